Background: an optimization exercise with open tools, aiming at a short achievable clock period and few clock cycles. Do not read the settings as production practice.
Function was checked by simulation only, so behaviour that the tests miss may differ from the original.
Order is by start time. A run may have started before the one above it ended, and the first run may already hold edits.
Some runs may be left out. An edit can pass the tests and still lose a function that they never use.
Power is estimated from default activity; no workload was simulated.

**design/flow/run.sh**
```bash
#!/bin/bash
# synth_recipe.tcl (not shown) runs the flow's synth.tcl, then flattens the netlist and writes it again
# the make line also repeats each setting of config.mk as NAME=value (left out here)
make -C /OpenROAD-flow-scripts/flow DESIGN_CONFIG=/design/flow/config.mk WORK_HOME=/design/flow/orfs CLKGATE_MAP_FILE= SYNTH_SCRIPT=/design/flow/synth_recipe.tcl finish
```
**design/flow/config.mk**
```make
export PLATFORM = sky130hd
export DESIGN_NAME = rvMagic
export DESIGN_NICKNAME = rvMagic
export VERILOG_FILES = /design/flow/design.v
export SDC_FILE = /design/flow/constraint.sdc
export NUM_CORES = 4
export LEC_CHECK = 0
export ABC_CLOCK_PERIOD_IN_PS = 3500
export CAP_MARGIN = 20
export CORE_MARGIN = 2
export CORE_UTILIZATION = 40
export SETUP_SLACK_MARGIN = 5
export SLEW_MARGIN = 20
```
**design/flow/constraint.sdc**
```tcl
create_clock -name core_clock -period 10.0 [get_ports {clk}]
set_input_delay 2.0000 -clock core_clock [delete_from_list [all_inputs] [get_ports {clk}]]
set_output_delay 2.0000 -clock core_clock [all_outputs]
set_load 0.01 [all_outputs]
```
**design/flow/design.v**
```verilog
module register(clk, rst_n, clr, en, d, q);
	parameter NB = 32;
	input clk, rst_n, clr, en;
	input [NB-1:0] d;
	output logic [NB-1:0] q;
	always_ff @(posedge clk, negedge rst_n) begin
		if (rst_n == 0)
			q <= 0;
		else 
			if (clr == 1)
				q <= 0;
			else 
				if (en == 1)
					q <= d;
		end
endmodule
module mux2(in0, in1, sel, out);
   parameter NB = 32;  
   input [NB-1:0] in0, in1;
   input sel;
   output logic [NB-1:0] out;
   assign out = sel ? in1 : in0;
endmodule
module mux3(in0, in1, in2, sel, out);
   parameter NB = 32;  
   input [NB-1:0] in0, in1, in2;
   input [1:0] sel;
   output logic [NB-1:0] out;
   always_comb begin
      case(sel)
         2'b00: out = in0;
         2'b01: out = in1;
         2'b10: out = in2;
         default: out = in0;  
      endcase
   end
endmodule
module rf
(
    input clk, regWrite, rst_n,
    input [5-1:0] readAddr0, readAddr1, writeAddr,
    input [32-1:0] dataIn,
    output logic [32-1:0] dataOut0, dataOut1
);
    localparam REGS = 1 << 5;  
    logic [32-1:0] regs [0:REGS-1];
    always_comb begin
        if (!readAddr0) dataOut0 = 0;
        else if ((readAddr0 == writeAddr) && regWrite) dataOut0 = dataIn;
        else dataOut0 = regs[readAddr0];
        if (!readAddr1) dataOut1 = 0;
        else if ((readAddr1 == writeAddr) && regWrite) dataOut1 = dataIn;
        else dataOut1 = regs[readAddr1];
    end
    always @ (posedge clk or negedge rst_n) begin
    	if (rst_n == 0) begin
    		for (integer i = 0; i < REGS; i++) begin
    			regs[i] <= 32'b0;
    		end
    	end
    	else if (regWrite && (writeAddr != 0)) regs[writeAddr] <= dataIn;
    end
endmodule
module hdu (
    input [5-1:0] ifidRs1, ifidRs2, idexRd,
    input ifidMemWrite, idexMemRead, branchOrJump,
    output logic stall_n, flushIdEx, flushIfIdExMem
);
    always_comb begin
        if (branchOrJump) 
            {stall_n, flushIdEx, flushIfIdExMem} = 3'b111;
        else if (idexMemRead && (idexRd != 0) && !ifidMemWrite && ((idexRd == ifidRs1) || (idexRd == ifidRs2)))
            {stall_n, flushIdEx, flushIfIdExMem} = 3'b010;
        else 
            {stall_n, flushIdEx, flushIfIdExMem} = 3'b100;
    end
endmodule
module fwu (
    input [5-1:0] idexRs1, idexRs2, exmemRs1, exmemRs2, exmemRd, memwbRd,
    input exmemRegWrite, exmemMemWrite, memwbRegWrite, memwbMemToReg,
    output logic [1:0] fwdA, fwdB,
    output logic fwdWriteData, fwdWriteAddr
);
    always_comb begin
        if (exmemRegWrite && (exmemRd != 0) && (exmemRd == idexRs1)) 
            fwdA = 2'b10;  
        else if (memwbRegWrite && (memwbRd != 0) && (memwbRd == idexRs1)) 
            fwdA = 2'b01;  
        else
            fwdA = 2'b00;  
        if (exmemRegWrite && (exmemRd != 0) && (exmemRd == idexRs2)) 
            fwdB = 2'b10;  
        else if (memwbRegWrite && (memwbRd != 0) && (memwbRd == idexRs2)) 
            fwdB = 2'b01;  
        else
            fwdB = 2'b00;  
        if (memwbMemToReg && exmemMemWrite && (memwbRd != 0) && (memwbRd == exmemRs2))
            fwdWriteData = 1;  
        else 
            fwdWriteData = 0;  
        if (memwbMemToReg && exmemMemWrite && (memwbRd != 0) && (memwbRd == exmemRs1))
            fwdWriteAddr = 1;  
        else 
            fwdWriteAddr = 0;  
    end
endmodule
module next_addr_sel_cu (
	input branchIn, compResult, 
	input jumpIn, jalrIn,
	output jalrOut, jumpOrBranch
);
	logic branchTaken;
	assign jalrOut = jalrIn;
	assign branchTaken = branchIn & compResult;
	assign jumpOrBranch = jumpIn | branchTaken;
endmodule
module immgen
(
    input [32-1:0] instruction,
    input [3-1:0] imm_type,  
    output logic [32-1:0] immediate
);
    always_comb begin
        case(imm_type)
            3'b110 :
            begin
                immediate[0] = instruction[20];
                immediate[1+:4] = instruction[21+:4];
                immediate[5+:6] = instruction[25+:6];
                for (int i = 0; i < 21; i++)
                    immediate[11+i] = instruction[31];
            end
            3'b001 :
            begin
                immediate[0] = instruction[7];
                immediate[1+:4] = instruction[8+:4];
                immediate[5+:6] = instruction[25+:6];
                for (int i = 0; i < 21; i++)
                    immediate[11+i] = instruction[31];
            end
            3'b010 :
            begin
                immediate[0+:4] = instruction[8+:4];
                immediate[4+:6] = instruction[25+:6];
                immediate[10] = instruction[7];
                for (int i = 0; i < 21; i++)
                    immediate[11+i] = instruction[31];
            end
            3'b011 :
            begin
                for (int i = 0; i < 12; i++)
                immediate[i] = 0;
                immediate[12+:8] = instruction[12+:8];
                immediate[20+:11] = instruction[20+:11];
                immediate[31] = instruction[31];
            end
            3'b100 :
            begin
                immediate[0+:4] = instruction[21+:4];
                immediate[4+:6] = instruction[25+:6];
                immediate[10] = instruction[20];
                immediate[11+:8] = instruction[12+:8];
                for (int i = 0; i < 13; i++)
                    immediate[19+i] = instruction[31];
            end
            default: immediate = 0;
        endcase
    end
endmodule
module alu (
    input [32-1:0] a, b,
    input [4-1:0] ctl,
    output logic [32-1:0] out
);
    always_comb begin
        case (ctl)
            4'h0:    out = a + b;
            4'h1:    out = a - b;
            4'h2:    out = a & b;
            4'h3:     out = a | b;
            4'h4:    out = a ^ b;
            4'h5:    out = a << b[5 - 1:0];
            4'h6:    out = a >> b[5 - 1:0];
            4'h7:    out = $signed(a) >>> b[5 - 1:0];
            4'h8:    out = a == b ? 1 : 0;
            4'h9:    out = a != b ? 1 : 0;
            4'hA:    out = $signed(a) < $signed(b) ? 1 : 0;
            4'hB:    out = $signed(a) >= $signed(b) ? 1 : 0;
            4'hC:   out = a < b ? 1 : 0;
            4'hD:   out = a >= b ? 1 : 0;
            4'hE:    out = b;
            default: out = 0;  
        endcase
    end
endmodule
module alu_decoder (
    input [6:0] opcode,
    input [2:0] funct3,
    input [6:0] funct7,
    output logic [4-1:0] ctl
);
    always_comb begin
        case (opcode)
            7'b0000011, 7'b0100011, 7'b0010111: ctl = 4'h0;
            7'b0110111: ctl = 4'hE;
            7'b1100011: 
                case (funct3)
                    0:    ctl = 4'h8;
                    1:    ctl = 4'h9;
                    4:    ctl = 4'hA;
                    5:    ctl = 4'hB;
                    6:   ctl = 4'hC;
                    7:   ctl = 4'hD;
                    default: ctl = 4'h0;  
                endcase
            7'b0110011, 7'b0010011:
                case (funct3)
                    0:    
                        ctl = (opcode == 7'b0110011 && funct7[5]) ? 
                        4'h1 : 4'h0;
                    1:        ctl = 4'h5;
                    2:        ctl = 4'hA;
                    3:       ctl = 4'hC;
                    4:        ctl = 4'h4;
                    5:    ctl = funct7[5] ? 4'h7 : 4'h6;
                    6:         ctl = 4'h3;
                    7:        ctl = 4'h2;
                    default: ctl = 4'h0;                
                    endcase
            default: ctl = 0;
        endcase
    end
endmodule
module cu
(
    input [32-1:0] instruction,   
    output logic [3-1:0] imm_type,  
    output logic D_MEM_write, D_MEM_read,  
    output logic [2-1:0] D_MEM_mode,
    output logic RF_write,  
    output logic RS1_PC_ALU_SRC_MUX_sel,  
    output logic RS2_IMM_ALU_SRC_MUX_sel,  
    output logic DMEM_ALU_WB_MUX_sel,  
    output logic branch, jump, jalr  
);
    always_comb begin
        imm_type = 3'b000;
        D_MEM_write = 0;
        D_MEM_read = 0;
        D_MEM_mode = 2'b00;
        RF_write = 0;
        RS1_PC_ALU_SRC_MUX_sel = 0;
        RS2_IMM_ALU_SRC_MUX_sel = 0;
        DMEM_ALU_WB_MUX_sel = 0;
        branch = 0;
        jump = 0;
        jalr = 0;
        if (instruction[0+:7] == 7'b0110111)
        begin
            imm_type = 3'b011;
            DMEM_ALU_WB_MUX_sel = 0;  
            RF_write = 1;
            RS2_IMM_ALU_SRC_MUX_sel = 1;  
        end
        else if (instruction[0+:7] == 7'b0010111)
        begin
            imm_type = 3'b011;
            RF_write = 1;
            RS1_PC_ALU_SRC_MUX_sel = 1;  
            RS2_IMM_ALU_SRC_MUX_sel = 1;  
        end
        else if (instruction[0+:7] == 7'b1101111)
        begin
            imm_type = 3'b100;
            RF_write = 1;
            jump = 1;
        end
        else if (instruction[0+:7] == 7'b1100111 && instruction[12+:3] == 3'b000)
        begin
            imm_type = 3'b110;
            RS2_IMM_ALU_SRC_MUX_sel = 1;
            RF_write = 1;
            jump = 1;
            jalr = 1;
        end
        else if (instruction[0+:7] == 7'b1100011 && instruction[12+:3] == 3'b000)
        begin
            imm_type = 3'b010;
            branch = 1;
        end
        else if (instruction[0+:7] == 7'b1100011 && instruction[12+:3] == 3'b001)
        begin
            imm_type = 3'b010;
            branch = 1;
        end
        else if (instruction[0+:7] == 7'b1100011 && instruction[12+:3] == 3'b100)
        begin
            imm_type = 3'b010;
            branch = 1;
        end
        else if (instruction[0+:7] == 7'b1100011 && instruction[12+:3] == 3'b101)
        begin
            imm_type = 3'b010;
            branch = 1;
        end
        else if (instruction[0+:7] == 7'b1100011 && instruction[12+:3] == 3'b110)
        begin
            imm_type = 3'b010;
            branch = 1;
        end
        else if (instruction[0+:7] == 7'b1100011 && instruction[12+:3] == 3'b111)
        begin
            imm_type = 3'b010;
            branch = 1;
        end
        else if (instruction[0+:7] == 7'b0000011 && instruction[12+:3] == 3'b000)
        begin
            imm_type = 3'b110;
            RS2_IMM_ALU_SRC_MUX_sel = 1;  
            DMEM_ALU_WB_MUX_sel = 1;  
            D_MEM_read = 1;
            D_MEM_mode = 2'b00;
            RF_write = 1;
        end
        else if (instruction[0+:7] == 7'b0000011 && instruction[12+:3] == 3'b001)
        begin
            imm_type = 3'b110;
            RS2_IMM_ALU_SRC_MUX_sel = 1;  
            DMEM_ALU_WB_MUX_sel = 1;  
            D_MEM_read = 1;
            D_MEM_mode = 2'b01;
            RF_write = 1;
        end
        else if (instruction[0+:7] == 7'b0000011 && instruction[12+:3] == 3'b010)
        begin
            imm_type = 3'b110;
            RS2_IMM_ALU_SRC_MUX_sel = 1;  
            DMEM_ALU_WB_MUX_sel = 1;  
            D_MEM_read = 1;
            D_MEM_mode = 2'b10;
            RF_write = 1;
        end
        else if (instruction[0+:7] == 7'b0000011 && instruction[12+:3] == 3'b100)
        begin
            imm_type = 3'b110;
            RS2_IMM_ALU_SRC_MUX_sel = 1;  
            DMEM_ALU_WB_MUX_sel = 1;  
            D_MEM_read = 1;
            D_MEM_mode = 2'b00;
            RF_write = 1;
        end
        else if (instruction[0+:7] == 7'b0000011 && instruction[12+:3] == 3'b101)
        begin
            imm_type = 3'b110;
            RS2_IMM_ALU_SRC_MUX_sel = 1;  
            DMEM_ALU_WB_MUX_sel = 1;  
            D_MEM_read = 1;
            D_MEM_mode = 2'b01;
            RF_write = 1;
        end
        else if (instruction[0+:7] == 7'b0100011 && instruction[12+:3] == 3'b000)
        begin
            imm_type = 3'b001;
            RS2_IMM_ALU_SRC_MUX_sel = 1;  
            D_MEM_write = 1;
            D_MEM_mode = 2'b00;
        end
        else if (instruction[0+:7] == 7'b0100011 && instruction[12+:3] == 3'b001)
        begin
            imm_type = 3'b001;
            RS2_IMM_ALU_SRC_MUX_sel = 1;  
            D_MEM_write = 1;
            D_MEM_mode = 2'b01;
        end
        else if (instruction[0+:7] == 7'b0100011 && instruction[12+:3] == 3'b010)
        begin
            imm_type = 3'b001;
            RS2_IMM_ALU_SRC_MUX_sel = 1;  
            D_MEM_write = 1;
            D_MEM_mode = 2'b10;
        end
        else if (instruction[0+:7] == 7'b0010011 && instruction[12+:3] == 3'b000)
        begin
            imm_type = 3'b110;
            RF_write = 1;
            RS2_IMM_ALU_SRC_MUX_sel = 1;  
            DMEM_ALU_WB_MUX_sel = 0;  
        end
        else if (instruction[0+:7] == 7'b0010011 && instruction[12+:3] == 3'b010)
        begin
            imm_type = 3'b110;
            RF_write = 1;
            RS2_IMM_ALU_SRC_MUX_sel = 1;  
            DMEM_ALU_WB_MUX_sel = 0;  
        end
        else if (instruction[0+:7] == 7'b0010011 && instruction[12+:3] == 3'b011)
        begin
            imm_type = 3'b110;
            RF_write = 1;
            RS2_IMM_ALU_SRC_MUX_sel = 1;  
            DMEM_ALU_WB_MUX_sel = 0;  
        end
        else if (instruction[0+:7] == 7'b0010011 && instruction[12+:3] == 3'b100)
        begin
            imm_type = 3'b110;
            RF_write = 1;
            RS2_IMM_ALU_SRC_MUX_sel = 1;  
            DMEM_ALU_WB_MUX_sel = 0;  
        end
        else if (instruction[0+:7] == 7'b0010011 && instruction[12+:3] == 3'b110)
        begin
            imm_type = 3'b110;
            RF_write = 1;
            RS2_IMM_ALU_SRC_MUX_sel = 1;  
            DMEM_ALU_WB_MUX_sel = 0;  
        end
        else if (instruction[0+:7] == 7'b0010011 && instruction[12+:3] == 3'b111)
        begin
            imm_type = 3'b110;
            RF_write = 1;
            RS2_IMM_ALU_SRC_MUX_sel = 1;  
            DMEM_ALU_WB_MUX_sel = 0;  
        end
        else if (instruction[0+:7] == 7'b0010011 && instruction[12+:3] == 3'b001 && instruction[25+:7] == 7'b0000000)
        begin
            imm_type = 3'b110;
            RF_write = 1;
            RS2_IMM_ALU_SRC_MUX_sel = 1;  
            DMEM_ALU_WB_MUX_sel = 0;  
        end
        else if (instruction[0+:7] == 7'b0010011 && instruction[12+:3] == 3'b101 && instruction[25+:7] == 7'b0000000)
        begin
            imm_type = 3'b110;
            RF_write = 1;
            RS2_IMM_ALU_SRC_MUX_sel = 1;  
            DMEM_ALU_WB_MUX_sel = 0;  
        end
        else if (instruction[0+:7] == 7'b0010011 && instruction[12+:3] == 3'b101 && instruction[25+:7] == 7'b0100000)
        begin
            imm_type = 3'b110;
            RF_write = 1;
            RS2_IMM_ALU_SRC_MUX_sel = 1;  
            DMEM_ALU_WB_MUX_sel = 0;  
        end
        else if (instruction[0+:7] == 7'b0110011 && instruction[12+:3] == 3'b000 && instruction[25+:7] == 7'b0000000)
        begin
            imm_type = 3'b101;
            RF_write = 1;
            RS2_IMM_ALU_SRC_MUX_sel = 0;  
            DMEM_ALU_WB_MUX_sel = 0;  
        end
        else if (instruction[0+:7] == 7'b0110011 && instruction[12+:3] == 3'b000 && instruction[25+:7] == 7'b0100000)
        begin
            imm_type = 3'b101;
            RF_write = 1;
            RS2_IMM_ALU_SRC_MUX_sel = 0;  
            DMEM_ALU_WB_MUX_sel = 0;  
        end
        else if (instruction[0+:7] == 7'b0110011 && instruction[12+:3] == 3'b001 && instruction[25+:7] == 7'b0000000)
        begin
            imm_type = 3'b101;
            RF_write = 1;
            RS2_IMM_ALU_SRC_MUX_sel = 0;  
            DMEM_ALU_WB_MUX_sel = 0;  
        end
        else if (instruction[0+:7] == 7'b0110011 && instruction[12+:3] == 3'b010 && instruction[25+:7] == 7'b0000000)
        begin
            imm_type = 3'b101;
            RF_write = 1;
            RS2_IMM_ALU_SRC_MUX_sel = 0;  
            DMEM_ALU_WB_MUX_sel = 0;  
        end
        else if (instruction[0+:7] == 7'b0110011 && instruction[12+:3] == 3'b011 && instruction[25+:7] == 7'b0000000)
        begin
            imm_type = 3'b101;
            RF_write = 1;
            RS2_IMM_ALU_SRC_MUX_sel = 0;  
            DMEM_ALU_WB_MUX_sel = 0;  
        end
        else if (instruction[0+:7] == 7'b0110011 && instruction[12+:3] == 3'b100 && instruction[25+:7] == 7'b0000000)
        begin
            imm_type = 3'b101;
            RF_write = 1;
            RS2_IMM_ALU_SRC_MUX_sel = 0;  
            DMEM_ALU_WB_MUX_sel = 0;  
        end
        else if (instruction[0+:7] == 7'b0110011 && instruction[12+:3] == 3'b101 && instruction[25+:7] == 7'b0000000)
        begin
            imm_type = 3'b101;
            RF_write = 1;
            RS2_IMM_ALU_SRC_MUX_sel = 0;  
            DMEM_ALU_WB_MUX_sel = 0;  
        end
        else if (instruction[0+:7] == 7'b0110011 && instruction[12+:3] == 3'b101 && instruction[25+:7] == 7'b0100000)
        begin
            imm_type = 3'b101;
            RF_write = 1;
            RS2_IMM_ALU_SRC_MUX_sel = 0;  
            DMEM_ALU_WB_MUX_sel = 0;  
        end
        else if (instruction[0+:7] == 7'b0110011 && instruction[12+:3] == 3'b110 && instruction[25+:7] == 7'b0000000)
        begin
            imm_type = 3'b101;
            RF_write = 1;
            RS2_IMM_ALU_SRC_MUX_sel = 0;  
            DMEM_ALU_WB_MUX_sel = 0;  
        end
        else if (instruction[0+:7] == 7'b0110011 && instruction[12+:3] == 3'b111 && instruction[25+:7] == 7'b0000000)
        begin
            imm_type = 3'b101;
            RF_write = 1;
            RS2_IMM_ALU_SRC_MUX_sel = 0;  
            DMEM_ALU_WB_MUX_sel = 0;  
        end
    end
endmodule
module rvMagic (
    input clk, rst_n,
    output [31:0] I_MEM_addr,
    output I_MEM_memRead,
    input [31:0] I_MEM_dataOut,
    output [31:0] D_MEM_addr,
    output [31:0] D_MEM_dataIn,
    output D_MEM_memRead, D_MEM_memWrite,
    output [1:0] D_MEM_memMode,
    input [31:0] D_MEM_dataOut
);
    localparam [6:0] OP_LUI    = 7'b0110111,
                     OP_AUIPC  = 7'b0010111,
                     OP_JAL    = 7'b1101111,
                     OP_JALR   = 7'b1100111,
                     OP_BRANCH = 7'b1100011,
                     OP_LOAD   = 7'b0000011,
                     OP_STORE  = 7'b0100011,
                     OP_IMM    = 7'b0010011,
                     OP_OP     = 7'b0110011;
    localparam [3:0] R_ADD  = 4'd0,
                     R_SUB  = 4'd1,
                     R_AND  = 4'd2,
                     R_OR   = 4'd3,
                     R_XOR  = 4'd4,
                     R_SLL  = 4'd5,
                     R_SRL  = 4'd6,
                     R_SRA  = 4'd7,
                     R_SLT  = 4'd8,
                     R_SLTU = 4'd9,
                     R_B    = 4'd10,
                     R_LINK = 4'd11;
    logic [31:0] pc_f;           
    logic [31:0] pc_d;           
    logic        d_valid;        
    logic        use_hold;       
    logic [31:0] hold_instr;
    logic        e_valid;
    logic [31:0] e_pc, e_link, e_btarget, e_imm;
    logic [31:0] e_rs1v, e_rs2v;
    logic [4:0]  e_rd;
    logic        e_regwrite, e_load, e_store, e_branch, e_jalr, e_jal;
    logic        e_pred_taken;
    logic        e_imm4, e_imm8;
    logic [2:0]  e_f3;
    logic [3:0]  e_rsel;
    logic        e_a_pc, e_b_imm;
    logic [1:0]  e_fa, e_fb;     
    logic [1:0]  e_fs;           
    logic [1:0]  e_mode;
    logic        m_regwrite, m_load;
    logic [4:0]  m_rd;
    logic [31:0] m_res;
    logic        m_rd_o, m_wr_o;
    logic [1:0]  m_mode_o;
    logic [31:0] m_addr_o, m_data_o;
    logic        w_regwrite, w_load;
    logic [4:0]  w_rd;
    logic [31:0] w_res;
    logic [31:0] regs [1:31];
    wire [31:0] instr = use_hold ? hold_instr : I_MEM_dataOut;
    wire [6:0]  opc   = instr[6:0];
    wire [4:0]  d_rd  = instr[11:7];
    wire [2:0]  d_f3  = instr[14:12];
    wire [4:0]  d_rs1 = instr[19:15];
    wire [4:0]  d_rs2 = instr[24:20];
    wire d_is_lui    = opc == OP_LUI;
    wire d_is_auipc  = opc == OP_AUIPC;
    wire d_is_jal    = opc == OP_JAL;
    wire d_is_jalr   = opc == OP_JALR;
    wire d_is_branch = opc == OP_BRANCH;
    wire d_is_load   = opc == OP_LOAD;
    wire d_is_store  = opc == OP_STORE;
    wire d_is_imm    = opc == OP_IMM;
    wire d_is_op     = opc == OP_OP;
    wire d_use1 = d_is_jalr | d_is_branch | d_is_load | d_is_store | d_is_imm | d_is_op;
    wire d_use2 = d_is_branch | d_is_store | d_is_op;
    wire d_use2_alu = d_is_branch | d_is_op;         
    wire d_writes = d_is_lui | d_is_auipc | d_is_jal | d_is_jalr | d_is_load | d_is_imm | d_is_op;
    wire [31:0] imm_i = {{21{instr[31]}}, instr[30:20]};
    wire [31:0] imm_s = {{21{instr[31]}}, instr[30:25], instr[11:7]};
    wire [31:0] imm_b = {{20{instr[31]}}, instr[7], instr[30:25], instr[11:8], 1'b0};
    wire [31:0] imm_u = {instr[31:12], 12'b0};
    wire [31:0] imm_j = {{12{instr[31]}}, instr[19:12], instr[20], instr[30:21], 1'b0};
    logic [31:0] d_imm;
    always_comb begin
        if (d_is_store)                 d_imm = imm_s;
        else if (d_is_lui | d_is_auipc) d_imm = imm_u;
        else                            d_imm = imm_i;
    end
    wire [31:0] d_timm = instr[2] ? imm_j : imm_b;
    wire [31:0] d_target = pc_d + d_timm;
    wire        d_pred_taken = d_is_jal | (d_is_branch & instr[31]);
    logic [3:0] d_rsel;
    always_comb begin
        d_rsel = R_ADD;
        if (d_is_op | d_is_imm) begin
            case (d_f3)
                3'b000: d_rsel = (d_is_op & instr[30]) ? R_SUB : R_ADD;
                3'b001: d_rsel = R_SLL;
                3'b010: d_rsel = R_SLT;
                3'b011: d_rsel = R_SLTU;
                3'b100: d_rsel = R_XOR;
                3'b101: d_rsel = instr[30] ? R_SRA : R_SRL;
                3'b110: d_rsel = R_OR;
                3'b111: d_rsel = R_AND;
            endcase
        end else if (d_is_lui)
            d_rsel = R_B;
        else if (d_is_jal | d_is_jalr)
            d_rsel = R_LINK;
    end
    wire [31:0] w_data = w_load ? D_MEM_dataOut : w_res;
    wire        w_we   = w_regwrite & (w_rd != 5'd0);
    logic [31:0] d_rs1v, d_rs2v;
    always_comb begin
        if (d_rs1 == 5'd0)                 d_rs1v = 32'd0;
        else if (w_we && (w_rd == d_rs1))  d_rs1v = w_data;
        else                               d_rs1v = regs[d_rs1];
        if (d_rs2 == 5'd0)                 d_rs2v = 32'd0;
        else if (w_we && (w_rd == d_rs2))  d_rs2v = w_data;
        else                               d_rs2v = regs[d_rs2];
    end
    wire e_wr_nz = e_valid & e_regwrite & (e_rd != 5'd0);
    wire m_wr_nz = m_regwrite & (m_rd != 5'd0);
    wire hit_e1 = e_wr_nz & (e_rd == d_rs1);
    wire hit_e2 = e_wr_nz & (e_rd == d_rs2);
    wire hit_m1 = m_wr_nz & (m_rd == d_rs1);
    wire hit_m2 = m_wr_nz & (m_rd == d_rs2);
    wire d_hazard = (e_load & ((hit_e1 & d_use1) | (hit_e2 & d_use2))) |
                    (m_load & ((hit_m1 & d_use1) | (hit_m2 & d_use2_alu)));
    logic e_redirect, e_kill_d;
    logic [31:0] e_target;
    wire d_stall    = d_valid & d_hazard;
    wire d_go       = d_valid & ~d_hazard & ~e_kill_d;
    wire d_redirect = d_go & d_pred_taken;
    logic [31:0] fa, fb, e_a, e_b, e_sd;
    always_comb begin
        case (e_fa)
            2'd1:    fa = m_res;
            2'd2:    fa = w_res;
            default: fa = e_rs1v;
        endcase
        case (e_fb)
            2'd1:    fb = m_res;
            2'd2:    fb = w_res;
            default: fb = e_rs2v;
        endcase
        case (e_fs)
            2'd1:    e_sd = m_res;
            2'd2:    e_sd = w_res;
            2'd3:    e_sd = D_MEM_dataOut;
            default: e_sd = e_rs2v;
        endcase
    end
    assign e_a = e_a_pc ? e_pc : fa;
    assign e_b = e_b_imm ? e_imm : fb;
    wire [31:0] sum  = e_a + e_b;
    wire [32:0] diff = {1'b0, e_a} - {1'b0, e_b};
    wire ltu = diff[32];
    wire lt  = (e_a[31] ^ e_b[31]) ? e_a[31] : diff[32];
    wire [4:0] shamt = e_b[4:0];
    logic [31:0] e_res;
    always_comb begin
        case (e_rsel)
            R_ADD:  e_res = sum;
            R_SUB:  e_res = diff[31:0];
            R_AND:  e_res = e_a & e_b;
            R_OR:   e_res = e_a | e_b;
            R_XOR:  e_res = e_a ^ e_b;
            R_SLL:  e_res = e_a << shamt;
            R_SRL:  e_res = e_a >> shamt;
            R_SRA:  e_res = $signed(e_a) >>> shamt;
            R_SLT:  e_res = {31'd0, lt};
            R_SLTU: e_res = {31'd0, ltu};
            R_B:    e_res = e_b;
            R_LINK: e_res = e_link;
            default: e_res = sum;
        endcase
    end
    wire [32:0] cdiff = {1'b0, fa} - {1'b0, fb};
    wire c_eq  = fa == fb;
    wire c_ltu = cdiff[32];
    wire c_lt  = (fa[31] ^ fb[31]) ? fa[31] : cdiff[32];
    logic c_taken;
    always_comb begin
        case (e_f3)
            3'b000:  c_taken = c_eq;
            3'b001:  c_taken = ~c_eq;
            3'b100:  c_taken = c_lt;
            3'b101:  c_taken = ~c_lt;
            3'b110:  c_taken = c_ltu;
            3'b111:  c_taken = ~c_ltu;
            default: c_taken = 1'b0;
        endcase
    end
    always_comb begin
        e_redirect = 1'b0;
        e_kill_d   = 1'b0;
        e_target   = e_btarget;
        if (e_valid & e_jalr) begin
            e_redirect = 1'b1;
            e_kill_d   = 1'b1;
            e_target   = {sum[31:1], 1'b0};
        end else if (e_valid & e_branch) begin
            if (e_pred_taken & ~c_taken) begin
                e_redirect = 1'b1;
                e_kill_d   = 1'b1;
                e_target   = e_link;
            end else if (~e_pred_taken & c_taken & ~e_imm4) begin
                e_kill_d   = 1'b1;
                e_redirect = ~e_imm8 | d_stall;
                e_target   = e_btarget;
            end
        end
    end
    always_ff @(posedge clk or negedge rst_n) begin
        if (!rst_n) begin
            pc_f     <= 32'd0;
            d_valid  <= 1'b0;
            use_hold <= 1'b0;
        end else begin
            if (e_redirect) begin
                pc_f     <= e_target;
                d_valid  <= 1'b0;
                use_hold <= 1'b0;
            end else if (d_stall) begin
                d_valid  <= 1'b1;
                use_hold <= 1'b1;
            end else if (d_redirect) begin
                pc_f     <= d_target;
                d_valid  <= 1'b0;
                use_hold <= 1'b0;
            end else begin
                pc_f     <= pc_f + 32'd4;
                d_valid  <= 1'b1;
                use_hold <= 1'b0;
            end
        end
    end
    always_ff @(posedge clk) begin
        if (!d_stall) pc_d <= pc_f;
        if (~use_hold) hold_instr <= I_MEM_dataOut;
    end
    always_ff @(posedge clk or negedge rst_n) begin
        if (!rst_n) begin
            e_valid    <= 1'b0;
            e_regwrite <= 1'b0;
            e_load     <= 1'b0;
            e_store    <= 1'b0;
            e_branch   <= 1'b0;
            e_jalr     <= 1'b0;
            e_jal      <= 1'b0;
        end else begin
            e_valid    <= d_go;
            e_regwrite <= d_go & d_writes;
            e_load     <= d_go & d_is_load;
            e_store    <= d_go & d_is_store;
            e_branch   <= d_go & d_is_branch;
            e_jalr     <= d_go & d_is_jalr;
            e_jal      <= d_go & d_is_jal;
        end
    end
    always_ff @(posedge clk) begin
        e_pc         <= pc_d;
        e_link       <= pc_d + 32'd4;
        e_btarget    <= d_target;
        e_imm        <= d_imm;
        e_imm4       <= d_timm == 32'd4;
        e_imm8       <= d_timm == 32'd8;
        e_rs1v       <= d_rs1v;
        e_rs2v       <= d_rs2v;
        e_rd         <= d_rd;
        e_f3         <= d_f3;
        e_mode       <= d_f3[1:0];
        e_rsel       <= d_rsel;
        e_pred_taken <= d_pred_taken;
        e_a_pc       <= d_is_auipc;
        e_b_imm      <= ~(d_is_op | d_is_branch);
        e_fa         <= hit_e1 ? 2'd1 : hit_m1 ? 2'd2 : 2'd0;
        e_fb         <= hit_e2 ? 2'd1 : hit_m2 ? 2'd2 : 2'd0;
        e_fs         <= hit_e2 ? 2'd1 : (hit_m2 & m_load) ? 2'd3 : hit_m2 ? 2'd2 : 2'd0;
    end
    always_ff @(posedge clk or negedge rst_n) begin
        if (!rst_n) begin
            m_regwrite <= 1'b0;
            m_load     <= 1'b0;
            m_rd_o     <= 1'b0;
            m_wr_o     <= 1'b0;
        end else begin
            m_regwrite <= e_regwrite;
            m_load     <= e_load;
            m_rd_o     <= e_load;
            m_wr_o     <= e_store;
        end
    end
    always_ff @(posedge clk) begin
        m_rd  <= e_rd;
        m_res <= e_res;
        if (e_load | e_store) begin
            m_addr_o <= sum;
            m_mode_o <= e_mode;
        end
        if (e_store) m_data_o <= e_sd;
    end
    always_ff @(posedge clk or negedge rst_n) begin
        if (!rst_n) begin
            w_regwrite <= 1'b0;
            w_load     <= 1'b0;
        end else begin
            w_regwrite <= m_regwrite;
            w_load     <= m_load;
        end
    end
    always_ff @(posedge clk) begin
        w_rd  <= m_rd;
        w_res <= m_res;
    end
    always_ff @(posedge clk or negedge rst_n) begin
        if (!rst_n) begin
            for (int i = 1; i < 32; i++) regs[i] <= 32'd0;
        end else if (w_we) begin
            regs[w_rd] <= w_data;
        end
    end
    assign I_MEM_addr     = pc_f;
    assign I_MEM_memRead  = 1'b1;
    assign D_MEM_addr     = m_addr_o;
    assign D_MEM_dataIn   = m_data_o;
    assign D_MEM_memRead  = m_rd_o;
    assign D_MEM_memWrite = m_wr_o;
    assign D_MEM_memMode  = m_mode_o;
endmodule
```
==> results of run 1 <==
worst max-delay path, cell delays in order:
cell and delay (ns):
clkdlybuf4s50_1 0.59, inv_1 0.06, o32ai_1 0.52, nand2_1 0.40
nor2_4 0.62, buf_6 0.52, a22oi_1 0.12, nand4_1 0.12
nand4b_1 0.12, nor3_1 0.07, a221oi_1 0.56
worst min-delay path by stage:
| stage | to |
|---|---|
| 6_report | e_btarget[0]$_DFF_P_ |
| 5_1_grt | w_res[23]$_DFF_P_ |
| 4_1_cts | e_btarget[0]$_DFF_P_ |
| 3_5_place_dp | e_btarget[0]$_DFF_P_ |
| 3_3_place_gp | e_btarget[0]$_DFF_P_ |
| 2_1_floorplan | e_btarget[0]$_DFF_P_ |
registers in the layout, indices dropped and copies added (netlist names), 4 cells and up:
register	cells
m_rd	5
w_rd	5
e_rs2v	32
e_imm	32
e_pc	30
pc_d	32
m_addr_o	32
e_link	31
e_rsel	4
pc_f	32
regs	992
w_res	32
e_btarget	32
e_rs1v	32
m_data_o	32
hold_instr	31
m_res	32
layer usage:
metal | up-vias | global-route usage | part of all wire
met4 | 14 | 0.312 | 0.10
met1 | 36996 | 0.490 | 0.35
met2 | 6807 | 0.602 | 0.42
met5 | - | 0.00496 | 0.00042
met3 | 2281 | 0.146 | 0.13
li1 | 31068 | - | -
layout by cell type, fill, tap and decap left out, drive strengths merged, types with 94 or more instances in the layout:
cell	netlist	routed
nand2	660	660
xnor2	99	99
nor2	1096	1096
mux2i	225	225
nand3	162	162
buf	193	348
a221oi	237	237
a22oi	555	555
clkdlybuf4s50	0	163
clkbuf	531	224
a22o	173	173
ha	168	168
edfxtp	98	98
inv	231	238
nand4	175	175
dfrtp	1037	1037
a21oi	968	968
nor3	102	102
o21ai	617	617
dfxtp	309	309
a222oi	94	94
cell type report:
class,instances,share of cell area
clock inverters,69,0.0113
clock buffers,220,0.0506
well taps,2511,0.0354
repair inverters,1,0.0000845
flip-flops and latches,1444,0.395
multi-input cells,6028,0.439
repair buffers,518,0.0584
diodes,18,0.000507
inverters,234,0.0103
report_power, final:
group / internal (mW) / switching [mW] / total, mW
Combinational: 1.80 / 3.38 / 5.18
Sequential: 6.74 / 1.23 / 7.97
Clock: 3.57 / 2.72 / 6.29
stage by stage:
step	util	setup WS, ns	total power [mW]	hold WS [ns]
after floorplan	-	5.01	10.2	0.347
after global placement	0.426	2.87	12.6	0.368
after detailed placement	0.427	3.07	12.7	0.358
after CTS	0.460	4.88	18.9	0.382
after global routing	0.469	4.82	20.0	0.393
final	0.469	4.91	19.4	0.382
kinds of logic after synthesis:
logic type | Yosys count | share of synthesized area
flip-flops | 1444 | 0.461
buffers and inverters | 958 | 0.0507
AO/OA/AOI/OAI | 3028 | 0.261
other | 1 | 0.0000493
XOR/XNOR | 122 | 0.0141
AND/OR/NAND/NOR | 2413 | 0.139
multiplexers | 293 | 0.0458
adder cells (fa/ha/maj) | 171 | 0.0284
what timing repair did:
action                                  4_1_cts  5_1_grt
gates cloned                                  3        4
pin swaps                                    10       32
resized for setup                            92      156
buffers inserted                             27       63
endpoints found under the setup margin      172      104
==> results.json, run 1 <==
{
  "required_ns": 10.65,
  "synth_flop_cell": "dfrtp_1",
  "cts_sinks": 1444,
  "yosys.area.top_type_share": 0.341,
  "viasPerCell": 6.99,
  "gr-total-overflow": 0,
  "cp-startpoint": "I_MEM_dataOut[17]",
  "grt_pass1_vias": 71652,
  "rows": 160,
  "root_buffer": "clkbuf_16",
  "worstSetupPathType": "in2reg",
  "antenna_found_initial": 18,
  "start_kind": "input port",
  "fin_crit_ns": 5.09,
  "syn_inst": 8430,
  "cp_max_fo": 22,
  "yosysUniqueCellTypes": 108,
  "io_pins": 167,
  "yosysTopAreaCell": "dfrtp_1",
  "wl_per_cell_microns": 37.0,
  "drt.antenna.violating_nets": 0,
  "synth-edff-count": 98,
  "drcViolationCount": 0,
  "ys_seq_elements": 1444,
  "multi_input_area_sq_um": 39000,
  "status": "timing/DRC/antenna clean",
  "holdBufCountCts": 0,
  "synth.avg_cell_area_sq_um": 9.02,
  "cp-endpoint": "e_rs1v[5]$_SDFF_PN0_",
  "place_area_sq_um": 81000,
  "synth_most_common_cell": "nor2_1",
  "dieWidth_microns": 440,
  "nFillCells": 17970,
  "hold_path.class": "reg2reg",
  "final-seq-area_sq_um": 35100,
  "skew_ns": 0.0612,
  "power_leakage_nw": 34.7,
  "grt_start_max_net_pins": 161,
  "hpwlAfterDp_mm": 257,
  "die_y_microns": 440,
  "timing.final.crit_share": 0.509,
  "async_flop_share": 0.718,
  "num_vias": 77166,
  "cts_buffers": 158,
  "worstHoldStart": "pc_d[0]$_DFFE_PN_",
  "firstDrtPassIters": 20,
  "initial_utilization": 0.401,
  "max_slew_margin": 0.154,
  "fin_area_sq_um": 88900,
  "io_buffer_count": 165,
  "drt_iter0_markers": 14919,
  "whs_path_depth": 0,
  "clock_path_buffers": 3,
  "max_cap_viol_count": 0,
  "clk_latency_ns": 0.88,
  "gp_congestion": 1.03,
  "tritoncts": "done",
  "grt_pass1_wl_mm": 563,
  "r2r_cells": 19,
  "syn_nets": 8667,
  "syn_to_final_growth_pct": 16.9,
  "yosys_warnings": 2,
  "final_max_slew_viol_count": 0,
  "drive_above_1_share": 0.119,
  "dp.cells": 10627,
  "synthTopCellsByCount": "nor2_1, dfrtp_1, a21oi_1",
  "netlist_top_cells_area": "dfrtp_1, dfxtp_1, a21oi_1, a22oi_1, nor2_1",
  "arrival_ns": 5.75,
  "setup_violations": 0,
  "num-nets-final": 8622,
  "grt_use_total": 0.410,
  "finalHoldViolCount": 0,
  "wl_mm": 409,
  "r2r_end": "pc_f[31]$_DFFE_PN0P_",
  "ir_worst_vdd_v": 0.000139,
  "power_density_nw_per_um2": 219,
  "rsz0062_at_grt": "yes",
  "ys_seq_area_frac": 0.461,
  "cp-end-kind": "flip-flop",
  "h-tree-depth": 4,
  "path_clk_slew_ns": 0.06,
  "max_freq_ghz": 0.196,
  "r2r_setup_slack_ns": 5.10,
  "worst_pin_slew_ns": 1.27,
  "worstReg2RegStart": "e_fa[1]$_SDFF_PP0_",
  "syn_area_sq_um": 76000,
  "die_area_sq_um": 194000,
  "fin_cells": 11043,
  "fp.coreArea_sq_um": 190000,
  "tns_ns": 0
}
Testbench counts, summed over its fixed seeds: cycles 69,207.
==> run 2, diff against run 1 <==
--- a/design/flow/design.v
+++ b/design/flow/design.v
@@ -526,4 +526,6 @@
     input [31:0] D_MEM_dataOut
 );
+    localparam BTBW   = 3;
+    localparam NBTB   = 1 << BTBW;
     localparam [6:0] OP_LUI    = 7'b0110111,
                      OP_AUIPC  = 7'b0010111,
@@ -535,16 +537,6 @@
                      OP_IMM    = 7'b0010011,
                      OP_OP     = 7'b0110011;
-    localparam [3:0] R_ADD  = 4'd0,
-                     R_SUB  = 4'd1,
-                     R_AND  = 4'd2,
-                     R_OR   = 4'd3,
-                     R_XOR  = 4'd4,
-                     R_SLL  = 4'd5,
-                     R_SRL  = 4'd6,
-                     R_SRA  = 4'd7,
-                     R_SLT  = 4'd8,
-                     R_SLTU = 4'd9,
-                     R_B    = 4'd10,
-                     R_LINK = 4'd11;
+    localparam S_ADD = 0, S_AND = 1, S_OR = 2, S_XOR = 3, S_SLL = 4, S_SR = 5,
+               S_SLT = 6, S_SLTU = 7, S_B = 8, S_LINK = 9, NSEL = 10;
     logic [31:0] pc_f;           
     logic [31:0] pc_d;           
@@ -552,18 +544,27 @@
     logic        use_hold;       
     logic [31:0] hold_instr;
+    logic        d_btb;          
+    logic [29:0] d_btb_tgt;
+    logic [BTBW-1:0] d_btb_idx, e_btb_idx, x_idx;
+    logic x_inval, x_alloc, e_back;
+    logic a_req, a_ret;
+    logic [29:0] a_pc, a_tgt;
+    logic [29:0] x_pc, x_tgt;
     logic        e_valid;
     logic [31:0] e_pc, e_link, e_btarget, e_imm;
     logic [31:0] e_rs1v, e_rs2v;
     logic [4:0]  e_rd;
-    logic        e_regwrite, e_load, e_store, e_branch, e_jalr, e_jal;
-    logic        e_pred_taken;
-    logic        e_imm4, e_imm8;
-    logic [2:0]  e_f3;
-    logic [3:0]  e_rsel;
-    logic        e_a_pc, e_b_imm;
-    logic [1:0]  e_fa, e_fb;     
-    logic [1:0]  e_fs;           
+    logic        e_regwrite, e_load, e_store, e_branch, e_jalr, e_jal, e_auipc;
+    logic        e_pred_taken, e_imm4, e_late, e_fused, e_btb;
+    logic [29:0] e_btb_tgt;
+    logic        e_beq, e_bne, e_blt, e_bge, e_bltu, e_bgeu;
+    logic [NSEL-1:0] e_sel;
+    logic        e_sub, e_sra, e_a_pc, e_b_imm;
+    logic        e_fa_m, e_fa_w, e_fa_l, e_fa_r;    
+    logic        e_fb_m, e_fb_w, e_fb_l, e_fb_r;    
+    logic        e_fs_m, e_fs_w, e_fs_l, e_fs_r;    
     logic [1:0]  e_mode;
-    logic        m_regwrite, m_load;
+    logic [31:0] au_val;         
+    logic        m_regwrite, m_load, m_late;
     logic [4:0]  m_rd;
     logic [31:0] m_res;
@@ -575,4 +576,28 @@
     logic [31:0] w_res;
     logic [31:0] regs [1:31];
+    logic [31:0] ras [0:3];
+    logic [3:0]  ras_v;
+    logic [1:0]  ras_p;
+    wire  [31:0] ras_top = ras[ras_p];
+    logic [NBTB-1:0] btb_v;
+    logic [29:0]     btb_tag [0:NBTB-1];
+    logic [29:0]     btb_dst [0:NBTB-1];
+    logic [NBTB-1:0] btb_ret;    
+    logic [BTBW-1:0] btb_rr;
+    logic            btb_hit;
+    logic [29:0]     btb_tgt;
+    logic [BTBW-1:0] btb_idx;
+    always_comb begin
+        btb_hit = 1'b0;
+        btb_tgt = 30'd0;
+        btb_idx = '0;
+        for (int i = 0; i < NBTB; i++) begin
+            if (btb_v[i] && btb_tag[i] == pc_f[31:2] && (!btb_ret[i] || ras_v[ras_p])) begin
+                btb_hit = 1'b1;
+                btb_idx = btb_idx | i[BTBW-1:0];
+                btb_tgt = btb_tgt | (btb_ret[i] ? ras_top[31:2] : btb_dst[i]);
+            end
+        end
+    end
     wire [31:0] instr = use_hold ? hold_instr : I_MEM_dataOut;
     wire [6:0]  opc   = instr[6:0];
@@ -605,25 +630,57 @@
         else                            d_imm = imm_i;
     end
-    wire [31:0] d_timm = instr[2] ? imm_j : imm_b;
-    wire [31:0] d_target = pc_d + d_timm;
-    wire        d_pred_taken = d_is_jal | (d_is_branch & instr[31]);
-    logic [3:0] d_rsel;
+    wire [31:0] d_link = pc_d + 32'd4;
+    wire [18:0] pc_h13   = pc_d[31:13];
+    wire [18:0] pc_h13p  = pc_d[31:13] + 19'd1;
+    wire [18:0] pc_h13m  = pc_d[31:13] - 19'd1;
+    wire [13:0] br_lo    = {1'b0, pc_d[12:0]} + {1'b0, imm_b[12:0]};
+    wire [18:0] br_hi    = instr[31] ? (br_lo[13] ? pc_h13 : pc_h13m)
+                                     : (br_lo[13] ? pc_h13p : pc_h13);
+    wire [31:0] t_br     = {br_hi, br_lo[12:0]};
+    wire [10:0] pc_h21   = pc_d[31:21];
+    wire [10:0] pc_h21p  = pc_d[31:21] + 11'd1;
+    wire [10:0] pc_h21m  = pc_d[31:21] - 11'd1;
+    wire [21:0] jl_lo    = {1'b0, pc_d[20:0]} + {1'b0, imm_j[20:0]};
+    wire [10:0] jl_hi    = instr[31] ? (jl_lo[21] ? pc_h21 : pc_h21m)
+                                     : (jl_lo[21] ? pc_h21p : pc_h21);
+    wire [31:0] t_jal    = {jl_hi, jl_lo[20:0]};
+    wire [19:0] au_h12   = au_val[31:12];
+    wire [19:0] au_h12p  = au_val[31:12] + 20'd1;
+    wire [19:0] au_h12m  = au_val[31:12] - 20'd1;
+    wire [12:0] fu_lo    = {1'b0, au_val[11:0]} + {1'b0, imm_i[11:0]};
+    wire [19:0] fu_hi    = instr[31] ? (fu_lo[12] ? au_h12 : au_h12m)
+                                     : (fu_lo[12] ? au_h12p : au_h12);
+    wire [31:0] t_fu     = {fu_hi, fu_lo[11:1], 1'b0};
+    wire d_rd_link  = (d_rd == 5'd1) | (d_rd == 5'd5);
+    wire d_rs1_link = (d_rs1 == 5'd1) | (d_rs1 == 5'd5);
+    wire d_is_call  = (d_is_jal | d_is_jalr) & d_rd_link;
+    wire d_is_ret   = d_is_jalr & d_rs1_link & (d_rd == 5'd0) & (instr[31:20] == 12'd0);
+    wire d_ret_pred = d_is_ret & ras_v[ras_p];
+    wire d_fused    = d_is_jalr & e_valid & e_auipc & (e_rd == d_rs1) & (d_rs1 != 5'd0);
+    wire [31:0] d_target = instr[2] ? (instr[3] ? t_jal : d_fused ? t_fu : ras_top) : t_br;
+    wire        d_pred_taken = d_is_jal | (d_is_branch & instr[31]) | d_ret_pred | d_fused;
+    logic [NSEL-1:0] d_sel;
+    logic d_sub, d_sra;
     always_comb begin
-        d_rsel = R_ADD;
+        d_sel = '0;
+        d_sub = 1'b0;
+        d_sra = instr[30];
         if (d_is_op | d_is_imm) begin
             case (d_f3)
-                3'b000: d_rsel = (d_is_op & instr[30]) ? R_SUB : R_ADD;
-                3'b001: d_rsel = R_SLL;
-                3'b010: d_rsel = R_SLT;
-                3'b011: d_rsel = R_SLTU;
-                3'b100: d_rsel = R_XOR;
-                3'b101: d_rsel = instr[30] ? R_SRA : R_SRL;
-                3'b110: d_rsel = R_OR;
-                3'b111: d_rsel = R_AND;
+                3'b000: begin d_sel[S_ADD] = 1'b1; d_sub = d_is_op & instr[30]; end
+                3'b001: d_sel[S_SLL] = 1'b1;
+                3'b010: begin d_sel[S_SLT] = 1'b1; d_sub = 1'b1; end
+                3'b011: begin d_sel[S_SLTU] = 1'b1; d_sub = 1'b1; end
+                3'b100: d_sel[S_XOR] = 1'b1;
+                3'b101: d_sel[S_SR] = 1'b1;
+                3'b110: d_sel[S_OR] = 1'b1;
+                3'b111: d_sel[S_AND] = 1'b1;
             endcase
         end else if (d_is_lui)
-            d_rsel = R_B;
+            d_sel[S_B] = 1'b1;
         else if (d_is_jal | d_is_jalr)
-            d_rsel = R_LINK;
+            d_sel[S_LINK] = 1'b1;
+        else
+            d_sel[S_ADD] = 1'b1;
     end
     wire [31:0] w_data = w_load ? D_MEM_dataOut : w_res;
@@ -644,91 +701,57 @@
     wire hit_m1 = m_wr_nz & (m_rd == d_rs1);
     wire hit_m2 = m_wr_nz & (m_rd == d_rs2);
-    wire d_hazard = (e_load & ((hit_e1 & d_use1) | (hit_e2 & d_use2))) |
-                    (m_load & ((hit_m1 & d_use1) | (hit_m2 & d_use2_alu)));
-    logic e_redirect, e_kill_d;
-    logic [31:0] e_target;
+    wire d_late = d_is_store & e_load & hit_e2 & ~hit_e1;
+    wire d_hazard = (e_load & ((hit_e1 & d_use1) | (hit_e2 & d_use2 & ~d_late))) |
+                    (e_late & (d_is_load | d_is_store)) |
+                    (m_load & ((hit_m1 & (d_is_branch | d_is_jalr)) | (hit_m2 & d_is_branch)));
+    wire d_btb_kind = d_is_jal | d_is_branch | d_is_ret;
     wire d_stall    = d_valid & d_hazard;
-    wire d_go       = d_valid & ~d_hazard & ~e_kill_d;
-    wire d_redirect = d_go & d_pred_taken;
-    logic [31:0] fa, fb, e_a, e_b, e_sd;
-    always_comb begin
-        case (e_fa)
-            2'd1:    fa = m_res;
-            2'd2:    fa = w_res;
-            default: fa = e_rs1v;
-        endcase
-        case (e_fb)
-            2'd1:    fb = m_res;
-            2'd2:    fb = w_res;
-            default: fb = e_rs2v;
-        endcase
-        case (e_fs)
-            2'd1:    e_sd = m_res;
-            2'd2:    e_sd = w_res;
-            2'd3:    e_sd = D_MEM_dataOut;
-            default: e_sd = e_rs2v;
-        endcase
-    end
-    assign e_a = e_a_pc ? e_pc : fa;
-    assign e_b = e_b_imm ? e_imm : fb;
-    wire [31:0] sum  = e_a + e_b;
-    wire [32:0] diff = {1'b0, e_a} - {1'b0, e_b};
-    wire ltu = diff[32];
-    wire lt  = (e_a[31] ^ e_b[31]) ? e_a[31] : diff[32];
+    wire d_redir    = d_valid & ~d_hazard & (d_btb ? ~d_btb_kind : d_pred_taken);
+    wire [31:0] d_next = d_pred_taken ? d_target : d_link;
+    wire [31:0] fa = ({32{e_fa_m}} & m_res) | ({32{e_fa_w}} & w_res) |
+                     ({32{e_fa_l}} & D_MEM_dataOut) | ({32{e_fa_r}} & e_rs1v);
+    wire [31:0] fb = ({32{e_fb_m}} & m_res) | ({32{e_fb_w}} & w_res) |
+                     ({32{e_fb_l}} & D_MEM_dataOut) | ({32{e_fb_r}} & e_rs2v);
+    wire [31:0] e_sd = ({32{e_fs_m}} & m_res) | ({32{e_fs_w}} & w_res) |
+                       ({32{e_fs_l}} & D_MEM_dataOut) | ({32{e_fs_r}} & e_rs2v);
+    wire [31:0] ca = ({32{e_fa_m}} & m_res) | ({32{e_fa_w}} & w_res) | ({32{e_fa_r}} & e_rs1v);
+    wire [31:0] cb = ({32{e_fb_m}} & m_res) | ({32{e_fb_w}} & w_res) | ({32{e_fb_r}} & e_rs2v);
+    wire [31:0] e_a = e_a_pc ? e_pc : fa;
+    wire [31:0] e_b = e_b_imm ? e_imm : fb;
+    wire [32:0] asum = {1'b0, e_a} + {1'b0, e_b ^ {32{e_sub}}} + {32'd0, e_sub};
+    wire [31:0] sum  = asum[31:0];
+    wire ltu = ~asum[32];
+    wire lt  = (e_a[31] ^ e_b[31]) ? e_a[31] : asum[31];
     wire [4:0] shamt = e_b[4:0];
-    logic [31:0] e_res;
-    always_comb begin
-        case (e_rsel)
-            R_ADD:  e_res = sum;
-            R_SUB:  e_res = diff[31:0];
-            R_AND:  e_res = e_a & e_b;
-            R_OR:   e_res = e_a | e_b;
-            R_XOR:  e_res = e_a ^ e_b;
-            R_SLL:  e_res = e_a << shamt;
-            R_SRL:  e_res = e_a >> shamt;
-            R_SRA:  e_res = $signed(e_a) >>> shamt;
-            R_SLT:  e_res = {31'd0, lt};
-            R_SLTU: e_res = {31'd0, ltu};
-            R_B:    e_res = e_b;
-            R_LINK: e_res = e_link;
-            default: e_res = sum;
-        endcase
-    end
-    wire [32:0] cdiff = {1'b0, fa} - {1'b0, fb};
-    wire c_eq  = fa == fb;
+    wire [31:0] shl = e_a << shamt;
+    wire [31:0] shr = $signed({e_sra & e_a[31], e_a}) >>> shamt;
+    wire [31:0] e_res = ({32{e_sel[S_ADD]}}  & sum) |
+                        ({32{e_sel[S_AND]}}  & (e_a & e_b)) |
+                        ({32{e_sel[S_OR]}}   & (e_a | e_b)) |
+                        ({32{e_sel[S_XOR]}}  & (e_a ^ e_b)) |
+                        ({32{e_sel[S_SLL]}}  & shl) |
+                        ({32{e_sel[S_SR]}}   & shr) |
+                        ({32{e_sel[S_SLT]}}  & {31'd0, lt}) |
+                        ({32{e_sel[S_SLTU]}} & {31'd0, ltu}) |
+                        ({32{e_sel[S_B]}}    & e_b) |
+                        ({32{e_sel[S_LINK]}} & e_link);
+    wire [32:0] cdiff = {1'b0, ca} - {1'b0, cb};
+    wire c_eq  = ca == cb;
     wire c_ltu = cdiff[32];
-    wire c_lt  = (fa[31] ^ fb[31]) ? fa[31] : cdiff[32];
-    logic c_taken;
-    always_comb begin
-        case (e_f3)
-            3'b000:  c_taken = c_eq;
-            3'b001:  c_taken = ~c_eq;
-            3'b100:  c_taken = c_lt;
-            3'b101:  c_taken = ~c_lt;
-            3'b110:  c_taken = c_ltu;
-            3'b111:  c_taken = ~c_ltu;
-            default: c_taken = 1'b0;
-        endcase
-    end
-    always_comb begin
-        e_redirect = 1'b0;
-        e_kill_d   = 1'b0;
-        e_target   = e_btarget;
-        if (e_valid & e_jalr) begin
-            e_redirect = 1'b1;
-            e_kill_d   = 1'b1;
-            e_target   = {sum[31:1], 1'b0};
-        end else if (e_valid & e_branch) begin
-            if (e_pred_taken & ~c_taken) begin
-                e_redirect = 1'b1;
-                e_kill_d   = 1'b1;
-                e_target   = e_link;
-            end else if (~e_pred_taken & c_taken & ~e_imm4) begin
-                e_kill_d   = 1'b1;
-                e_redirect = ~e_imm8 | d_stall;
-                e_target   = e_btarget;
-            end
-        end
-    end
+    wire c_lt  = (ca[31] ^ cb[31]) ? ca[31] : cdiff[32];
+    wire c_taken = (e_beq & c_eq) | (e_bne & ~c_eq) | (e_blt & c_lt) | (e_bge & ~c_lt) |
+                   (e_bltu & c_ltu) | (e_bgeu & ~c_ltu);
+    wire [31:0] jsum = ca + e_imm;
+    wire e_btb_bad = e_btb & (e_btb_tgt != e_btarget[31:2]);
+    wire e_redirect = e_valid & (
+        (e_jalr & ~(e_pred_taken & (e_fused | (ca[31:1] == e_btarget[31:1])))) |
+        (e_branch & (c_taken ? (~e_pred_taken & ~e_imm4) | e_btb_bad : e_pred_taken)) |
+        (e_jal & e_btb_bad));
+    wire [31:0] e_target = e_jalr ? {jsum[31:1], 1'b0} :
+                           (e_jal | c_taken) ? e_btarget : e_link;
+    wire d_go = d_valid & ~d_hazard & ~e_redirect;
+    wire [31:0] pc_seq  = btb_hit ? {btb_tgt, 2'b00} : pc_f + 32'd4;
+    wire [31:0] pc_dsel = d_stall ? pc_f : d_redir ? d_next : pc_seq;
+    wire [31:0] pc_next = e_redirect ? e_target : pc_dsel;
     always_ff @(posedge clk or negedge rst_n) begin
         if (!rst_n) begin
@@ -737,28 +760,85 @@
             use_hold <= 1'b0;
         end else begin
-            if (e_redirect) begin
-                pc_f     <= e_target;
-                d_valid  <= 1'b0;
-                use_hold <= 1'b0;
-            end else if (d_stall) begin
-                d_valid  <= 1'b1;
-                use_hold <= 1'b1;
-            end else if (d_redirect) begin
-                pc_f     <= d_target;
-                d_valid  <= 1'b0;
-                use_hold <= 1'b0;
-            end else begin
-                pc_f     <= pc_f + 32'd4;
-                d_valid  <= 1'b1;
-                use_hold <= 1'b0;
-            end
+            pc_f     <= pc_next;
+            d_valid  <= ~e_redirect & ~d_redir;
+            use_hold <= ~e_redirect & d_stall;
         end
     end
     always_ff @(posedge clk) begin
-        if (!d_stall) pc_d <= pc_f;
+        if (!d_stall) begin
+            pc_d      <= pc_f;
+            d_btb     <= btb_hit;
+            d_btb_tgt <= btb_tgt;
+            d_btb_idx <= btb_idx;
+        end
         if (~use_hold) hold_instr <= I_MEM_dataOut;
     end
     always_ff @(posedge clk or negedge rst_n) begin
         if (!rst_n) begin
+            ras_v <= 4'd0;
+            ras_p <= 2'd0;
+        end else if (d_go & d_is_call) begin
+            ras_p        <= ras_p + 2'd1;
+            ras_v[ras_p + 2'd1] <= 1'b1;
+        end else if (d_go & d_is_ret) begin
+            ras_p        <= ras_p - 2'd1;
+            ras_v[ras_p] <= 1'b0;
+        end
+    end
+    always_ff @(posedge clk) begin
+        if (d_valid & d_is_call) ras[ras_p + 2'd1] <= d_link;
+    end
+    wire btb_alloc = d_valid & ~d_hazard & ~d_btb & d_btb_kind & d_pred_taken;
+    always_ff @(posedge clk or negedge rst_n) begin
+        if (!rst_n) begin
+            btb_v  <= '0;
+            btb_rr <= '0;
+        end else begin
+            if (a_req) begin
+                btb_v[btb_rr] <= 1'b1;
+                btb_rr        <= btb_rr + 1'b1;
+            end else if (x_alloc) begin
+                btb_v[btb_rr] <= 1'b1;
+                btb_rr        <= btb_rr + 1'b1;
+            end
+            if (x_inval) btb_v[x_idx] <= 1'b0;
+        end
+    end
+    always_ff @(posedge clk or negedge rst_n) begin
+        if (!rst_n) begin
+            x_inval <= 1'b0;
+            x_alloc <= 1'b0;
+        end else begin
+            x_inval <= e_valid & e_branch & e_btb & ~c_taken & ~e_back;
+            x_alloc <= e_valid & e_branch & ~e_btb & c_taken & ~e_back & ~e_imm4;
+        end
+    end
+    always_ff @(posedge clk or negedge rst_n) begin
+        if (!rst_n) a_req <= 1'b0;
+        else        a_req <= btb_alloc;
+    end
+    always_ff @(posedge clk) begin
+        a_pc  <= pc_d[31:2];
+        a_tgt <= d_target[31:2];
+        a_ret <= d_is_ret;
+    end
+    always_ff @(posedge clk) begin
+        x_idx <= e_btb_idx;
+        x_pc  <= e_pc[31:2];
+        x_tgt <= e_btarget[31:2];
+    end
+    always_ff @(posedge clk) begin
+        if (a_req) begin
+            btb_tag[btb_rr] <= a_pc;
+            btb_ret[btb_rr] <= a_ret;
+            btb_dst[btb_rr] <= a_tgt;
+        end else if (x_alloc) begin
+            btb_tag[btb_rr] <= x_pc;
+            btb_ret[btb_rr] <= 1'b0;
+            btb_dst[btb_rr] <= x_tgt;
+        end
+    end
+    always_ff @(posedge clk or negedge rst_n) begin
+        if (!rst_n) begin
             e_valid    <= 1'b0;
             e_regwrite <= 1'b0;
@@ -768,4 +848,6 @@
             e_jalr     <= 1'b0;
             e_jal      <= 1'b0;
+            e_late     <= 1'b0;
+            e_auipc    <= 1'b0;
         end else begin
             e_valid    <= d_go;
@@ -776,25 +858,50 @@
             e_jalr     <= d_go & d_is_jalr;
             e_jal      <= d_go & d_is_jal;
+            e_late     <= d_go & d_late;
+            e_auipc    <= d_go & d_is_auipc;
         end
     end
+    wire ld_m1 = hit_m1 & m_load;
+    wire ld_m2 = hit_m2 & m_load;
     always_ff @(posedge clk) begin
         e_pc         <= pc_d;
-        e_link       <= pc_d + 32'd4;
-        e_btarget    <= d_target;
+        e_link       <= d_link;
+        au_val       <= pc_d + imm_u;
+        e_fused      <= d_fused;
+        e_btb        <= d_btb & d_btb_kind;
+        e_btb_tgt    <= d_btb_tgt;
+        e_btb_idx    <= d_btb_idx;
+        e_btarget    <= (d_btb & d_is_ret) ? {d_btb_tgt, 2'b00} : d_target;
+        e_pred_taken <= d_pred_taken | (d_btb & d_btb_kind);
         e_imm        <= d_imm;
-        e_imm4       <= d_timm == 32'd4;
-        e_imm8       <= d_timm == 32'd8;
+        e_imm4       <= imm_b == 32'd4;
+        e_back       <= instr[31];
         e_rs1v       <= d_rs1v;
         e_rs2v       <= d_rs2v;
         e_rd         <= d_rd;
-        e_f3         <= d_f3;
         e_mode       <= d_f3[1:0];
-        e_rsel       <= d_rsel;
-        e_pred_taken <= d_pred_taken;
+        e_beq        <= d_f3 == 3'b000;
+        e_bne        <= d_f3 == 3'b001;
+        e_blt        <= d_f3 == 3'b100;
+        e_bge        <= d_f3 == 3'b101;
+        e_bltu       <= d_f3 == 3'b110;
+        e_bgeu       <= d_f3 == 3'b111;
+        e_sel        <= d_sel;
+        e_sub        <= d_sub;
+        e_sra        <= d_sra;
         e_a_pc       <= d_is_auipc;
         e_b_imm      <= ~(d_is_op | d_is_branch);
-        e_fa         <= hit_e1 ? 2'd1 : hit_m1 ? 2'd2 : 2'd0;
-        e_fb         <= hit_e2 ? 2'd1 : hit_m2 ? 2'd2 : 2'd0;
-        e_fs         <= hit_e2 ? 2'd1 : (hit_m2 & m_load) ? 2'd3 : hit_m2 ? 2'd2 : 2'd0;
+        e_fa_m       <= hit_e1;
+        e_fa_l       <= ~hit_e1 & ld_m1;
+        e_fa_w       <= ~hit_e1 & ~ld_m1 & hit_m1;
+        e_fa_r       <= ~hit_e1 & ~hit_m1;
+        e_fb_m       <= hit_e2;
+        e_fb_l       <= ~hit_e2 & ld_m2;
+        e_fb_w       <= ~hit_e2 & ~ld_m2 & hit_m2;
+        e_fb_r       <= ~hit_e2 & ~hit_m2;
+        e_fs_m       <= hit_e2;
+        e_fs_l       <= ~hit_e2 & ld_m2;
+        e_fs_w       <= ~hit_e2 & ~ld_m2 & hit_m2;
+        e_fs_r       <= ~hit_e2 & ~hit_m2;
     end
     always_ff @(posedge clk or negedge rst_n) begin
@@ -804,9 +911,11 @@
             m_rd_o     <= 1'b0;
             m_wr_o     <= 1'b0;
+            m_late     <= 1'b0;
         end else begin
             m_regwrite <= e_regwrite;
             m_load     <= e_load;
             m_rd_o     <= e_load;
-            m_wr_o     <= e_store;
+            m_wr_o     <= (e_store & ~e_late) | m_late;
+            m_late     <= e_late;
         end
     end
@@ -818,5 +927,6 @@
             m_mode_o <= e_mode;
         end
-        if (e_store) m_data_o <= e_sd;
+        if (m_late) m_data_o <= D_MEM_dataOut;
+        else if (e_store) m_data_o <= e_sd;
     end
     always_ff @(posedge clk or negedge rst_n) begin
==> design/flow/flow/run.sh (new file) <==
#!/bin/bash
set -euo pipefail
bash standard.sh SETUP_SLACK_MARGIN=6.2 finish > standard_flow.log 2>&1
==> design/flow/standard.sh (new file) <==
#!/bin/bash
# synth_recipe.tcl (not shown) runs the flow's synth.tcl, then flattens the netlist and writes it again
# the make line also repeats each setting of config.mk as NAME=value (left out here)
make -C /OpenROAD-flow-scripts/flow DESIGN_CONFIG=/design/flow/config.mk WORK_HOME=/design/flow/orfs CLKGATE_MAP_FILE= SYNTH_SCRIPT=/design/flow/synth_recipe.tcl "${@:-finish}"
--- a/design/flow/config.mk
+++ b/design/flow/config.mk
@@ -6,8 +6,8 @@
 export NUM_CORES = 4
 export LEC_CHECK = 0
-export ABC_CLOCK_PERIOD_IN_PS = 3500
+export ABC_CLOCK_PERIOD_IN_PS = 1500
 export CAP_MARGIN = 20
 export CORE_MARGIN = 2
-export CORE_UTILIZATION = 40
+export CORE_UTILIZATION = 30
 export SETUP_SLACK_MARGIN = 5
 export SLEW_MARGIN = 20
removed: design/flow/run.sh
==> results.json, run 2 <==
{
  "met2_length_mm": 254,
  "worstSetupPathType": "reg2reg",
  "cp-end-kind": "flip-flop",
  "setup_violations": 0,
  "synthTopCellsByCount": "nor2_1, nand2_1, dfrtp_1",
  "num_vias": 109234,
  "finalHoldViolCount": 0,
  "synth_flop_cell": "dfrtp_1",
  "power_leakage_nw": 55.5,
  "drt.antenna.violating_nets": 0,
  "status": "timing/DRC/antenna clean",
  "yosys.area.top_type_share": 0.235,
  "finalWorstSetupSlack_ns": 5.38,
  "start_kind": "flip-flop",
  "netlist_top_cells_area": "dfrtp_1, edfxtp_1, dfxtp_1, a21oi_1, nor2_1",
  "timing.final.crit_share": 0.462,
  "cts_buffers": 243,
  "fin_crit_ns": 4.62,
  "critPathBufInv": 7,
  "synth.avg_cell_area_sq_um": 9.94,
  "rsz0062_at_grt": "yes",
  "gp_congestion": 1.03,
  "final_cell_mix": "nand2_1, nor2_1, dfrtp_1",
  "wl_per_cell_microns": 35.8,
  "power_density_nw_per_um2": 227,
  "syn_inst": 11391,
  "worst_pin_slew_ns": 1.34,
  "pre_cts_slack_ns": 2.82,
  "cpMaxStageDelayCell": "o211ai_1",
  "syn_area_sq_um": 113000,
  "clkPwrFrac": 0.287,
  "yosysUniqueCellTypes": 100,
  "holdWs_ns": 0.297,
  "dieWidth_microns": 618,
  "syn_to_final_growth_pct": 29.8,
  "largest_register_ff_count": 992,
  "io_pins": 167,
  "io_buffer_count": 165,
  "root_buffer": "clkbuf_16",
  "p_seq_frac": 0.382,
  "p_int_mw": 20.5,
  "cts_sinks": 2282,
  "topRoutingLayerUsed": "met5",
  "required_ns": 10.92,
  "skew_ns": 0.147,
  "ys_seq_elements": 2282,
  "max_slew_margin": 0.105,
  "syn_nets": 11689,
  "async_flop_share": 0.465,
  "top_regs": "regs x992, btb_dst x240, btb_tag x240",
  "gr-total-overflow": 0,
  "drt_iter0_markers": 19172,
  "m1WireLength_mm": 219,
  "die_area_sq_um": 382000,
  "fp.coreArea_sq_um": 376000,
  "tns_ns": 0,
  "antenna_found_initial": 74,
  "tritoncts": "done",
  "largest-register": "regs",
  "grt_start_max_net_pins": 180,
  "path_delay_family": "compound AO/OA/AOI/OAI gates",
  "critPathMaxStageDelay_ns": 0.92,
  "swShare": 0.384,
  "met3RoutedLength_mm": 85.0,
  "firstDrtPassIters": 12,
  "drive_above_1_share": 0.228,
  "h-tree-depth": 4,
  "clk_latency_ns": 1.06,
  "pwr-share-comb": 0.331,
  "wl_mm": 622,
  "viasPerCell": 6.28,
  "grt_pass1_wl_mm": 829,
  "yosysTopAreaCell": "dfrtp_1",
  "max_cap_viol_count": 0,
  "hold_path.class": "reg2reg",
  "die_y_microns": 618,
  "ir_worst_vdd_v": 0.000183,
  "crit_top_cell": "buf_4",
  "cp.depth": 19,
  "initial_utilization": 0.301,
  "r2r_cells": 19,
  "clock_path_buffers": 4,
  "num-nets-final": 12404,
  "grt_use_total": 0.308,
  "p_sw_mw": 12.8,
  "grt_pass1_vias": 99651,
  "synth_most_common_cell": "nor2_1",
  "hpwlAfterDp_mm": 383,
  "final_util": 0.391,
  "holdBufCountCts": 0,
  "drcViolationCount": 0,
  "arrival_ns": 5.53,
  "max_freq_ghz": 0.217,
  "yosys_warnings": 2,
  "rows": 225,
  "synth-edff-count": 748,
  "p_total_mw": 33.3,
  "path_cells": "buf_6 > buf_16 > a222oi_1 > buf_4 > inv_4 > ha_4 > nand4_1 > buf_4 > nor2_4 > a221oi_2 > buf_4 > a31oi_4 > buf_6 > or3b_4 > and4b_4 > nand2_8 > mux2i_1 > o211ai_1 > o31a_1",
  "layout_commonest_cell": "nand2_1",
  "final_max_slew_viol_count": 0,
  "path_clk_slew_ns": 0.07,
  "whs_path_depth": 0,
  "cp_max_fo": 8,
  "ys_seq_area_frac": 0.517
}
## run 2: cell types whose count changed in the layout (fill, tap and decap cells not counted), moves of 161 or more
| cell | delta |
|---|---|
| buf_4 | +515 |
| clkdlybuf4s50_1 | -161 |
| dfxtp_1 | +163 |
| edfxtp_1 | +650 |
| nand2_1 | +420 |
| xnor2_1 | +288 |
## run 2: power groups by stage
stage / clock network, mW / registers [mW] / logic, mW
detailed placement: 0 / 12.7 / 8.28
finish: 9.57 / 12.7 / 11.0
floorplan: 0 / 11.8 / 4.81
CTS: 9.54 / 12.6 / 9.90
global placement: 0 / 12.7 / 8.18
global route: 9.91 / 12.7 / 11.3
## run 2: stage by stage
stage | instances | area [sq um]
after floorplan | 11391 | 116000
after global placement | 16054 | 124000
after detailed placement | 16068 | 124000
after CTS | 17077 | 142000
after global routing | 17351 | 147000
final | 17384 | 147000
## run 2: timing repair
item                                     CTS  global route
gates cloned                              35            16
gates resized for setup                 1465           528
endpoints found under the setup margin   591           366
setup buffers                            514           212
pin swaps                                281           277
hold endpoints to repair                   0             0
## run 2: kinds of logic after synthesis
logic type | synth area share
AOI/OAI and AO/OA | 0.201
adders and majority gates | 0.0260
and+or+nand+nor | 0.132
xor gates and xnor gates | 0.0407
muxes | 0.0461
DFF | 0.517
other | 0.0000331
buffers and inverters | 0.0376
## run 2: layout make-up
cell class,instances,area (sq um)
Timing Repair inverter,2,25.0
Antenna cell,69,173
Fill cell,36524,229000
Timing Repair Buffer,1333,14200
Clock buffer,336,6840
Tap cell,4994,6250
Sequential cell,2282,58500
Clock inverter,124,1430
Multi-Input combinational cell,8021,58400
Inverter,223,1010
## run 2: metal layers
| metal | global-route usage | vias to the layer above |
|---|---|---|
| met1 | 0.368 | 53255 |
| li1 | - | 43835 |
| met3 | 0.113 | 2799 |
| met2 | 0.442 | 9297 |
| met4 | 0.252 | 48 |
| met5 | 0.00732 | - |
## run 2: path summary, 6_finish.rpt
| kind | end | slack (ns) | from |
|---|---|---|---|
| setup / recovery | pc_f[20]$_DFFE_PN0N_ | 5.38 | e_fa_m$_DFF_P_ |
| hold / removal | w_rd[3]$_DFF_P_ | 0.30 | m_rd[3]$_DFF_P_ |
| setup reg to reg | pc_f[20]$_DFFE_PN0N_ | 5.38 | e_fa_m$_DFF_P_ |
| hold reg to reg | w_rd[3]$_DFF_P_ | 0.30 | m_rd[3]$_DFF_P_ |
| max in group asynchronous | regs[21][21]$_DFFE_PN0P_ | 6.75 | rst_n |
| min in group asynchronous | regs[23][27]$_DFFE_PN0P_ | 1.00 | rst_n |
Testbench counts for the RTL of run 2, summed over its fixed seeds: cycles 59,952.
==> run 3, diff against run 2 <==
--- a/design/flow/design.v
+++ b/design/flow/design.v
@@ -515,4 +515,32 @@
     end
 endmodule
+module rv_ksadd #(parameter W = 32) (
+    input  [W-1:0] a, b,
+    input          ci,
+    output [W-1:0] s,
+    output         co
+);
+    logic [W-1:0] g [0:6];
+    logic [W-1:0] p [0:6];
+    wire  [W-1:0] p0 = a ^ b;
+    always_comb begin
+        g[0] = a & b;
+        p[0] = p0;
+        g[0][0] = (a[0] & b[0]) | (p0[0] & ci);
+        for (int k = 1; k <= 6; k++) begin
+            for (int i = 0; i < W; i++) begin
+                if (i >= (1 << (k - 1))) begin
+                    g[k][i] = g[k-1][i] | (p[k-1][i] & g[k-1][i - (1 << (k - 1))]);
+                    p[k][i] = p[k-1][i] & p[k-1][i - (1 << (k - 1))];
+                end else begin
+                    g[k][i] = g[k-1][i];
+                    p[k][i] = p[k-1][i];
+                end
+            end
+        end
+    end
+    assign s  = p0 ^ {g[6][W-2:0], ci};
+    assign co = g[6][W-1];
+endmodule
 module rvMagic (
     input clk, rst_n,
@@ -557,5 +585,5 @@
     logic        e_regwrite, e_load, e_store, e_branch, e_jalr, e_jal, e_auipc;
     logic        e_pred_taken, e_imm4, e_late, e_fused, e_btb;
-    logic [29:0] e_btb_tgt;
+    logic [29:0] e_btb_tgt, e_rtgt;
     logic        e_beq, e_bne, e_blt, e_bge, e_bltu, e_bgeu;
     logic [NSEL-1:0] e_sel;
@@ -564,4 +592,6 @@
     logic        e_fb_m, e_fb_w, e_fb_l, e_fb_r;    
     logic        e_fs_m, e_fs_w, e_fs_l, e_fs_r;    
+    logic        ea_m, ea_w, ea_l, ea_r, eb_m, eb_w, eb_l, eb_r;    
+    logic        k_eq, k_ne, k_lt, k_ge, k_ltu, k_geu, x_flush;
     logic [1:0]  e_mode;
     logic [31:0] au_val;         
@@ -634,5 +664,6 @@
     wire [18:0] pc_h13p  = pc_d[31:13] + 19'd1;
     wire [18:0] pc_h13m  = pc_d[31:13] - 19'd1;
-    wire [13:0] br_lo    = {1'b0, pc_d[12:0]} + {1'b0, imm_b[12:0]};
+    wire [13:0] br_lo;
+    rv_ksadd #(13) u_br (.a(pc_d[12:0]), .b(imm_b[12:0]), .ci(1'b0), .s(br_lo[12:0]), .co(br_lo[13]));
     wire [18:0] br_hi    = instr[31] ? (br_lo[13] ? pc_h13 : pc_h13m)
                                      : (br_lo[13] ? pc_h13p : pc_h13);
@@ -641,5 +672,6 @@
     wire [10:0] pc_h21p  = pc_d[31:21] + 11'd1;
     wire [10:0] pc_h21m  = pc_d[31:21] - 11'd1;
-    wire [21:0] jl_lo    = {1'b0, pc_d[20:0]} + {1'b0, imm_j[20:0]};
+    wire [21:0] jl_lo;
+    rv_ksadd #(21) u_jl (.a(pc_d[20:0]), .b(imm_j[20:0]), .ci(1'b0), .s(jl_lo[20:0]), .co(jl_lo[21]));
     wire [10:0] jl_hi    = instr[31] ? (jl_lo[21] ? pc_h21 : pc_h21m)
                                      : (jl_lo[21] ? pc_h21p : pc_h21);
@@ -648,5 +680,6 @@
     wire [19:0] au_h12p  = au_val[31:12] + 20'd1;
     wire [19:0] au_h12m  = au_val[31:12] - 20'd1;
-    wire [12:0] fu_lo    = {1'b0, au_val[11:0]} + {1'b0, imm_i[11:0]};
+    wire [12:0] fu_lo;
+    rv_ksadd #(12) u_fu (.a(au_val[11:0]), .b(imm_i[11:0]), .ci(1'b0), .s(fu_lo[11:0]), .co(fu_lo[12]));
     wire [19:0] fu_hi    = instr[31] ? (fu_lo[12] ? au_h12 : au_h12m)
                                      : (fu_lo[12] ? au_h12p : au_h12);
@@ -709,14 +742,14 @@
     wire d_redir    = d_valid & ~d_hazard & (d_btb ? ~d_btb_kind : d_pred_taken);
     wire [31:0] d_next = d_pred_taken ? d_target : d_link;
-    wire [31:0] fa = ({32{e_fa_m}} & m_res) | ({32{e_fa_w}} & w_res) |
-                     ({32{e_fa_l}} & D_MEM_dataOut) | ({32{e_fa_r}} & e_rs1v);
-    wire [31:0] fb = ({32{e_fb_m}} & m_res) | ({32{e_fb_w}} & w_res) |
-                     ({32{e_fb_l}} & D_MEM_dataOut) | ({32{e_fb_r}} & e_rs2v);
+    wire [31:0] fa = ({32{e_fa_m}} & m_res) | ({32{e_fa_w}} & w_res) | ({32{e_fa_r}} & e_rs1v);
+    wire [31:0] fb = ({32{e_fb_m}} & m_res) | ({32{e_fb_w}} & w_res) | ({32{e_fb_r}} & e_rs2v);
     wire [31:0] e_sd = ({32{e_fs_m}} & m_res) | ({32{e_fs_w}} & w_res) |
                        ({32{e_fs_l}} & D_MEM_dataOut) | ({32{e_fs_r}} & e_rs2v);
-    wire [31:0] ca = ({32{e_fa_m}} & m_res) | ({32{e_fa_w}} & w_res) | ({32{e_fa_r}} & e_rs1v);
-    wire [31:0] cb = ({32{e_fb_m}} & m_res) | ({32{e_fb_w}} & w_res) | ({32{e_fb_r}} & e_rs2v);
-    wire [31:0] e_a = e_a_pc ? e_pc : fa;
-    wire [31:0] e_b = e_b_imm ? e_imm : fb;
+    wire [31:0] ca = fa;
+    wire [31:0] cb = fb;
+    wire [31:0] e_a = ({32{e_a_pc}} & e_pc) | ({32{ea_m}} & m_res) | ({32{ea_w}} & w_res) |
+                      ({32{ea_l}} & D_MEM_dataOut) | ({32{ea_r}} & e_rs1v);
+    wire [31:0] e_b = ({32{e_b_imm}} & e_imm) | ({32{eb_m}} & m_res) | ({32{eb_w}} & w_res) |
+                      ({32{eb_l}} & D_MEM_dataOut) | ({32{eb_r}} & e_rs2v);
     wire [32:0] asum = {1'b0, e_a} + {1'b0, e_b ^ {32{e_sub}}} + {32'd0, e_sub};
     wire [31:0] sum  = asum[31:0];
@@ -736,5 +769,8 @@
                         ({32{e_sel[S_B]}}    & e_b) |
                         ({32{e_sel[S_LINK]}} & e_link);
-    wire [32:0] cdiff = {1'b0, ca} - {1'b0, cb};
+    wire [32:0] cdiff;
+    wire        cdiff_co;
+    rv_ksadd #(32) u_cmp (.a(ca), .b(~cb), .ci(1'b1), .s(cdiff[31:0]), .co(cdiff_co));
+    assign cdiff[32] = ~cdiff_co;
     wire c_eq  = ca == cb;
     wire c_ltu = cdiff[32];
@@ -742,15 +778,33 @@
     wire c_taken = (e_beq & c_eq) | (e_bne & ~c_eq) | (e_blt & c_lt) | (e_bge & ~c_lt) |
                    (e_bltu & c_ltu) | (e_bgeu & ~c_ltu);
-    wire [31:0] jsum = ca + e_imm;
+    wire [31:0] jsum;
+    wire        jsum_co;
+    rv_ksadd #(32) u_jsum (.a(ca), .b(e_imm), .ci(1'b0), .s(jsum), .co(jsum_co));
     wire e_btb_bad = e_btb & (e_btb_tgt != e_btarget[31:2]);
     wire e_redirect = e_valid & (
-        (e_jalr & ~(e_pred_taken & (e_fused | (ca[31:1] == e_btarget[31:1])))) |
-        (e_branch & (c_taken ? (~e_pred_taken & ~e_imm4) | e_btb_bad : e_pred_taken)) |
-        (e_jal & e_btb_bad));
+        (e_jalr & ~(e_pred_taken & (e_fused | ((ca[31:2] == e_rtgt) & ~ca[1])))) |
+        (c_eq & k_eq) | (~c_eq & k_ne) | (c_lt & k_lt) | (~c_lt & k_ge) |
+        (c_ltu & k_ltu) | (~c_ltu & k_geu) |
+        e_btb_bad);
     wire [31:0] e_target = e_jalr ? {jsum[31:1], 1'b0} :
-                           (e_jal | c_taken) ? e_btarget : e_link;
+                           e_btb_bad ? e_pc :
+                           e_pred_taken ? e_link : e_btarget;
     wire d_go = d_valid & ~d_hazard & ~e_redirect;
-    wire [31:0] pc_seq  = btb_hit ? {btb_tgt, 2'b00} : pc_f + 32'd4;
-    wire [31:0] pc_dsel = d_stall ? pc_f : d_redir ? d_next : pc_seq;
+    wire d_ok   = d_valid & ~d_hazard;
+    wire s_jal  = d_ok & ~d_btb & d_is_jal;
+    wire s_br   = d_ok & ~d_btb & d_is_branch & instr[31];
+    wire s_fu   = d_ok & d_fused & ~(d_btb & d_is_ret);
+    wire s_ras  = d_ok & ~d_btb & d_ret_pred & ~d_fused;
+    wire s_link = d_ok & d_btb & ~d_btb_kind & ~d_fused;
+    wire s_seq  = ~d_stall & ~s_jal & ~s_br & ~s_fu & ~s_ras & ~s_link;
+    wire [31:0] pc_inc = pc_f + 32'd4;
+    wire [31:0] pc_dsel = ({32{d_stall}} & pc_f) |
+                          ({32{s_jal}} & t_jal) |
+                          ({32{s_br}} & t_br) |
+                          ({32{s_fu}} & t_fu) |
+                          ({32{s_ras}} & ras_top) |
+                          ({32{s_link}} & d_link) |
+                          ({32{s_seq & btb_hit}} & {btb_tgt, 2'b00}) |
+                          ({32{s_seq & ~btb_hit}} & pc_inc);
     wire [31:0] pc_next = e_redirect ? e_target : pc_dsel;
     always_ff @(posedge clk or negedge rst_n) begin
@@ -803,4 +857,5 @@
             end
             if (x_inval) btb_v[x_idx] <= 1'b0;
+            if (x_flush) btb_v <= '0;
         end
     end
@@ -809,6 +864,8 @@
             x_inval <= 1'b0;
             x_alloc <= 1'b0;
+            x_flush <= 1'b0;
         end else begin
             x_inval <= e_valid & e_branch & e_btb & ~c_taken & ~e_back;
+            x_flush <= e_valid & e_btb_bad;
             x_alloc <= e_valid & e_branch & ~e_btb & c_taken & ~e_back & ~e_imm4;
         end
@@ -862,4 +919,7 @@
         end
     end
+    wire d_rs2_alu = d_is_op | d_is_branch;
+    wire d_br_p  = d_pred_taken | (d_btb & d_btb_kind);
+    wire d_br_nt = ~d_br_p & (imm_b != 32'd4);
     wire ld_m1 = hit_m1 & m_load;
     wire ld_m2 = hit_m2 & m_load;
@@ -869,8 +929,9 @@
         au_val       <= pc_d + imm_u;
         e_fused      <= d_fused;
-        e_btb        <= d_btb & d_btb_kind;
+        e_btb        <= d_btb & (d_is_jal | d_is_branch);
         e_btb_tgt    <= d_btb_tgt;
         e_btb_idx    <= d_btb_idx;
-        e_btarget    <= (d_btb & d_is_ret) ? {d_btb_tgt, 2'b00} : d_target;
+        e_btarget    <= instr[2] ? (instr[3] ? t_jal : t_fu) : t_br;
+        e_rtgt       <= d_btb ? d_btb_tgt : ras_top[31:2];
         e_pred_taken <= d_pred_taken | (d_btb & d_btb_kind);
         e_imm        <= d_imm;
@@ -900,4 +961,18 @@
         e_fb_w       <= ~hit_e2 & ~ld_m2 & hit_m2;
         e_fb_r       <= ~hit_e2 & ~hit_m2;
+        ea_m         <= ~d_is_auipc & hit_e1;
+        ea_l         <= ~d_is_auipc & ~hit_e1 & ld_m1;
+        ea_w         <= ~d_is_auipc & ~hit_e1 & ~ld_m1 & hit_m1;
+        ea_r         <= ~d_is_auipc & ~hit_e1 & ~hit_m1;
+        eb_m         <= d_rs2_alu & hit_e2;
+        eb_l         <= d_rs2_alu & ~hit_e2 & ld_m2;
+        eb_w         <= d_rs2_alu & ~hit_e2 & ~ld_m2 & hit_m2;
+        eb_r         <= d_rs2_alu & ~hit_e2 & ~hit_m2;
+        k_eq         <= d_is_branch & ((d_f3 == 3'b000) ? d_br_nt : (d_f3 == 3'b001) & d_br_p);
+        k_ne         <= d_is_branch & ((d_f3 == 3'b001) ? d_br_nt : (d_f3 == 3'b000) & d_br_p);
+        k_lt         <= d_is_branch & ((d_f3 == 3'b100) ? d_br_nt : (d_f3 == 3'b101) & d_br_p);
+        k_ge         <= d_is_branch & ((d_f3 == 3'b101) ? d_br_nt : (d_f3 == 3'b100) & d_br_p);
+        k_ltu        <= d_is_branch & ((d_f3 == 3'b110) ? d_br_nt : (d_f3 == 3'b111) & d_br_p);
+        k_geu        <= d_is_branch & ((d_f3 == 3'b111) ? d_br_nt : (d_f3 == 3'b110) & d_br_p);
         e_fs_m       <= hit_e2;
         e_fs_l       <= ~hit_e2 & ld_m2;
--- a/design/flow/config.mk
+++ b/design/flow/config.mk
@@ -9,5 +9,5 @@
 export CAP_MARGIN = 20
 export CORE_MARGIN = 2
-export CORE_UTILIZATION = 30
+export CORE_UTILIZATION = 40
 export SETUP_SLACK_MARGIN = 5
 export SLEW_MARGIN = 20
==> results.json, run 3 <==
{
  "worstHoldStart": "e_btb_idx[1]$_DFF_P_",
  "synth_most_common_cell": "nand2_1",
  "gp_congestion": 1.04,
  "holdWs_ns": 0.341,
  "layout_commonest_cell": "nand2_1",
  "rsz0062_at_grt": "yes",
  "required_ns": 10.83,
  "r2r_end": "pc_f[31]$_DFF_PN0_",
  "whs_path_depth": 0,
  "num-nets-final": 12588,
  "die_y_microns": 540,
  "io_buffer_count": 165,
  "h-tree-depth": 5,
  "syn_nets": 11894,
  "fin_area_sq_um": 147000,
  "power_density_nw_per_um2": 242,
  "viasPerCell": 6.92,
  "yosysUniqueCellTypes": 96,
  "root_buffer": "clkbuf_16",
  "cts_sinks": 2325,
  "setup_violations": 0,
  "power_leakage_nw": 56.5,
  "clk_latency_ns": 0.96,
  "ys_seq_area_frac": 0.516,
  "num_vias": 112968,
  "hpwlAfterDp_mm": 404,
  "clock_path_buffers": 4,
  "syn_inst": 11596,
  "dieWidth_microns": 540,
  "max_freq_ghz": 0.220,
  "drcViolationCount": 0,
  "wl_per_cell_microns": 40.4,
  "rows": 196,
  "top_regs": "regs x992, btb_dst x240, btb_tag x240",
  "start_kind": "flip-flop",
  "top_usage_layer": "met2",
  "arrival_ns": 5.37,
  "yosys.area.top_type_share": 0.231,
  "async_flop_share": 0.456,
  "grt_pass1_vias": 103569,
  "r2r_setup_slack_ns": 5.45,
  "max_cap_viol_count": 0,
  "syn_area_sq_um": 115000,
  "worst_pin_slew_ns": 1.31,
  "cp_max_fo": 7,
  "path_clk_slew_ns": 0.06,
  "synth-edff-count": 748,
  "io_pins": 167,
  "netlist_top_cells_area": "dfrtp_1, edfxtp_1, dfxtp_1, a22oi_1, a21oi_1",
  "fin_crit_ns": 4.55,
  "min_to": "x_idx[1]$_DFF_P_",
  "drive_above_1_share": 0.234,
  "tns_ns": 0,
  "gr-total-overflow": 0,
  "holdBufCountCts": 0,
  "grt_pass1_wl_mm": 874,
  "final_util": 0.516,
  "finalHoldViolCount": 0,
  "cpMaxStageDelayCell": "a222oi_1",
  "grt_use_met1": 0.536,
  "globalRouteMet3Util": 0.194,
  "yosysTopAreaCell": "dfrtp_1",
  "path_delay_family": "compound AO/OA/AOI/OAI gates",
  "worstSetupPathType": "reg2reg",
  "yosys_warnings": 14,
  "cp-end-kind": "flip-flop",
  "grt_start_max_net_pins": 173,
  "tritoncts": "done",
  "firstDrtPassIters": 19,
  "drt_iter0_markers": 23248,
  "syn_to_final_growth_pct": 28.2,
  "largest-register": "regs",
  "skew_ns": 0.0841,
  "hold_path.class": "reg2reg",
  "ir_worst_vdd_v": 0.000156,
  "ys_seq_elements": 2325,
  "timing.final.crit_share": 0.455,
  "synth_flop_cell": "dfrtp_1",
  "path_cells": "buf_12 > a222oi_1 > buf_4 > inv_2 > ha_4 > inv_1 > o21ai_0 > o21ai_0 > and3_2 > a21oi_4 > o2111ai_2 > a31o_2 > o211a_1 > a211oi_4 > o32a_1",
  "crit_top_cell": "o21ai_0",
  "wl_mm": 659,
  "worstReg2RegStart": "e_fa_m$_DFF_P_",
  "max_slew_margin": 0.118,
  "antenna_found_initial": 82,
  "largest_register_ff_count": 992,
  "synthTopCellsByCount": "nand2_1, nor2_1, dfrtp_1",
  "critPathMaxStageDelay_ns": 0.66,
  "initial_utilization": 0.403,
  "drt.antenna.violating_nets": 0,
  "status": "timing/DRC/antenna clean",
  "critPathBufInv": 4,
  "globalRouteMet2Util": 0.584,
  "final_cell_mix": "nand2_1, dfrtp_1, nor2_1",
  "synth.avg_cell_area_sq_um": 9.91,
  "fp.coreArea_sq_um": 285000,
  "grt_use_total": 0.431,
  "r2r_cells": 15,
  "final_max_slew_viol_count": 0,
  "cts_buffers": 267,
  "place_area_sq_um": 123000,
  "die_area_sq_um": 292000
}
[run 3: cell count changes in the layout (fill, tap and decap cells not counted), sizes merged, moves of 31 or more]
cell	previous run	this run
a22o	190	136
a22oi	475	688
nand4	330	240
a221oi	224	173
a31oi	92	59
or2	18	49
nor2b	56	16
nand2	1117	1280
xnor2	411	468
dfxtp	473	516
[run 3: repair_timing]
| action | in CTS | in global routing |
|---|---|---|
| buffers inserted | 633 | 150 |
| cloned | 55 | 15 |
| setup endpoints to repair | 556 | 337 |
| resized for setup | 1519 | 344 |
| pin swaps | 425 | 269 |
[run 3: power by group]
part / leakage, nW / switching, mW / internal [mW] / total [mW]
logic: 31.1 / 7.67 / 4.31 / 12.0
registers: 21.1 / 2.13 / 11.3 / 13.5
clock network: 4.29 / 4.37 / 5.79 / 10.2
total: 56.5 / 14.2 / 21.4 / 35.6
[run 3: logic make-up (layout without fill, tap and decap cells)]
group,count (synthesis),after routing,synth area share
AO/OA/AOI/OAI,3539,3543,0.204
XOR/XNOR,571,571,0.0435
adder cells (fa/ha/maj),234,234,0.0258
buffers and inverters,1122,2015,0.0371
flip-flops,2325,2325,0.516
multiplexers,461,461,0.0447
other,1,57,0.0000326
AND/OR/NAND/NOR,3343,3350,0.128
[run 3: final cells by class]
cell class	instances	area, sq um
multi-input combinational	8160	58800
fill	25298	138000
clock inverter	122	1340
inverter	203	956
sequential	2325	59400
antenna	56	140
timing repair inverter	4	32.5
tap	3762	4710
timing repair buffer	1329	14500
clock buffer	357	7470
[run 3: per-layer routing]
| metal | share of wire | wire [microns] | up-vias |
|---|---|---|---|
| met5 | 0.0025 | 1670 | - |
| met4 | 0.095 | 62600 | 57 |
| met3 | 0.15 | 102000 | 3138 |
| met2 | 0.39 | 255000 | 10446 |
| met1 | 0.36 | 238000 | 54894 |
| li1 | - | - | 44433 |
[run 3: metrics by stage]
stage | instances | setup WS (ns) | power [mW]
floorplan | 11596 | 4.84 | 17.4
global placement | 14916 | 2.94 | 22.5
detailed placement | 14921 | 2.91 | 22.5
CTS | 16088 | 5.64 | 34.3
global route | 16274 | 5.44 | 36.2
finish | 16318 | 5.45 | 35.6
[run 3: worst max-delay path by stage]
stage | to | slack (ns) | depth (start not counted) | startpoint
6_report | pc_f[31]$_DFF_PN0_ | 5.45 | 15 | e_fa_m$_DFF_P_
5_1_grt | pc_f[23]$_DFF_PN0_ | 5.44 | 19 | e_fs_w$_DFF_P_
4_1_cts | m_addr_o[30]$_DFFE_PP_ | 5.64 | 17 | D_MEM_dataOut[1]
3_5_place_dp | pc_f[17]$_DFF_PN0_ | 2.91 | 13 | I_MEM_dataOut[24]
3_3_place_gp | pc_f[17]$_DFF_PN0_ | 2.94 | 13 | I_MEM_dataOut[24]
2_1_floorplan | m_addr_o[30]$_DFFE_PP_ | 4.84 | 18 | D_MEM_dataOut[1]
Testbench counts for the RTL of run 3, summed over its fixed seeds: cycles 59,952.
==> run 4, diff against run 3 <==
--- a/design/flow/design.v
+++ b/design/flow/design.v
@@ -589,6 +589,6 @@
     logic [NSEL-1:0] e_sel;
     logic        e_sub, e_sra, e_a_pc, e_b_imm;
-    logic        e_fa_m, e_fa_w, e_fa_l, e_fa_r;    
-    logic        e_fb_m, e_fb_w, e_fb_l, e_fb_r;    
+    logic        e_fa_m, e_fa_w, e_fa_r;    
+    logic        e_fb_m, e_fb_w, e_fb_r;    
     logic        e_fs_m, e_fs_w, e_fs_l, e_fs_r;    
     logic        ea_m, ea_w, ea_l, ea_r, eb_m, eb_w, eb_l, eb_r;    
@@ -922,4 +922,5 @@
     wire d_br_p  = d_pred_taken | (d_btb & d_btb_kind);
     wire d_br_nt = ~d_br_p & (imm_b != 32'd4);
+    wire d_cmp1 = d_is_branch | d_is_jalr;
     wire ld_m1 = hit_m1 & m_load;
     wire ld_m2 = hit_m2 & m_load;
@@ -953,12 +954,10 @@
         e_a_pc       <= d_is_auipc;
         e_b_imm      <= ~(d_is_op | d_is_branch);
-        e_fa_m       <= hit_e1;
-        e_fa_l       <= ~hit_e1 & ld_m1;
-        e_fa_w       <= ~hit_e1 & ~ld_m1 & hit_m1;
-        e_fa_r       <= ~hit_e1 & ~hit_m1;
-        e_fb_m       <= hit_e2;
-        e_fb_l       <= ~hit_e2 & ld_m2;
-        e_fb_w       <= ~hit_e2 & ~ld_m2 & hit_m2;
-        e_fb_r       <= ~hit_e2 & ~hit_m2;
+        e_fa_m       <= d_cmp1 & hit_e1;
+        e_fa_w       <= d_cmp1 & ~hit_e1 & hit_m1;
+        e_fa_r       <= d_cmp1 & ~hit_e1 & ~hit_m1;
+        e_fb_m       <= d_is_branch & hit_e2;
+        e_fb_w       <= d_is_branch & ~hit_e2 & hit_m2;
+        e_fb_r       <= d_is_branch & ~hit_e2 & ~hit_m2;
         ea_m         <= ~d_is_auipc & hit_e1;
         ea_l         <= ~d_is_auipc & ~hit_e1 & ld_m1;
@@ -975,8 +974,8 @@
         k_ltu        <= d_is_branch & ((d_f3 == 3'b110) ? d_br_nt : (d_f3 == 3'b111) & d_br_p);
         k_geu        <= d_is_branch & ((d_f3 == 3'b111) ? d_br_nt : (d_f3 == 3'b110) & d_br_p);
-        e_fs_m       <= hit_e2;
-        e_fs_l       <= ~hit_e2 & ld_m2;
-        e_fs_w       <= ~hit_e2 & ~ld_m2 & hit_m2;
-        e_fs_r       <= ~hit_e2 & ~hit_m2;
+        e_fs_m       <= d_is_store & hit_e2;
+        e_fs_l       <= d_is_store & ~hit_e2 & ld_m2;
+        e_fs_w       <= d_is_store & ~hit_e2 & ~ld_m2 & hit_m2;
+        e_fs_r       <= d_is_store & ~hit_e2 & ~hit_m2;
     end
     always_ff @(posedge clk or negedge rst_n) begin
==> results.json, run 4 <==
{
  "io_buffer_count": 165,
  "arrival_ns": 5.33,
  "final_cell_mix": "nand2_1, nor2_1, dfrtp_1",
  "whs_path_depth": 0,
  "largest-register": "regs",
  "grt_use_total": 0.416,
  "num-nets-final": 12603,
  "syn_area_sq_um": 115000,
  "path_delay_family": "compound AO/OA/AOI/OAI gates",
  "grt_start_max_net_pins": 177,
  "tns_ns": 0,
  "syn_nets": 11939,
  "cp_max_fo": 12,
  "io_pins": 167,
  "worstSetupPathType": "reg2reg",
  "ys_seq_area_frac": 0.516,
  "top_regs": "regs x992, btb_dst x240, btb_tag x240",
  "cts_buffers": 264,
  "critPathMaxStageDelay_ns": 0.68,
  "viasPerCell": 6.93,
  "r2r_cells": 15,
  "initial_utilization": 0.403,
  "yosysTopAreaCell": "dfrtp_1",
  "setup_violations": 0,
  "drive_above_1_share": 0.227,
  "wl_per_cell_microns": 39.5,
  "final_max_slew_viol_count": 0,
  "syn_inst": 11641,
  "cp-end-kind": "flip-flop",
  "synth_most_common_cell": "nand2_1",
  "hpwlAfterDp_mm": 388,
  "max_cap_viol_count": 0,
  "critPathBufInv": 2,
  "async_flop_share": 0.456,
  "max_freq_ghz": 0.220,
  "antenna_found_initial": 70,
  "largest_register_ff_count": 992,
  "holdBufCountCts": 0,
  "grt_pass1_wl_mm": 851,
  "yosysUniqueCellTypes": 104,
  "synth_flop_cell": "dfrtp_1",
  "dieWidth_microns": 540,
  "num_vias": 113099,
  "ys_seq_elements": 2328,
  "cp.depth": 15,
  "synthTopCellsByCount": "nand2_1, nor2_1, dfrtp_1",
  "fin_crit_ns": 4.55,
  "die_y_microns": 540,
  "status": "timing/DRC/antenna clean",
  "power_leakage_nw": 57.7,
  "yosys_warnings": 14,
  "synth-edff-count": 748,
  "fp.coreArea_sq_um": 286000,
  "die_area_sq_um": 292000,
  "path_cells": "buf_12 > a222oi_1 > ha_4 > a211o_1 > o211ai_1 > a31oi_1 > or4_4 > a221oi_4 > a21boi_2 > o41a_4 > buf_12 > or2_4 > nor2_8 > a21boi_2 > a211o_1",
  "rsz0062_at_grt": "yes",
  "cpMaxStageDelayCell": "a222oi_1",
  "skew_ns": 0.0803,
  "max_slew_margin": 0.126,
  "h-tree-depth": 5,
  "clock_path_buffers": 4,
  "drt.antenna.violating_nets": 0,
  "wl_mm": 644,
  "drt_iter0_markers": 23370,
  "start_kind": "flip-flop",
  "firstDrtPassIters": 15,
  "ir_worst_vdd_v": 0.000164,
  "required_ns": 10.79,
  "timing.final.crit_share": 0.455,
  "worst_pin_slew_ns": 1.31,
  "grt_pass1_vias": 103806,
  "hold_path.class": "reg2reg",
  "netlist_top_cells_area": "dfrtp_1, edfxtp_1, dfxtp_1, a21oi_1, nand2_1",
  "power_density_nw_per_um2": 229,
  "finalHoldViolCount": 0,
  "syn_to_final_growth_pct": 28.4,
  "cts_sinks": 2328,
  "gr-total-overflow": 0,
  "tritoncts": "done",
  "holdWs_ns": 0.330,
  "drcViolationCount": 0,
  "clk_latency_ns": 0.96,
  "synth.avg_cell_area_sq_um": 9.89,
  "gp_congestion": 1.03,
  "layout_commonest_cell": "nand2_1",
  "rows": 196,
  "yosys.area.top_type_share": 0.231,
  "root_buffer": "clkbuf_16",
  "path_clk_slew_ns": 0.06
}
run 4: changes by cell type in the layout (fill, tap and decap cells not counted), sizes merged, moves of 42 or more:
cell / change
a22oi: -196
nor2: +109
a221oi: +97
a22o: +84
a222oi: +65
o211ai: -42
run 4: repair_timing:
action                                   CTS  global route
cloned                                    41            23
setup buffers                            549           249
pin swaps                                332           303
hold endpoints to repair                   0             0
endpoints found under the setup margin   572           385
gates resized for setup                 1334           536
run 4: logic make-up (layout without fill, tap and decap cells):
family	Yosys count	count (layout)	share of synthesized area
xor gates and xnor gates	565	565	0.0430
and+or+nand+nor	3449	3455	0.131
buffers and inverters	1141	2007	0.0384
muxes	436	436	0.0423
adders and majority gates	232	232	0.0256
DFF	2328	2328	0.516
AOI/OAI and AO/OA	3489	3494	0.204
other	1	45	0.0000326
run 4: final cells by class:
class                           count  area (sq um)
Fill cell                       25095        138000
Clock inverter                    114          1350
Multi-Input combinational cell   8183         58900
Inverter                          201           925
Timing Repair inverter              7          75.1
Sequential cell                  2328         59400
Clock buffer                      365          7610
Antenna cell                       44           110
Timing Repair Buffer             1320         14600
Tap cell                         3762          4710
run 4: metrics by stage:
| step | instances | util | power (mW) | setup WS (ns) | area, sq um |
|---|---|---|---|---|---|
| 6_report | 16324 | 0.517 | 33.9 | 5.45 | 148000 |
| 5_1_grt | 16291 | 0.517 | 34.4 | 5.43 | 148000 |
| 4_1_cts | 15997 | 0.498 | 32.6 | 5.52 | 142000 |
| 3_5_place_dp | 14928 | 0.431 | 21.1 | 2.65 | 123000 |
| 3_3_place_gp | 14927 | 0.431 | 21.0 | 2.57 | 123000 |
| 2_1_floorplan | 11641 | - | 16.8 | 4.77 | 118000 |
run 4: metal layers:
metal	global-route usage	part of all wire	wire length [microns]	vias up
met2	0.576	0.39	254000	10504
met3	0.166	0.15	97500	3239
met1	0.512	0.35	227000	54804
met4	0.324	0.10	65500	63
met5	0.00279	0.0013	841	-
li1	-	-	-	44489
run 4: path summary, 6_finish.rpt:
path / to / start / slack, ns
setup / recovery: ras_v[2]$_DFFE_PN0P_ / e_fb_m$_DFF_P_ / 5.45
hold / removal: x_idx[2]$_DFF_P_ / e_btb_idx[2]$_DFF_P_ / 0.33
setup reg to reg: ras_v[2]$_DFFE_PN0P_ / e_fb_m$_DFF_P_ / 5.45
hold reg to reg: x_idx[2]$_DFF_P_ / e_btb_idx[2]$_DFF_P_ / 0.33
max in group asynchronous: m_rd_o$_DFF_PN0_ / rst_n / 6.74
min in group asynchronous: regs[25][4]$_DFFE_PN0P_ / rst_n / 1.09
run 4: worst register-to-register path: stages (launching register included):
cell and delay, ns:
dfxtp_4 0.35, buf_12 0.15, a222oi_1 0.70, ha_4 0.31, a211o_1 0.26, o211ai_1 0.12
a31oi_1 0.12, or4_4 0.48, a221oi_4 0.34, a21boi_2 0.11, o41a_4 0.55, buf_12 0.17
or2_4 0.30, nor2_8 0.17, a21boi_2 0.07, a211o_1 0.23
run 4: power by group:
group          switching [mW]  total [mW]  internal (mW)  leakage [nW]
combinational            6.60        10.3           3.68          32.1
sequential               2.01        13.3           11.3          21.2
clock                    4.40        10.3           5.92          4.39
Testbench counts for the RTL of run 4, summed over its fixed seeds: cycles 59,952.

==> re-timing with driven ports <==
The flow's constraints put no driver on any port. The routed layouts listed below were extracted and timed again, unchanged, in two steps.
Step 1: set_driving_cell puts a clkbuf_16 on clk and a buf_2 on each other input, an assumption about the parent block.
Step 2 adds t to the input delays and takes it off the output delays; t is the mean of the earliest and latest rising clock arrival at the registers after step 1. Input paths then give back, and output paths get back, about the clock's delay inside the block.
Slacks: ideal / step 1 / step 2; pairs: ideal / step 1.
run	t (ns)	setup WS [ns]	worst hold slack (ns)	worst slew at a driven data input, ns
run 1	0.936	4.907 / 4.971 / 4.035	0.382 / 0.382 / 0.382	0.07
run 2	1.090	5.384 / 5.384 / 4.355	0.297 / 0.297 / 0.297	0.29
run 3	1.010	5.454 / 5.454 / 4.569	0.341 / 0.341 / 0.341	0.33
run 4	1.031	5.453 / 5.453 / 4.472	0.330 / 0.330 / 0.330	0.29
After both steps setup and hold are still met in every run listed. The setup slack of run 2, which loses most, moves by 0.000 ns with the drivers and by -1.029 ns with both steps.
